This design comes from an exercise in tuning for small area on the open sky130 flow, not from production work. Only simulation tests tie the RTL to the original design; equivalence was not proved. Order is by start time. A run may have started before the one above it ended, and the first run may already hold edits. Not every run is shown, and edits may drop behaviour that the tests do not exercise.

**design/flow/run.sh**
```bash
#!/bin/bash
# synth_recipe.tcl (not shown) runs the flow's synth.tcl, then flattens the netlist and writes it again
# the make line also repeats each setting of config.mk as NAME=value (left out here)
make -C /OpenROAD-flow-scripts/flow DESIGN_CONFIG=/design/flow/config.mk WORK_HOME=/design/flow/orfs CLKGATE_MAP_FILE= SYNTH_SCRIPT=/design/flow/synth_recipe.tcl finish
```
**design/flow/config.mk**
```make
export PLATFORM = sky130hd
export DESIGN_NAME = simon
export DESIGN_NICKNAME = simon
export VERILOG_FILES = /design/flow/design.v
export SDC_FILE = /design/flow/constraint.sdc
export NUM_CORES = 4
export LEC_CHECK = 0
export CAP_MARGIN = 20
export CORE_MARGIN = 2
export CORE_UTILIZATION = 40
export SLEW_MARGIN = 20
```
**design/flow/constraint.sdc**
```tcl
create_clock -name core_clock -period 10.0 [get_ports {clk}]
set_input_delay 2.0000 -clock core_clock [delete_from_list [all_inputs] [get_ports {clk}]]
set_output_delay 2.0000 -clock core_clock [all_outputs]
set_load 0.01 [all_outputs]
```
**design/flow/design.v**
```verilog
`timescale 1ns / 1ps
module sevenSeg(
    input clk,
    input rst,
    input[6:0] score,
    input game_started,
    output reg[6:0] seg,
    output reg[3:0] an
    );
    reg[6:0] score_r;
    reg[3:0] ones;     
    reg[3:0] tens;
    localparam ZERO = 'b1000000;
    localparam ONE = 'b1111001;
    localparam TWO = 'b0100100;
    localparam THREE = 'b0110000;
    localparam FOUR = 'b0011001;
    localparam FIVE = 'b0010010;
    localparam SIX = 'b0000010;
    localparam SEVEN = 'b1111000;
    localparam EIGHT = 'b0000000;
    localparam NINE = 'b0010000;
    localparam SEG_DIV = 10**1/2;   
    reg counter;
    reg[31:0] counter2;
    reg clk2;
    wire clk2_rise = (counter2 + 1 == SEG_DIV) && !clk2;   
    always@(posedge clk)begin    
        if(rst)begin
            counter2 <= 0;
            clk2 <= 0;
        end
        else if(counter2 + 1 == SEG_DIV)begin
            clk2 <= ~clk2;
            counter2 <= 1;
        end
        else
            counter2 <= counter2 + 1;
    end
    always@(posedge clk)begin
        if(rst)begin
            seg <= ZERO;
            an <= 'b1111;
            counter <= 0;
        end
        else if(clk2_rise)begin
        if(!game_started)    
            an <= 'b1111;
        else begin
            score_r = score;
            ones = score % 10;
            score_r = (score_r - ones)/10;
            tens = score_r % 10;
            if(counter == 0)begin
                case (tens)
                    0: seg <= ZERO;
                    1: seg <= ONE;
                    2: seg <= TWO;
                    3: seg <= THREE;
                    4: seg <= FOUR;
                    5: seg <= FIVE;
                    6: seg <= SIX;
                    7: seg <= SEVEN;
                    8: seg <= EIGHT;
                    9: seg <= NINE;
                endcase
                an <= 'b1101;
                counter <= 1;
            end
            else begin
                case (ones)
                    0: seg <= ZERO;
                    1: seg <= ONE;
                    2: seg <= TWO;
                    3: seg <= THREE;
                    4: seg <= FOUR;
                    5: seg <= FIVE;
                    6: seg <= SIX;
                    7: seg <= SEVEN;
                    8: seg <= EIGHT;
                    9: seg <= NINE;
                endcase
                an <= 'b1110;
                counter <= 0;
            end
        end
        end
    end
endmodule
`timescale 1ns / 1ps
module simon(
    input clk,
    input rst,   
    input btnR,  
    input btnD,
    input btnU,
    input btnL,
    input btnC,
    output reg[3:0] led,
    output [6:0] seg,
    output [3:0] an
    );
    localparam START_STATE = 'b00;
    localparam LED_STATE = 'b01;
    localparam INPUT_STATE = 'b10;
    localparam FAIL_STATE = 'b11;
    localparam TICK_DIV = 10**2/2;   
    localparam [511:0] COLORS = 512'h00000000000000000000000000011111141848248142184218284182418142841418482481421842182841824181428414184824814218421828418241814281;
    reg[31:0] counter; 
    reg[1:0] state;
    reg blink; 
    reg[6:0] score; 
    reg[6:0] button_counter;   
    reg[6:0] color_counter;     
    reg[31:0] timeout;  
    reg btnC_next,btnR_next,btnL_next,btnD_next,btnU_next;
    reg game_started;  
    reg[1:0] state_v;
    reg blink_v;
    reg[6:0] score_v;
    reg[6:0] button_counter_v;
    reg[6:0] color_counter_v;
    reg[6:0] color_prev_v;
    reg[31:0] timeout_v;
    reg[3:0] led_v;
    reg[3:0] color_cur;
    reg[3:0] color_prev;
    reg game_started_v;
    wire tick = (counter == TICK_DIV);
    sevenSeg an0(.clk(clk),.rst(rst),.score(score-7'd1),.game_started(game_started),.seg(seg),.an(an));
    always@(posedge clk) begin   
        if(rst)
            counter <= 0;
        else if(counter == TICK_DIV)
            counter <= 1;
        else
            counter <= counter + 1;
    end
    always@(posedge clk)begin
        if(rst)begin
            btnC_next <= 0;
            btnU_next <= 0;
            btnD_next <= 0;
            btnR_next <= 0;
            btnL_next <= 0;
            state <= START_STATE;
            blink <= 0;
            score <= 0;
            button_counter <= 0;
            color_counter <= 0;
            timeout <= 0;
            led <= 0;
            game_started <= 0;
        end
        else begin
        btnC_next <= btnC;
        btnU_next <= btnU;
        btnD_next <= btnD;
        btnR_next <= btnR;
        btnL_next <= btnL;
        state_v = state;
        blink_v = blink;
        score_v = score;
        button_counter_v = button_counter;
        color_counter_v = color_counter;
        timeout_v = timeout;
        led_v = led;
        game_started_v = game_started;
        if(tick)begin
            timeout_v = timeout_v + 1;
        end
        if(btnC_next)begin    
            score_v = 1 ;
            timeout_v = 0;
            color_counter_v = 0;
            button_counter_v = 0;
            state_v = LED_STATE;
            game_started_v = 'b1;
        end
        if(state_v == START_STATE && tick)begin   
            led_v[0] = blink;
            led_v[1] = ~blink;
            led_v[2] = blink;
            led_v[3] = ~blink;
            blink_v = ~blink;
        end
        else if(state_v == LED_STATE && tick)begin
            led_v = COLORS[{color_counter_v,2'b00} +: 4];
            color_counter_v = color_counter_v + 1;
            if(color_counter_v == score_v+1)begin  
                color_counter_v = 0;
                button_counter_v = 0;
                timeout_v = 'd0;
                state_v = INPUT_STATE;
            end
        end
        else if(state_v == INPUT_STATE)begin
            led_v = 'b0000;
            if(timeout_v >= score_v * 3 + 1)  
                state_v = FAIL_STATE;
            color_cur = COLORS[{color_counter_v,2'b00} +: 4];
            if(color_cur == 'b0001)begin
                if(btnU_next == 1)begin
                    button_counter_v = button_counter_v + 1;
                    color_counter_v = color_counter_v + 1;
                end
            end
            else if(color_cur == 'b0010)begin
                if(btnR_next == 1)begin
                    color_counter_v = color_counter_v + 1;
                    button_counter_v = button_counter_v + 1;
                end
            end
            else if(color_cur == 'b0100)begin
                if(btnD_next == 1)begin
                    color_counter_v = color_counter_v + 1;
                    button_counter_v = button_counter_v + 1;
                end
            end
            else if(color_cur == 'b1000)begin
                if(btnL_next == 1)begin
                    color_counter_v = color_counter_v + 1;
                    button_counter_v = button_counter_v + 1;
                end
            end
            color_prev_v = color_counter_v - 7'd1;
            color_prev = COLORS[{color_prev_v,2'b00} +: 4];
            if ((btnU_next && (color_prev != 'b0001)) ||	 
                (btnR_next && (color_prev != 'b0010)) ||
                (btnD_next && (color_prev != 'b0100)) ||
                (btnL_next && (color_prev != 'b1000))) begin
                state_v = FAIL_STATE;
            end
            if(button_counter_v == score_v)begin   
                score_v = score_v + 1;
                color_counter_v = 'd0;
                button_counter_v = 'd0;
                led_v = 'b0000;
                state_v = LED_STATE;
            end
            if(score_v-1 == 100)     
                state_v = FAIL_STATE;
        end
        else if(state_v == FAIL_STATE)begin
            button_counter_v = 'd0;
            color_counter_v = 'd0;
            state_v = START_STATE;
        end
        state <= state_v;
        blink <= blink_v;
        score <= score_v;
        button_counter <= button_counter_v;
        color_counter <= color_counter_v;
        timeout <= timeout_v;
        led <= led_v;
        game_started <= game_started_v;
        end
    end
endmodule
```
==> results of run 1 <==
final cells by class:
type,count,area [µm²],area share (%)
multi-input cells,1176,7520,63.4
flip-flops and latches,141,2820,23.8
clock buffers,21,450,3.79
well taps,341,427,3.59
repair buffers,42,358,3.01
inverters,53,199,1.68
clock inverters,9,91.3,0.769
metal layers:
metal,global-route usage (%),vias to the layer above
met5,0,-
met4,5.86,0
met3,3.69,49
met2,31.6,311
met1,26.1,4651
li1,-,5094
per-stage QoR:
step / util (%) / cell area [µm²] / TNS [ns]
6_report: 44.5 / 11900 / 0
3_5_place_dp: 42.2 / 11200 / 0
2_1_floorplan: - / 10800 / 0
5_1_grt: 44.5 / 11900 / -0.0207
3_3_place_gp: 42.2 / 11200 / 0
4_1_cts: 44.2 / 11800 / 0
cell usage in the layout (no fill, tap or decap), types with 5 or more instances in the layout:
cell type / netlist / layout
nor2_1: 225 / 225
mux2i_1: 16 / 16
ha_1: 43 / 42
nand3b_1: 6 / 6
clkbuf_16: 0 / 17
o21a_1: 11 / 11
a31oi_1: 16 / 15
clkdlybuf4s50_1: 0 / 18
o21ai_0: 46 / 45
nand3_1: 73 / 73
a21oi_1: 80 / 79
dfxtp_1: 141 / 140
xor2_1: 80 / 80
nor2b_1: 26 / 26
nand2_1: 120 / 120
nand2b_1: 16 / 16
o211ai_1: 9 / 9
inv_1: 48 / 48
and2_1: 9 / 10
xnor2_1: 74 / 72
mux2_2: 5 / 5
and3_1: 26 / 26
a21o_1: 8 / 8
nor3_1: 59 / 59
a211oi_1: 8 / 8
o22ai_1: 10 / 10
nor4_1: 19 / 19
o31ai_1: 10 / 9
buf_4: 4 / 23
and4_1: 8 / 8
or3_1: 13 / 13
nand4_1: 25 / 25
a22oi_1: 14 / 14
a211o_1: 10 / 10
logic make-up after synthesis:
logic type | synth area share (%)
simple gates | 29.9
buf+inv | 4.53
other cells | 0.0349
compound gates | 19.1
mux | 2.01
fa+ha+maj | 5.28
flops | 26.2
xor+xnor | 12.9
repair_timing:
action / 4_1_cts / 5_1_grt
resized for setup: 0 / 14
setup endpoints to repair: 0 / 7
buffers inserted: 0 / 3
critical path: cells and delay by family, from the launching register on:
| kind | cells | cell delay [ns] |
|---|---|---|
| buf+inv | 3 | 0.49 |
| fa+ha+maj | 5 | 1.39 |
| xor+xnor | 1 | 0.24 |
| flops | 1 | 0.34 |
| compound gates | 17 | 3.97 |
| mux | 1 | 0.33 |
| simple gates | 10 | 2.38 |
flip-flops by register name, indices dropped and copies added (netlist names), 2 cells and up:
signal and count:
an0.an 2, an0.counter2 32, an0.seg 7, button_counter 7
color_counter 7, counter 32, led 4, score 7
state 2, timeout 32
worst max-delay path by stage:
| stage | from | slack (ns) | endpoint | cells past startpoint |
|---|---|---|---|---|
| after global placement | score[0] | 0.49 | an0.seg[6] | 37 |
| final | score[3] | 0.73 | an0.seg[6] | 37 |
| after CTS | score[0] | 0.21 | an0.seg[6] | 39 |
| after detailed placement | score[0] | 0.25 | an0.seg[6] | 39 |
| after floorplan | score[0] | 0.83 | an0.seg[6] | 42 |
| after global routing | score[3] | -0.02 | an0.seg[6] | 38 |
==> results.cfg, run 1 <==
[run_status]
status = timing/DRC/antenna clean

[worst_hold_path]
whs_path_depth = 2
hold_end = an0.seg[4]
hold_path_class = reg -> reg
hold_start = an0.seg[4]

[cells_and_area]
layout.cells.non_filler = 1783
n_antenna_cell = 0
drive_gt1_share_pct = 7.28
syn_to_final_growth_pct = 10.3
fill_cells = 2659
num-nets-final = 1482

[grt]
track_usage_pct = 19.4
first_global_vias = 9307
grt_pass1_wl_um = 45500
grt_max_degree = 62
antenna_found_initial = 0
grt-ovfl-total = 0

[routing]
wl_met1_um = 12900
drt-initial-drc-count = 934
num_vias = 10105
wl_met3_um = 1310
ant_nets = 0
vias_per_cell = 5.67
route.met2.wl_um = 12300
wire_per_inst_um = 15.2
top_layer_used = met4
drt-pass1-iter-count = 8
wirelength_um = 27100
drcViolationCount = 0

[logic_synthesis]
ys_warn_count = 2
yosys_register_bits = 141
synth_top_cell_by_area = dfxtp_1
synth_edf_count = 0
ys.flop_type = dfxtp_1
synth_cell_types = 99
syn_area_um2 = 10800
netlist_top_cells_area = dfxtp_1, nor2_1, xor2_1
synthCells = 1435
synth_most_common_cell = nor2_1
ys_seq_area_share_pct = 26.2
synth_common_cells = nor2_1, dfxtp_1, nand2_1, a21oi_1, xor2_1
avgSynthCellArea_um2 = 7.50
async_flop_share_pct = 0
yosysTopAreaCellShare_pct = 26.2

[critical_path]
cp_max_fo = 12
r2r_end = an0.seg[6]
worstSetupPathType = reg -> reg
critPathCaptureType = register
crit_arrival_ns = 9.59
cp_common_cell = ha_1
cpPeakStageDelay_ns = 0.41
cpMaxStageDelayCell = nor4_4
start_kind = register
r2r_slack_ns = 0.73
rr_worst_depth = 37
required_ns = 10.32
timing.rr.start = score[3]

[cts]
clkTransAtPathRegs_ns = 0.06
numCtsBuffers = 17
insertion_delay_ns = 0.43
cts_sinks = 141
cts-root-buf = clkbuf_16
tritoncts = done
hold_buffers = 0
cts_max_level = 4
cts_buffer_depth = 2

[placed_design]
pre_cts_ws_ns = 0.253
dp.cells = 1750
place.gp.congestion = 0.918
port_buffers = 19
hpwl_um = 19500

[floorplanning]
die_area_um2 = 28200
rows = 60
core-area_um2 = 26700
initial_utilization_pct = 40.4
die_w_um = 168
io_pins = 22
dieHeight_um = 168

[timing]
max_freq_mhz = 108
skew_ns = 0.0116
slew_violations = 0
finalSetupViolCount = 0
period_share_pct = 92.7
finalCriticalPeriod_ns = 9.27
tightest_slew_ns = 1.03
finalHoldViolCount = 0
whs_ns = 0.476
relSlewSlack_pct = 31.2
fin_ws_ns = 0.734

[job]
maxCapViolations = 0
Power of run 1 is not shown: the default activity estimate is doubtful for this run.
==> inputs of run 2 (changes only) <==
==> design/flow/design.v (replaced) <==
`timescale 1ns / 1ps
module sevenSeg(
    input clk,
    input rst,
    input clr,
    input inc,
    input seg_en,           
    output reg[6:0] seg,
    output[3:0] an
    );
    reg[3:0] tens;       
    reg[3:0] ones;
    reg clr_p, inc_p;    
    reg counter;         
    reg on;              
    wire game_started = clr_p || !(tens[3] && tens[2]);
    wire upd = seg_en && game_started;
    always@(posedge clk)begin
        if(rst)begin
            tens <= 4'd15;
            ones <= 4'd0;
            clr_p <= 0;
            counter <= 0;
            on <= 0;
        end
        else begin
            clr_p <= clr || (clr_p && !upd);
            if(upd)begin
                if(clr_p)begin
                    tens <= 4'd0;
                    ones <= 4'd0;
                end
                else if(inc_p)begin
                    if(ones == 4'd9)begin
                        ones <= 4'd0;
                        tens <= tens + 4'd1;
                    end
                    else
                        ones <= ones + 4'd1;
                end
                counter <= ~counter;
                on <= 1;
            end
        end
    end
    always@(posedge clk)
        inc_p <= inc || (inc_p && !upd);
    assign an = {2'b11, ~counter, ~(on & ~counter)};
    localparam [15:0] SEG0 = 16'h0012;
    localparam [15:0] SEG1 = 16'h0060;
    localparam [15:0] SEG2 = 16'h0004;
    localparam [15:0] SEG3 = 16'h0092;
    localparam [15:0] SEG4 = 16'h02ba;
    localparam [15:0] SEG5 = 16'h008e;
    localparam [15:0] SEG6 = 16'hfc83;
    wire[3:0] digit = counter ? tens : ones;
    always@(*)begin
        seg = {SEG6[digit], SEG5[digit], SEG4[digit], SEG3[digit], SEG2[digit], SEG1[digit], SEG0[digit]};
    end
endmodule
`timescale 1ns / 1ps
module simon(
    input clk,
    input rst,   
    input btnR,  
    input btnD,
    input btnU,
    input btnL,
    input btnC,
    output reg[3:0] led,
    output [6:0] seg,
    output [3:0] an
    );
    localparam START_STATE = 2'b00;
    localparam LED_STATE = 2'b01;
    localparam INPUT_STATE = 2'b10;
    localparam FAIL_STATE = 2'b11;
    reg[7:0] div;
    wire tick = (div == 8'd50) || (div == 8'd100) || (div == 8'd150) || (div == 8'd200);
    wire seg_en = (div[2:0] == 3'd4);
    always@(posedge clk) begin
        if(rst)
            div <= 0;
        else if(div == 8'd207)
            div <= 8'd8;
        else
            div <= div + 8'd1;
    end
    localparam [1:0] CU = 2'd0, CR = 2'd1, CD = 2'd2, CL = 2'd3;
    function [1:0] base;
        input [4:0] i;
        case(i)
            5'd0: base = CD;   5'd1: base = CL;   5'd2: base = CR;   5'd3: base = CD;
            5'd4: base = CU;   5'd5: base = CL;   5'd6: base = CU;   5'd7: base = CD;
            5'd8: base = CR;   5'd9: base = CL;   5'd10: base = CU;  5'd11: base = CD;
            5'd12: base = CL;  5'd13: base = CR;  5'd14: base = CL;  5'd15: base = CU;
            5'd16: base = CR;  5'd17: base = CD;  5'd18: base = CL;  5'd19: base = CU;
            5'd20: base = CR;  5'd21: base = CD;  5'd22: base = CU;  5'd23: base = CL;
            5'd24: base = CD;  5'd25: base = CR;  5'd26: base = CL;  5'd27: base = CD;
            5'd28: base = CL;  5'd29: base = CU;  5'd30: base = CD;  default: base = CU;
        endcase
    endfunction
    function [3:0] onehot;
        input [1:0] c;
        onehot = 4'b0001 << c;
    endfunction
    reg[1:0] state;
    reg blink;
    reg[6:0] sc;            
    reg[6:0] cc;            
    reg[6:0] th;            
    reg[1:0] lo;            
    reg btnC_next,btnR_next,btnL_next,btnD_next,btnU_next;
    wire[3:0] btn = {btnL_next, btnD_next, btnR_next, btnU_next};
    wire pos0 = (cc == 7'd0);
    wire pos_hi = (cc[6:2] == 5'b11000);     
    wire[1:0] cur_code = (pos0 || pos_hi) ? CU : base(cc[4:0]);
    wire[1:0] prev_code = (pos_hi || cc == 7'd1) ? CU : base(cc[4:0] - 5'd1);
    wire[3:0] color_cur = onehot(cur_code);
    wire[3:0] color_before = pos0 ? 4'b0000 : onehot(prev_code);
    wire at_score = (cc == sc);
    reg[1:0] state_v;
    reg blink_v;
    reg[6:0] sc_v, cc_v, th_v;
    reg[1:0] lo_v;
    reg[3:0] led_v;
    reg[3:0] color_prev;
    reg match, fail, inc;
    always@(*) begin
        state_v = state;
        blink_v = blink;
        sc_v = sc;
        cc_v = cc;
        th_v = th;
        lo_v = lo;
        led_v = led;
        color_prev = 4'b0000;
        match = 1'b0;
        fail = 1'b0;
        inc = 1'b0;
        if(btnC_next)begin
            sc_v = 7'd0;
            cc_v = 7'd0;
            lo_v = 2'd0;
            state_v = LED_STATE;
            if(tick)begin
                led_v = onehot(CU);
                cc_v = 7'd1;
                lo_v = 2'd2;
            end
        end
        else case(state)
        START_STATE: begin
            if(tick)begin
                led_v = {~blink, blink, ~blink, blink};
                blink_v = ~blink;
            end
        end
        LED_STATE: begin
            if(tick)begin
                led_v = color_cur;
                if(lo == 2'd2)begin
                    cc_v = 7'd0;
                    th_v = sc;
                    lo_v = 2'd3;
                    state_v = INPUT_STATE;
                end
                else begin
                    cc_v = cc + 7'd1;
                    if(at_score)
                        lo_v = 2'd2;
                end
            end
        end
        INPUT_STATE: begin
            led_v = 4'b0000;
            if(tick)begin
                if(th == 7'd0 && lo == 2'd2)
                    fail = 1'b1;
                if(lo == 2'd2)begin
                    lo_v = 2'd0;
                    th_v = th - 7'd1;
                end
                else
                    lo_v = lo + 2'd1;
            end
            match = |(btn & color_cur);
            color_prev = match ? color_cur : color_before;
            if(|(btn & ~color_prev))
                fail = 1'b1;
            if(match && at_score)begin
                inc = 1'b1;
                sc_v = sc + 7'd1;
                cc_v = 7'd0;
                lo_v = 2'd0;
                state_v = (sc == 7'd99) ? FAIL_STATE : LED_STATE;
            end
            else begin
                if(match)
                    cc_v = cc + 7'd1;
                if(fail)
                    state_v = FAIL_STATE;
            end
        end
        FAIL_STATE: begin
            state_v = START_STATE;
        end
        endcase
    end
    always@(posedge clk)begin
        if(rst)begin
            btnC_next <= 0;
            btnU_next <= 0;
            btnD_next <= 0;
            btnR_next <= 0;
            btnL_next <= 0;
            state <= START_STATE;
            blink <= 0;
            led <= 0;
        end
        else begin
            btnC_next <= btnC;
            btnU_next <= btnU;
            btnD_next <= btnD;
            btnR_next <= btnR;
            btnL_next <= btnL;
            state <= state_v;
            blink <= blink_v;
            led <= led_v;
        end
    end
    always@(posedge clk)begin
        sc <= sc_v;
        cc <= cc_v;
        th <= th_v;
        lo <= lo_v;
    end
    sevenSeg an0(.clk(clk),.rst(rst),.clr(btnC_next),.inc(inc),.seg_en(seg_en),.seg(seg),.an(an));
endmodule
--- a/design/flow/config.mk
+++ b/design/flow/config.mk
@@ -5,7 +5,8 @@
 export SDC_FILE = /design/flow/constraint.sdc
 export NUM_CORES = 4
 export LEC_CHECK = 0
+export ABC_AREA = 1
 export CAP_MARGIN = 20
 export CORE_MARGIN = 2
-export CORE_UTILIZATION = 40
+export CORE_UTILIZATION = 65
 export SLEW_MARGIN = 20
==> results.cfg, run 2 <==
[critical_path]
crit_arrival_ns = 2.55
cpMaxStageDelayCell = clkdlybuf4s50_1
startpoint = an0.counter
worstSetupPathType = reg -> out
timing.rr.start = cc[0]
critical_path.cell_chain = inv_1 > or2_2 > o21ai_0 > inv_1 > ha_1 > o21ai_0 > a21oi_1 > clkdlybuf4s50_1
cp_max_fo = 7
start_kind = register
rr_worst_depth = 12
required_ns = 8.00
cpPeakStageDelay_ns = 0.49
critPathCaptureType = primary output

[routing]
route.met2.wl_um = 3960
drt-pass1-iter-count = 5
wl_met3_um = 365
wire_per_inst_um = 12.7
ant_nets = 0
wl_met1_um = 3910
num_vias = 3586
wirelength_um = 8330
drcViolationCount = 0
vias_per_cell = 5.47
top_layer_used = met4
drt-initial-drc-count = 261

[timing]
fin_tns_setup_ns = 0
relSlewSlack_pct = 41.0
finalSetupViolCount = 0
finalCriticalPeriod_ns = 4.55
finalHoldViolCount = 0
max_freq_mhz = 220
slew_violations = 0
period_share_pct = 45.5
tightest_slew_ns = 0.881
rsz0062_at_grt = no
skew_ns = 0.00719

[grt]
grt-ovfl-total = 0
antenna_found_initial = 0
first_global_vias = 3282
grt_pass1_wl_um = 14200
track_usage_pct = 27.4
grt_max_degree = 18

[job]
maxCapViolations = 0

[logic_synthesis]
synth_top_cell_by_area = dfxtp_1
avgSynthCellArea_um2 = 6.75
ys.flop_type = dfxtp_1
yosys_register_bits = 55
yosysTopAreaCellShare_pct = 20.4
netlist_top_cells_area = dfxtp_1, nand2_1, edfxtp_1
synth_common_cells = nand2_1, inv_1, nor2_1, nand3_1, dfxtp_1
ys_seq_area_share_pct = 33.0
synthCells = 567
synth_most_common_cell = nand2_1
async_flop_share_pct = 0
synth_cell_types = 43
syn_area_um2 = 3830
synth_edf_count = 16
ys_warn_count = 2

[cells_and_area]
drive_gt1_share_pct = 5.65
syn_to_final_growth_pct = 8.92
final_common_cell = nand2_1
final_cell_mix = nand2_1, inv_1, nor2_1
n_antenna_cell = 0
top_register = div
largest_reg_flops = 8
num-nets-final = 616

[cts]
hold_buffers = 0
clkTransAtPathRegs_ns = 0.09
tritoncts = done
cts_buffer_depth = 2
cts_sinks = 55
cts_max_level = 2
insertion_delay_ns = 0.31
cts-root-buf = clkbuf_8
ctsResizeCount = 0
numCtsBuffers = 5
cts_setup_buffers = 0

[floorplanning]
dieHeight_um = 80.7
rows = 27
die_w_um = 80.7
core-area_um2 = 5610
initial_utilization_pct = 68.3
io_pins = 22
die_area_um2 = 6520

[placed_design]
port_buffers = 19
hpwl_um = 6450
place.gp.congestion = 0.818

[worst_hold_path]
hold_start = div[0]
whs_path_depth = 1
hold_path_class = reg -> reg

[run_status]
status = timing/DRC/antenna clean
## run 2: cell count changes in the layout (fill, tap and decap cells not counted), moves of 26 or more
| cell | delta |
|---|---|
| nor2b_1 | -26 |
| and3_1 | -26 |
| xnor2_1 | -68 |
| nor3_1 | -49 |
| nor2_1 | -156 |
| nand3_1 | -30 |
| a21oi_1 | -47 |
| xor2_1 | -72 |
| inv_1 | +34 |
| dfxtp_1 | -101 |
## run 2: cell type report
class	instances	area [µm²]
sequential	55	1260
multi-input combinational	415	2190
inverter	86	323
tap	72	90.1
clock inverter	2	38.8
fill	486	1440
timing repair buffer	20	198
clock buffer	6	72.6
## run 2: per-layer routing
| layer | up-vias | global-route usage (%) |
|---|---|---|
| met5 | - | 0 |
| met4 | 0 | 7.63 |
| met3 | 8 | 4.22 |
| met2 | 82 | 47.8 |
| met1 | 1633 | 35.5 |
| li1 | 1863 | - |
## run 2: worst paths after layout
kind              endpoint  slack [ns]
hold / removal      div[0]        0.46
setup / recovery    seg[3]        5.45
setup reg to reg     cc[2]        6.79
hold reg to reg     div[0]        0.46
## run 2: kinds of logic after synthesis
logic type               share of synthesized area (%)
AND/OR/NAND/NOR                                   32.8
other                                           0.0980
adder cells (fa/ha/maj)                           8.50
XOR/XNOR                                          2.75
flip-flops                                        33.0
AO/OA/AOI/OAI                                     12.8
buffers and inverters                             10.2
## run 2: through the flow
step | area (µm²) | cells | setup slack [ns] | hold slack [ns] | util (%)
2_1_floorplan | 3830 | 568 | 6.41 | 0.417 | -
3_3_place_gp | 4050 | 648 | 5.92 | 0.433 | 72.3
3_5_place_dp | 4050 | 648 | 5.82 | 0.447 | 72.3
4_1_cts | 4160 | 656 | 5.46 | 0.466 | 74.3
5_1_grt | 4170 | 656 | 5.26 | 0.492 | 74.3
6_report | 4170 | 656 | 5.45 | 0.459 | 74.3
## run 2: critical path: cells and delay by family (launching register included)
family,cells,cell delay [ns]
DFF,1,0.43
and+or+nand+nor,1,0.28
buffers and inverters,3,0.77
adders and majority gates,1,0.24
AOI/OAI and AO/OA,3,0.54
Power of run 2 is not shown: the default activity estimate is doubtful for this run.
==> inputs of run 3 (changes only) <==
--- a/design/flow/design.v
+++ b/design/flow/design.v
@@ -75,30 +75,36 @@
     localparam LED_STATE = 2'b01;
     localparam INPUT_STATE = 2'b10;
     localparam FAIL_STATE = 2'b11;
-    reg[7:0] div;
-    wire tick = (div == 8'd50) || (div == 8'd100) || (div == 8'd150) || (div == 8'd200);
-    wire seg_en = (div[2:0] == 3'd4);
+    localparam [31:0] F25 = 32'hf0a00f0f;
+    localparam [4:0] I25 = 5'd6;
+    localparam [4:0] Z25 = 5'd22;
+    reg[2:0] c8;
+    reg[4:0] m25;
+    wire tick = (m25 == Z25) && !c8[0];
+    wire seg_en = (c8 == 3'd4);
     always@(posedge clk) begin
-        if(rst)
-            div <= 0;
-        else if(div == 8'd207)
-            div <= 8'd8;
-        else
-            div <= div + 8'd1;
+        if(rst)begin
+            c8 <= 3'd0;
+            m25 <= I25;
+        end
+        else begin
+            c8 <= c8 + 3'd1;
+            m25 <= {m25[3:0], F25[m25]};
+        end
     end
     localparam [1:0] CU = 2'd0, CR = 2'd1, CD = 2'd2, CL = 2'd3;
-    function [1:0] base;
-        input [4:0] i;
-        case(i)
-            5'd0: base = CD;   5'd1: base = CL;   5'd2: base = CR;   5'd3: base = CD;
-            5'd4: base = CU;   5'd5: base = CL;   5'd6: base = CU;   5'd7: base = CD;
-            5'd8: base = CR;   5'd9: base = CL;   5'd10: base = CU;  5'd11: base = CD;
-            5'd12: base = CL;  5'd13: base = CR;  5'd14: base = CL;  5'd15: base = CU;
-            5'd16: base = CR;  5'd17: base = CD;  5'd18: base = CL;  5'd19: base = CU;
-            5'd20: base = CR;  5'd21: base = CD;  5'd22: base = CU;  5'd23: base = CL;
-            5'd24: base = CD;  5'd25: base = CR;  5'd26: base = CL;  5'd27: base = CD;
-            5'd28: base = CL;  5'd29: base = CU;  5'd30: base = CD;  default: base = CU;
-        endcase
+    localparam [31:0] FS = 32'h0cfef301;      
+    localparam [31:0] PS = 32'h55a5aaa9;      
+    localparam [31:0] ROM0 = 32'h62b2b686;   
+    localparam [31:0] ROM1 = 32'heb02ee73;
+    localparam [4:0] S1 = 5'd1, S2 = 5'd2, S3 = 5'd4, S31 = 5'd16;
+    function [6:0] succ;
+        input [6:0] p;
+        succ = {p[6:5] + {1'b0, p[4:0] == S31}, p[3:0], FS[p[4:0]]};
+    endfunction
+    function [6:0] pred;
+        input [6:0] p;
+        pred = {p[6:5] - {1'b0, p[4:0] == 5'd0}, PS[p[4:0]], p[4:1]};
     endfunction
     function [3:0] onehot;
         input [1:0] c;
@@ -110,21 +116,18 @@
     reg[6:0] cc;            
     reg[6:0] th;            
     reg[1:0] lo;            
+    reg[1:0] prev;          
     reg btnC_next,btnR_next,btnL_next,btnD_next,btnU_next;
     wire[3:0] btn = {btnL_next, btnD_next, btnR_next, btnU_next};
-    wire pos0 = (cc == 7'd0);
-    wire pos_hi = (cc[6:2] == 5'b11000);     
-    wire[1:0] cur_code = (pos0 || pos_hi) ? CU : base(cc[4:0]);
-    wire[1:0] prev_code = (pos_hi || cc == 7'd1) ? CU : base(cc[4:0] - 5'd1);
-    wire[3:0] color_cur = onehot(cur_code);
-    wire[3:0] color_before = pos0 ? 4'b0000 : onehot(prev_code);
+    wire r_low = (cc[4:0] == 5'd0) || (cc[4:0] == S1) || (cc[4:0] == S2) || (cc[4:0] == S3);
+    wire exc = ((cc[6:5] == 2'd0) && (cc[4:0] == 5'd0)) || ((cc[6:5] == 2'd3) && r_low);
+    wire[1:0] cur = exc ? CU : {ROM1[cc[4:0]], ROM0[cc[4:0]]};
     wire at_score = (cc == sc);
     reg[1:0] state_v;
     reg blink_v;
     reg[6:0] sc_v, cc_v, th_v;
-    reg[1:0] lo_v;
+    reg[1:0] lo_v, prev_v;
     reg[3:0] led_v;
-    reg[3:0] color_prev;
     reg match, fail, inc;
     always@(*) begin
         state_v = state;
@@ -133,8 +136,8 @@
         cc_v = cc;
         th_v = th;
         lo_v = lo;
+        prev_v = prev;
         led_v = led;
-        color_prev = 4'b0000;
         match = 1'b0;
         fail = 1'b0;
         inc = 1'b0;
@@ -145,7 +148,7 @@
             state_v = LED_STATE;
             if(tick)begin
                 led_v = onehot(CU);
-                cc_v = 7'd1;
+                cc_v = {2'd0, S1};
                 lo_v = 2'd2;
             end
         end
@@ -158,15 +161,16 @@
         end
         LED_STATE: begin
             if(tick)begin
-                led_v = color_cur;
+                led_v = onehot(cur);
                 if(lo == 2'd2)begin
                     cc_v = 7'd0;
                     th_v = sc;
                     lo_v = 2'd3;
+                    prev_v = CU;
                     state_v = INPUT_STATE;
                 end
                 else begin
-                    cc_v = cc + 7'd1;
+                    cc_v = succ(cc);
                     if(at_score)
                         lo_v = 2'd2;
                 end
@@ -179,25 +183,26 @@
                     fail = 1'b1;
                 if(lo == 2'd2)begin
                     lo_v = 2'd0;
-                    th_v = th - 7'd1;
+                    th_v = pred(th);
                 end
                 else
                     lo_v = lo + 2'd1;
             end
-            match = |(btn & color_cur);
-            color_prev = match ? color_cur : color_before;
-            if(|(btn & ~color_prev))
+            match = btn[cur];
+            if(|(btn & ~onehot(match ? cur : prev)))
                 fail = 1'b1;
+            if(match)
+                prev_v = cur;
             if(match && at_score)begin
                 inc = 1'b1;
-                sc_v = sc + 7'd1;
+                sc_v = succ(sc);
                 cc_v = 7'd0;
                 lo_v = 2'd0;
-                state_v = (sc == 7'd99) ? FAIL_STATE : LED_STATE;
+                state_v = (sc == {2'd3, S3}) ? FAIL_STATE : LED_STATE;
             end
             else begin
                 if(match)
-                    cc_v = cc + 7'd1;
+                    cc_v = succ(cc);
                 if(fail)
                     state_v = FAIL_STATE;
             end
@@ -234,6 +239,7 @@
         cc <= cc_v;
         th <= th_v;
         lo <= lo_v;
+        prev <= prev_v;
     end
     sevenSeg an0(.clk(clk),.rst(rst),.clr(btnC_next),.inc(inc),.seg_en(seg_en),.seg(seg),.an(an));
 endmodule
==> design/flow/flow/run.sh (new file) <==
#!/bin/bash
# Layout flow: the standard layout, except that synthesis maps the logic
# with an area-oriented ABC script (flow/abc.script) and without Yosys's
# adder extraction. Everything after synthesis is the standard flow.
set -euo pipefail
W=$PWD
rm -rf "$W/scripts_synth"
cp -r "$FLOW_HOME/scripts" "$W/scripts_synth"
cp "$W/flow/abc.script" "$W/scripts_synth/abc_area.script"
cp "$W/flow/abc.script" "$W/scripts_synth/abc_speed.script"
# synthesis (the same ORFS synthesis steps, with the ABC script above)
SCRIPTS_DIR="$W/scripts_synth" ADDER_MAP_FILE= bash standard.sh synth > "$W/synth.log" 2>&1
# the rest of the standard flow, from the synthesized netlist
bash standard.sh > "$W/layout.log" 2>&1
==> design/flow/flow/abc.script (new file) <==
strash
&get -n
&deepsyn -T 60
&put
dch -f
map -a
topo
==> design/flow/standard.sh (new file) <==
#!/bin/bash
# synth_recipe.tcl (not shown) runs the flow's synth.tcl, then flattens the netlist and writes it again
# the make line also repeats each setting of config.mk as NAME=value (left out here)
make -C /OpenROAD-flow-scripts/flow DESIGN_CONFIG=/design/flow/config.mk WORK_HOME=/design/flow/orfs CLKGATE_MAP_FILE= SYNTH_SCRIPT=/design/flow/synth_recipe.tcl "${@:-finish}"
removed: design/flow/run.sh
==> results.cfg, run 3 <==
[run_status]
status = timing/DRC/antenna clean

[grt]
first_global_vias = 2234
antenna_found_initial = 0
grt_max_degree = 21
grt_pass1_wl_um = 9390
grt-ovfl-total = 0
track_usage_pct = 27.3

[floorplanning]
io_pins = 22
die_w_um = 68.1
initial_utilization_pct = 67.3
core-area_um2 = 3970
dieHeight_um = 68.1
rows = 23
die_area_um2 = 4640

[routing]
wire_per_inst_um = 13.4
vias_per_cell = 5.56
ant_nets = 0
drcViolationCount = 0
drt-pass1-iter-count = 4
wirelength_um = 5740
num_vias = 2387
drt-initial-drc-count = 118

[cts]
clkTransAtPathRegs_ns = 0.06
hold_buffers = 0
ctsResizeCount = 0
cts_buffer_depth = 2
cts-root-buf = clkbuf_8
cts_setup_buffers = 0
cts_max_level = 3
insertion_delay_ns = 0.33
numCtsBuffers = 9
cts_sinks = 57
tritoncts = done

[cells_and_area]
drive_gt1_share_pct = 4.75
layout.cells.non_filler = 429
seqCellArea_um2 = 1320
multi_input_area_um2 = 1110
fill_cells = 301
n_antenna_cell = 0
syn_to_final_growth_pct = 16.5
final_cell_mix = nor2_1, clkinv_1, nand2_1
reg_top3 = cc (7), sc (7), th (7)
final_common_cell = nor2_1
num-nets-final = 382

[logic_synthesis]
yosysTopAreaCellShare_pct = 29.2
synth_top_cell_by_area = dfxtp_1
async_flop_share_pct = 0
ys.flop_type = dfxtp_1
avgSynthCellArea_um2 = 7.72
synth_cell_types = 30
synth_common_cells = nor2_1, clkinv_1, nand2_1, dfxtp_1, o21ai_0
ys_seq_area_share_pct = 49.5
synth_most_common_cell = nor2_1
ys_warn_count = 2
synthCells = 346
yosys_register_bits = 57
netlist_top_cells_area = dfxtp_1, edfxtp_1, nor2_1
synth_edf_count = 18
syn_area_um2 = 2670

[timing]
period_share_pct = 46.9
tightest_slew_ns = 1.08
fin_ws_ns = 5.31
finalSetupViolCount = 0
fin_tns_setup_ns = 0
rsz0062_at_grt = no
finalHoldViolCount = 0
slew_violations = 0
max_freq_mhz = 213
finalCriticalPeriod_ns = 4.69
relSlewSlack_pct = 27.3
skew_ns = 0.00525

[critical_path]
cp_max_fo = 10
crit_arrival_ns = 2.69
worstSetupPathType = reg -> out
critical_path.cell_chain = clkinv_1 > or2_2 > o21ai_0 > clkinv_1 > a211oi_1 > nand2_1 > nand2_1 > nor3_1 > clkdlybuf4s50_1
required_ns = 8.00
start_kind = register
critPathCaptureType = primary output
cpPeakStageDelay_ns = 0.50
cpMaxStageDelayCell = clkdlybuf4s50_1

[placed_design]
place.gp.congestion = 0.903
dp.cells = 414
hpwl_um = 4240
port_buffers = 19
pre_cts_ws_ns = 5.66

[job]
maxCapViolations = 0

[worst_hold_path]
hold_path_class = reg -> reg
[run 3: path summary, 6_finish.rpt]
kind / start / endpoint / slack, ns / depth (start not counted)
worst max-delay path: an0.counter / seg[1] / 5.31 / 9
worst min-delay path: m25[3] / m25[4] / 0.44 / 2
worst max register to register: cc[3] / cc[0] / 6.47 / 18
worst min register to register: m25[3] / m25[4] / 0.44 / 2
[run 3: worst max-delay path: cells and delay by family, from the launching register on]
| family | cells | cell delay [ns] |
|---|---|---|
| buf+inv | 3 | 0.86 |
| simple gates | 4 | 0.56 |
| compound gates | 2 | 0.48 |
| flops | 1 | 0.46 |
[run 3: kinds of logic after synthesis]
logic type             count (synthesis)  synth area share (%)
AND/OR/NAND/NOR                      140                  21.6
AO/OA/AOI/OAI                         79                  17.8
buffers and inverters                 64                  9.27
flip-flops                            57                  49.5
XOR/XNOR                               5                  1.64
other                                  1                 0.140
[run 3: layout make-up]
type                       instances  area share, %
clock inverter                     1          0.161
inverter                          62           7.48
sequential                        57           42.4
tap                               50           2.01
timing repair buffer              19           6.11
clock buffer                      14           6.27
multi-input combinational        226           35.5
[run 3: through the flow]
step	cell area, µm²	hold slack, ns	utilization [%]
final	3110	0.439	78.4
after global routing	3110	0.450	78.4
after CTS	3110	0.437	78.4
after detailed placement	2910	0.428	73.3
after global placement	2910	0.423	73.3
after floorplan	2680	0.407	-
[run 3: per-layer routing]
layer	GRT usage (%)	wire length, µm
met1	33.0	2680
met2	46.2	2750
met3	5.26	233
met4	14.0	74
met5	0	0
Power of run 3 is not shown: the default activity estimate is doubtful for this run.
==> inputs of run 4 (changes only) <==
--- a/design/flow/design.v
+++ b/design/flow/design.v
@@ -12,16 +12,15 @@
     reg[3:0] ones;
     reg clr_p, inc_p;    
     reg counter;         
-    reg on;              
-    wire game_started = clr_p || !(tens[3] && tens[2]);
+    wire on = !(tens[3] && tens[2]);
+    wire game_started = clr_p || on;
     wire upd = seg_en && game_started;
     always@(posedge clk)begin
         if(rst)begin
-            tens <= 4'd15;
+            tens[3:2] <= 2'b11;
             ones <= 4'd0;
             clr_p <= 0;
             counter <= 0;
-            on <= 0;
         end
         else begin
             clr_p <= clr || (clr_p && !upd);
@@ -39,7 +38,6 @@
                         ones <= ones + 4'd1;
                 end
                 counter <= ~counter;
-                on <= 1;
             end
         end
     end
@@ -71,10 +69,11 @@
     output [6:0] seg,
     output [3:0] an
     );
-    localparam START_STATE = 2'b00;
-    localparam LED_STATE = 2'b01;
-    localparam INPUT_STATE = 2'b10;
-    localparam FAIL_STATE = 2'b11;
+    localparam START_STATE = 3'b000;
+    localparam FAIL_STATE = 3'b001;
+    localparam LED_STATE = 3'b010;
+    localparam LAST_STATE = 3'b011;
+    localparam INPUT_STATE = 3'b111;
     localparam [31:0] F25 = 32'hf0a00f0f;
     localparam [4:0] I25 = 5'd6;
     localparam [4:0] Z25 = 5'd22;
@@ -110,12 +109,11 @@
         input [1:0] c;
         onehot = 4'b0001 << c;
     endfunction
-    reg[1:0] state;
+    reg[2:0] state;
     reg blink;
     reg[6:0] sc;            
     reg[6:0] cc;            
     reg[6:0] th;            
-    reg[1:0] lo;            
     reg[1:0] prev;          
     reg btnC_next,btnR_next,btnL_next,btnD_next,btnU_next;
     wire[3:0] btn = {btnL_next, btnD_next, btnR_next, btnU_next};
@@ -123,10 +121,10 @@
     wire exc = ((cc[6:5] == 2'd0) && (cc[4:0] == 5'd0)) || ((cc[6:5] == 2'd3) && r_low);
     wire[1:0] cur = exc ? CU : {ROM1[cc[4:0]], ROM0[cc[4:0]]};
     wire at_score = (cc == sc);
-    reg[1:0] state_v;
+    reg[2:0] state_v;
     reg blink_v;
     reg[6:0] sc_v, cc_v, th_v;
-    reg[1:0] lo_v, prev_v;
+    reg[1:0] prev_v;
     reg[3:0] led_v;
     reg match, fail, inc;
     always@(*) begin
@@ -135,7 +133,6 @@
         sc_v = sc;
         cc_v = cc;
         th_v = th;
-        lo_v = lo;
         prev_v = prev;
         led_v = led;
         match = 1'b0;
@@ -144,49 +141,24 @@
         if(btnC_next)begin
             sc_v = 7'd0;
             cc_v = 7'd0;
-            lo_v = 2'd0;
             state_v = LED_STATE;
             if(tick)begin
                 led_v = onehot(CU);
                 cc_v = {2'd0, S1};
-                lo_v = 2'd2;
-            end
-        end
-        else case(state)
-        START_STATE: begin
-            if(tick)begin
-                led_v = {~blink, blink, ~blink, blink};
-                blink_v = ~blink;
-            end
-        end
-        LED_STATE: begin
-            if(tick)begin
-                led_v = onehot(cur);
-                if(lo == 2'd2)begin
-                    cc_v = 7'd0;
-                    th_v = sc;
-                    lo_v = 2'd3;
-                    prev_v = CU;
-                    state_v = INPUT_STATE;
-                end
-                else begin
-                    cc_v = succ(cc);
-                    if(at_score)
-                        lo_v = 2'd2;
-                end
-            end
-        end
-        INPUT_STATE: begin
+                state_v = LAST_STATE;
+            end
+        end
+        else if(state[2])begin
             led_v = 4'b0000;
             if(tick)begin
-                if(th == 7'd0 && lo == 2'd2)
+                if(th == 7'd0 && state[1:0] == 2'd2)
                     fail = 1'b1;
-                if(lo == 2'd2)begin
-                    lo_v = 2'd0;
+                if(state[1:0] == 2'd2)begin
+                    state_v = 3'b100;
                     th_v = pred(th);
                 end
                 else
-                    lo_v = lo + 2'd1;
+                    state_v = {1'b1, state[1:0] + 2'd1};
             end
             match = btn[cur];
             if(|(btn & ~onehot(match ? cur : prev)))
@@ -197,7 +169,6 @@
                 inc = 1'b1;
                 sc_v = succ(sc);
                 cc_v = 7'd0;
-                lo_v = 2'd0;
                 state_v = (sc == {2'd3, S3}) ? FAIL_STATE : LED_STATE;
             end
             else begin
@@ -207,7 +178,30 @@
                     state_v = FAIL_STATE;
             end
         end
-        FAIL_STATE: begin
+        else case(state[1:0])
+        2'b00: begin
+            if(tick)begin
+                led_v = {~blink, blink, ~blink, blink};
+                blink_v = ~blink;
+            end
+        end
+        2'b10, 2'b11: begin
+            if(tick)begin
+                led_v = onehot(cur);
+                if(state[0])begin
+                    cc_v = 7'd0;
+                    th_v = sc;
+                    prev_v = CU;
+                    state_v = INPUT_STATE;
+                end
+                else begin
+                    cc_v = succ(cc);
+                    if(at_score)
+                        state_v = LAST_STATE;
+                end
+            end
+        end
+        2'b01: begin
             state_v = START_STATE;
         end
         endcase
@@ -215,20 +209,12 @@
     always@(posedge clk)begin
         if(rst)begin
             btnC_next <= 0;
-            btnU_next <= 0;
-            btnD_next <= 0;
-            btnR_next <= 0;
-            btnL_next <= 0;
             state <= START_STATE;
             blink <= 0;
             led <= 0;
         end
         else begin
             btnC_next <= btnC;
-            btnU_next <= btnU;
-            btnD_next <= btnD;
-            btnR_next <= btnR;
-            btnL_next <= btnL;
             state <= state_v;
             blink <= blink_v;
             led <= led_v;
@@ -238,7 +224,10 @@
         sc <= sc_v;
         cc <= cc_v;
         th <= th_v;
-        lo <= lo_v;
+        btnU_next <= btnU;
+        btnD_next <= btnD;
+        btnR_next <= btnR;
+        btnL_next <= btnL;
         prev <= prev_v;
     end
     sevenSeg an0(.clk(clk),.rst(rst),.clr(btnC_next),.inc(inc),.seg_en(seg_en),.seg(seg),.an(an));
==> design/flow/flow/run.sh (replaced) <==
#!/bin/bash
# Layout flow: the standard layout (standard.sh) with these changes:
#  - synthesis maps the logic with an area-oriented ABC script (flow/abc.script)
#    and without Yosys's adder extraction; the synthesis steps are otherwise
#    ORFS's, so the registers are the standard synthesis's;
#  - the port buffers are buf_1 cells;
#  - clock tree synthesis uses clkbuf_8 buffers and no dummy loads.
set -euo pipefail
W=$PWD
rm -rf "$W/scripts_synth"
cp -r "$FLOW_HOME/scripts" "$W/scripts_synth"
cp "$W/flow/abc.script" "$W/scripts_synth/abc_area.script"
cp "$W/flow/abc.script" "$W/scripts_synth/abc_speed.script"
SCRIPTS_DIR="$W/scripts_synth" ADDER_MAP_FILE= bash standard.sh synth > "$W/synth.log" 2>&1
export BUFFER_PORTS_ARGS="-buffer_cell sky130_fd_sc_hd__buf_1"
export CTS_ARGS="-buf_list sky130_fd_sc_hd__clkbuf_8 -sink_clustering_enable -repair_clock_nets -dont_use_dummy_load"
bash standard.sh > "$W/layout.log" 2>&1
==> design/flow/flow/abc.script (replaced) <==
strash
&get -n
&deepsyn -T 60
&put
dch -f
amap
topo
==> results.cfg, run 4 <==
[run_status]
status = timing/DRC/antenna clean

[cells_and_area]
reg_top3 = cc (7), sc (7), th (7)
final_cell_mix = nor2_1, clkinv_1, dfxtp_1
n_antenna_cell = 0
fin_area_um2 = 2720
fill_cells = 290
syn_to_final_growth_pct = 7.77
layout.cells.non_filler = 379
num-nets-final = 340
drive_gt1_share_pct = 1.81
final_common_cell = nor2_1

[routing]
wirelength_um = 5200
num_vias = 2201
ant_nets = 0
drt-pass1-iter-count = 6
drt-initial-drc-count = 242
drcViolationCount = 0
wire_per_inst_um = 13.7
vias_per_cell = 5.81

[timing]
max_freq_mhz = 222
relSlewSlack_pct = 47.7
skew_ns = 0.0154
finalHoldViolCount = 0
period_share_pct = 45.0
finalCriticalPeriod_ns = 4.50
fin_tns_setup_ns = 0
tightest_slew_ns = 0.776
rsz0062_at_grt = no
slew_violations = 0
finalSetupViolCount = 0
fin_ws_ns = 5.50

[logic_synthesis]
avgSynthCellArea_um2 = 8.23
async_flop_share_pct = 0
synth_top_cell_by_area = dfxtp_1
ys.flop_type = dfxtp_1
yosys_register_bits = 55
synthCells = 307
synth_common_cells = nor2_1, clkinv_1, dfxtp_1, o22ai_1
synth_edf_count = 18
synth_cell_types = 36
syn_area_um2 = 2530
ys_warn_count = 2
yosysTopAreaCellShare_pct = 29.3
ys_seq_area_share_pct = 50.7
synth_most_common_cell = nor2_1
netlist_top_cells_area = dfxtp_1, edfxtp_1, nor2_1

[grt]
grt-ovfl-total = 0
grt_max_degree = 18
antenna_found_initial = 0
first_global_vias = 2056
track_usage_pct = 26.2
grt_pass1_wl_um = 8810

[critical_path]
crit_family = compound AO/OA/AOI/OAI gates
required_ns = 8.00
critPathBufInv = 3
cpPeakStageDelay_ns = 0.44
cpMaxStageDelayCell = dfxtp_1
crit_arrival_ns = 2.50
cp_common_cell = clkinv_1
cp_max_fo = 7
critical_path.cell_chain = clkinv_1 > o22ai_1 > clkinv_1 > o21a_1 > a31oi_1 > o31ai_1 > or2_0 > nor2_1 > nor3_1 > buf_1
start_kind = register
critPathCaptureType = primary output
worstSetupPathType = reg -> out

[floorplanning]
initial_utilization_pct = 68.5
core-area_um2 = 3690
rows = 22
dieHeight_um = 66.4
die_area_um2 = 4400
io_pins = 22
die_w_um = 66.4

[cts]
insertion_delay_ns = 0.30
numCtsBuffers = 5
cts-root-buf = clkbuf_8
cts_setup_buffers = 0
cts_buffer_depth = 2
hold_buffers = 0
cts_max_level = 2
tritoncts = done
ctsResizeCount = 0
cts_sinks = 55
clkTransAtPathRegs_ns = 0.09

[placed_design]
place.gp.congestion = 0.925
port_buffers = 19
dp.cells = 374
dpl_cell_area_um2 = 2660
pre_cts_ws_ns = 5.84
hpwl_um = 4000

[job]
maxCapViolations = 0

[worst_hold_path]
hold_path_class = reg -> reg
[run 4: cell types whose count changed in the layout (fill, tap and decap cells not counted), sizes merged, moves of 8 or more]
cell	delta
nor3	-8
o22ai	+17
clkdlybuf4s50	-19
nand3	-8
clkbuf	-9
nand2	-25
buf	+20
o21ai	-11
clkinv	-15
[run 4: worst reg2reg max path, cell delays in order, from the launching register on]
cell,delay (ns)
edfxtp_1,0.49
clkinv_1,0.19
nor2_1,0.22
clkinv_1,0.09
a31oi_1,0.19
a21oi_1,0.05
o21ai_0,0.46
clkinv_1,0.18
o221a_1,0.17
o21ai_0,0.32
nor2_1,0.09
nor2_1,0.13
o311ai_0,0.13
a211oi_1,0.32
nor2_1,0.11
o21a_1,0.20
nor2_1,0.08
nor2_1,0.04
[run 4: stage by stage]
stage	hold WS [ns]	util (%)
floorplan	0.417	-
global placement	0.430	72.0
detailed placement	0.439	72.0
CTS	0.461	73.8
global route	0.487	73.8
finish	0.456	73.8
[run 4: layout make-up]
class                      count  area, µm²  share of cell area, %
sequential                    55       1280                   47.0
multi-input combinational    203       1050                   38.7
inverter                      48        180                   6.61
timing repair buffer          20       78.8                   2.89
clock buffer                   5       68.8                   2.53
tap                           48       60.1                   2.20
[run 4: worst paths after layout]
| path | from | end | slack [ns] | cells after the start |
|---|---|---|---|---|
| setup / recovery | an0.counter | seg[5] | 5.50 | 10 |
| hold / removal | led[2] | led[2] | 0.46 | 2 |
| setup reg to reg | cc[1] | state[0] | 6.40 | 17 |
| hold reg to reg | led[2] | led[2] | 0.46 | 2 |
[run 4: logic make-up (layout without fill, tap and decap cells)]
| group | after synthesis | count (layout) | share of synthesized area, % |
|---|---|---|---|
| simple gates | 114 | 114 | 19.6 |
| compound gates | 87 | 87 | 21.8 |
| flops | 55 | 55 | 50.7 |
| other cells | 1 | 2 | 0.148 |
| buf+inv | 50 | 73 | 7.72 |
[run 4: metal layers]
metal	track usage, %	wire length [µm]
met1	34.2	2380
met2	42.0	2430
met3	6.30	327
met4	10.2	63
met5	0	0
Power of run 4 is not shown: the default activity estimate is doubtful for this run.
==> inputs of run 5 (changes only) <==
--- a/design/flow/design.v
+++ b/design/flow/design.v
@@ -92,11 +92,11 @@
         end
     end
     localparam [1:0] CU = 2'd0, CR = 2'd1, CD = 2'd2, CL = 2'd3;
-    localparam [31:0] FS = 32'h0cfef301;      
-    localparam [31:0] PS = 32'h55a5aaa9;      
-    localparam [31:0] ROM0 = 32'h62b2b686;   
-    localparam [31:0] ROM1 = 32'heb02ee73;
-    localparam [4:0] S1 = 5'd1, S2 = 5'd2, S3 = 5'd4, S31 = 5'd16;
+    localparam [31:0] FS = 32'h5d0ca2f3;      
+    localparam [31:0] PS = 32'h66a655a5;      
+    localparam [31:0] ROM0 = 32'hbe4a1c1a;   
+    localparam [31:0] ROM1 = 32'hce205df7;
+    localparam [4:0] S1 = 5'd1, S2 = 5'd3, S3 = 5'd6, S31 = 5'd16;
     function [6:0] succ;
         input [6:0] p;
         succ = {p[6:5] + {1'b0, p[4:0] == S31}, p[3:0], FS[p[4:0]]};
@@ -105,9 +105,9 @@
         input [6:0] p;
         pred = {p[6:5] - {1'b0, p[4:0] == 5'd0}, PS[p[4:0]], p[4:1]};
     endfunction
-    function [3:0] onehot;
+    function [3:0] onehot;      
         input [1:0] c;
-        onehot = 4'b0001 << c;
+        onehot = {c == CL, c == CD, c == CR, c == CU};
     endfunction
     reg[2:0] state;
     reg blink;
@@ -160,16 +160,16 @@
                 else
                     state_v = {1'b1, state[1:0] + 2'd1};
             end
-            match = btn[cur];
+            match = |(btn & onehot(cur));
             if(|(btn & ~onehot(match ? cur : prev)))
                 fail = 1'b1;
             if(match)
                 prev_v = cur;
             if(match && at_score)begin
                 inc = 1'b1;
-                sc_v = succ(sc);
+                sc_v = succ(cc);        
                 cc_v = 7'd0;
-                state_v = (sc == {2'd3, S3}) ? FAIL_STATE : LED_STATE;
+                state_v = (cc == {2'd3, S3}) ? FAIL_STATE : LED_STATE;
             end
             else begin
                 if(match)
==> design/flow/flow/run.sh (replaced) <==
#!/bin/bash
# Layout flow: the standard layout (standard.sh) with these changes:
#  - synthesis maps the logic with an area-oriented ABC script (flow/abc.script,
#    deep synthesis with random seed @SEED@) and without Yosys's adder
#    extraction; it runs for four seeds and keeps the smallest netlist. The
#    synthesis steps are otherwise ORFS's, so the registers are the standard
#    synthesis's;
#  - the port buffers are buf_1 cells;
#  - clock tree synthesis uses clkbuf_8 buffers and no dummy loads.
set -euo pipefail
W=$PWD
best=""
bestarea=""
for s in 0 1 2 3; do
  rm -rf "$W/scripts_s$s" "$W/orfs_s$s"
  cp -r "$FLOW_HOME/scripts" "$W/scripts_s$s"
  sed "s/@SEED@/$s/" "$W/flow/abc.script" > "$W/scripts_s$s/abc_area.script"
  cp "$W/scripts_s$s/abc_area.script" "$W/scripts_s$s/abc_speed.script"
  sed "s#WORK_HOME=[^ ]*#WORK_HOME=$W/orfs_s$s#" standard.sh > "$W/standard_s$s.sh"
  (SCRIPTS_DIR="$W/scripts_s$s" ADDER_MAP_FILE= bash "$W/standard_s$s.sh" synth > "$W/synth_s$s.log" 2>&1) &
done
wait
for s in 0 1 2 3; do
  a=$(grep -h "Chip area for module" "$W/orfs_s$s/reports/$FLOW_PLATFORM/simon/base/synth_stat.txt" | awk '{print $NF}')
  echo "seed $s: synthesized area $a" >> "$W/synth_choice.log"
  if [[ -z "$bestarea" ]] || awk "BEGIN {exit !($a < $bestarea)}"; then best=$s; bestarea=$a; fi
done
echo "kept seed $best" >> "$W/synth_choice.log"
rm -rf "$W/orfs"
cp -a "$W/orfs_s$best" "$W/orfs"
export BUFFER_PORTS_ARGS="-buffer_cell sky130_fd_sc_hd__buf_1"
export CTS_ARGS="-buf_list sky130_fd_sc_hd__clkbuf_8 -sink_clustering_enable -repair_clock_nets -dont_use_dummy_load"
bash standard.sh > "$W/layout.log" 2>&1
==> design/flow/flow/abc.script (replaced) <==
strash
&get -n
&deepsyn -T 60 -S @SEED@
&put
dch -f
amap
topo
==> results.cfg, run 5 <==
[run_status]
status = timing/DRC/antenna clean

[logic_synthesis]
syn_area_um2 = 2540
synth_most_common_cell = nor2_1
avgSynthCellArea_um2 = 8.30
ys.flop_type = dfxtp_1
synthCells = 306
yosys_register_bits = 55
async_flop_share_pct = 0
synth_top_cell_by_area = dfxtp_1
synth_cell_types = 36
synth_common_cells = nor2_1, clkinv_1, dfxtp_1, o21ai_0
netlist_top_cells_area = dfxtp_1, edfxtp_1, nor2_1
ys_seq_area_share_pct = 50.4
ys_warn_count = 2
synth_edf_count = 18
yosysTopAreaCellShare_pct = 29.2

[cells_and_area]
final_cell_mix = nor2_1, clkinv_1, dfxtp_1
drive_gt1_share_pct = 1.82
final_common_cell = nor2_1
num-nets-final = 338
reg_top3 = cc (7), sc (7), th (7)
syn_to_final_growth_pct = 7.64
n_antenna_cell = 0

[grt]
track_usage_pct = 25.4
grt_use_met3_pct = 6.08
grt_max_degree = 21
first_global_vias = 1928
grt_pass1_wl_um = 8450
top_usage_layer = met2
grt-ovfl-total = 0
grt_util_met2_pct = 40.4
globalRouteMet1Util_pct = 33.3
antenna_found_initial = 0

[routing]
drt-initial-drc-count = 162
ant_nets = 0
vias_per_cell = 5.93
wirelength_um = 5190
drcViolationCount = 0
drt-pass1-iter-count = 5
num_vias = 2235
wire_per_inst_um = 13.8

[cts]
numCtsBuffers = 5
hold_buffers = 0
clkTransAtPathRegs_ns = 0.09
cts_buffer_depth = 2
cts_setup_buffers = 0
tritoncts = done
insertion_delay_ns = 0.30
ctsResizeCount = 0
cts_max_level = 2
cts_sinks = 55
cts-root-buf = clkbuf_8

[timing]
finalSetupViolCount = 0
relSlewSlack_pct = 43.8
skew_ns = 0.00903
max_freq_mhz = 212
fin_tns_setup_ns = 0
tightest_slew_ns = 0.835
period_share_pct = 47.2
rsz0062_at_grt = no
slew_violations = 0
finalHoldViolCount = 0
finalCriticalPeriod_ns = 4.72

[critical_path]
critPathCaptureType = register
required_ns = 10.20
worstSetupPathType = reg -> reg
cpMaxStageDelayCell = edfxtp_1
cpPeakStageDelay_ns = 0.50
start_kind = register
crit_arrival_ns = 4.92
critical_path.cell_chain = clkinv_1 > nand2_1 > o211ai_1 > or4_1 > o311ai_0 > o32ai_1 > o31ai_1 > o221ai_1 > o21ai_0 > nor2_1 > a21oi_1 > clkinv_1 > o32a_1 > a2111oi_0 > nor2_1 > or3_1 > o21ai_0 > a21oi_1
cp_max_fo = 8

[floorplanning]
die_area_um2 = 4420
initial_utilization_pct = 68.4
io_pins = 22
dieHeight_um = 66.5
core-area_um2 = 3720
rows = 22
die_w_um = 66.5

[placed_design]
place.gp.congestion = 0.988
hpwl_um = 3810
port_buffers = 19

[worst_hold_path]
hold_path_class = reg -> reg

[job]
maxCapViolations = 0
run 5: routing by layer:
layer / vias up / share of wire, % / wire [µm]
li1: 1130 / - / -
met1: 1011 / 46 / 2410
met2: 82 / 45 / 2350
met3: 12 / 6.4 / 331
met4: 0 / 1.8 / 92
met5: - / 0 / 0
run 5: kinds of logic after synthesis:
family                 count (synthesis)  synth area share, %
AOI/OAI and AO/OA                     91                 23.0
buffers and inverters                 52                 7.98
DFF                                   55                 50.4
other                                  1                0.148
and+or+nand+nor                      107                 18.4
run 5: worst max-delay path: cells and delay by family (launching register included):
kind	cells	cell delay, ns
buffers and inverters	2	0.35
DFF	1	0.50
and+or+nand+nor	5	1.19
AOI/OAI and AO/OA	11	2.58
run 5: final cells by class:
type	instances	area (µm²)
Clock buffer	5	68.8
Timing Repair Buffer	19	71.3
Tap cell	48	60.1
Fill cell	297	982
Inverter	50	188
Multi-Input combinational cell	200	1060
Sequential cell	55	1280
run 5: final timing paths:
path	slack [ns]	cells after the start	startpoint	endpoint
setup / recovery	5.28	18	cc[3]	state[0]
hold / removal	0.46	2	led[2]	led[2]
setup reg to reg	5.28	18	cc[3]	state[0]
hold reg to reg	0.46	2	led[2]	led[2]
run 5: per-stage QoR:
stage	instances	util [%]	setup WS (ns)	area (µm²)	hold slack, ns
floorplan	307	-	5.95	2540	0.418
global placement	372	71.6	5.61	2660	0.426
detailed placement	372	71.6	5.43	2660	0.433
CTS	377	73.4	5.42	2730	0.469
global route	377	73.6	4.90	2730	0.474
finish	377	73.6	5.28	2730	0.462
Power of run 5 is not shown: the default activity estimate is doubtful for this run.
==> inputs of run 6 (changes only) <==
--- a/design/flow/design.v
+++ b/design/flow/design.v
@@ -109,6 +109,10 @@
         input [1:0] c;
         onehot = {c == CL, c == CD, c == CR, c == CU};
     endfunction
+    function [1:0] ledbit;      
+        input [1:0] c;
+        ledbit = (c == CU) ? 2'd0 : (c == CR) ? 2'd1 : (c == CD) ? 2'd2 : 2'd3;
+    endfunction
     reg[2:0] state;
     reg blink;
     reg[6:0] sc;            
@@ -121,6 +125,7 @@
     wire exc = ((cc[6:5] == 2'd0) && (cc[4:0] == 5'd0)) || ((cc[6:5] == 2'd3) && r_low);
     wire[1:0] cur = exc ? CU : {ROM1[cc[4:0]], ROM0[cc[4:0]]};
     wire at_score = (cc == sc);
+    wire multi = (btn[0] & btn[1]) | (btn[2] & btn[3]) | ((btn[0] | btn[1]) & (btn[2] | btn[3]));
     reg[2:0] state_v;
     reg blink_v;
     reg[6:0] sc_v, cc_v, th_v;
@@ -160,8 +165,8 @@
                 else
                     state_v = {1'b1, state[1:0] + 2'd1};
             end
-            match = |(btn & onehot(cur));
-            if(|(btn & ~onehot(match ? cur : prev)))
+            match = btn[ledbit(cur)];
+            if(multi || (!match && (btn != 4'd0) && !btn[ledbit(prev)]))
                 fail = 1'b1;
             if(match)
                 prev_v = cur;
--- a/design/flow/flow/run.sh
+++ b/design/flow/flow/run.sh
@@ -2,7 +2,8 @@
 # Layout flow: the standard layout (standard.sh) with these changes:
 #  - synthesis maps the logic with an area-oriented ABC script (flow/abc.script,
 #    deep synthesis with random seed @SEED@) and without Yosys's adder
-#    extraction; it runs for four seeds and keeps the smallest netlist. The
+#    extraction; it runs for eight seeds (four at a time) and keeps the
+#    smallest netlist. The
 #    synthesis steps are otherwise ORFS's, so the registers are the standard
 #    synthesis's;
 #  - the port buffers are buf_1 cells;
@@ -11,18 +12,20 @@
 W=$PWD
 best=""
 bestarea=""
-for s in 0 1 2 3; do
+for s in 0 1 2 3 4 5 6 7; do
   rm -rf "$W/scripts_s$s" "$W/orfs_s$s"
   cp -r "$FLOW_HOME/scripts" "$W/scripts_s$s"
   sed "s/@SEED@/$s/" "$W/flow/abc.script" > "$W/scripts_s$s/abc_area.script"
   cp "$W/scripts_s$s/abc_area.script" "$W/scripts_s$s/abc_speed.script"
   sed "s#WORK_HOME=[^ ]*#WORK_HOME=$W/orfs_s$s#" standard.sh > "$W/standard_s$s.sh"
   (SCRIPTS_DIR="$W/scripts_s$s" ADDER_MAP_FILE= bash "$W/standard_s$s.sh" synth > "$W/synth_s$s.log" 2>&1) &
+  if [[ $s == 3 ]]; then wait; fi
 done
 wait
-for s in 0 1 2 3; do
-  a=$(grep -h "Chip area for module" "$W/orfs_s$s/reports/$FLOW_PLATFORM/simon/base/synth_stat.txt" | awk '{print $NF}')
+for s in 0 1 2 3 4 5 6 7; do
+  a=$(grep -h "Chip area for module" "$W/orfs_s$s/reports/$FLOW_PLATFORM/simon/base/synth_stat.txt" 2>/dev/null | awk '{print $NF}' || true)
   echo "seed $s: synthesized area $a" >> "$W/synth_choice.log"
+  if [[ -z "$a" || ! -f "$W/orfs_s$s/results/$FLOW_PLATFORM/simon/base/1_synth.odb" ]]; then continue; fi
   if [[ -z "$bestarea" ]] || awk "BEGIN {exit !($a < $bestarea)}"; then best=$s; bestarea=$a; fi
 done
 echo "kept seed $best" >> "$W/synth_choice.log"
==> results.cfg, run 6 <==
[cells_and_area]
drive_gt1_share_pct = 1.54
final_cell_mix = clkinv_1, nor2_1, dfxtp_1
final_common_cell = clkinv_1
num-nets-final = 334
n_antenna_cell = 0
reg_top3 = cc (7), sc (7), th (7)
syn_to_final_growth_pct = 7.48

[logic_synthesis]
synth-compound-area-share_pct = 23.0
syn_area_um2 = 2530
muxShareOfSynthArea_pct = 0
ys_seq_area_share_pct = 50.7
ys_warn_count = 2
synth_edf_count = 18
avgSynthCellArea_um2 = 8.37
yosysTopAreaCellShare_pct = 29.3
synth_top_cell_by_area = dfxtp_1
synth_fa_ha_area_share_pct = 0
synth_xor_xnor_area_share_pct = 0
yosys_register_bits = 55
synth_top_family_by_area = compound AO/OA/AOI/OAI gates
ys.flop_type = dfxtp_1
async_flop_share_pct = 0
synth_common_cells = clkinv_1, nor2_1, dfxtp_1, nand2_1, o21ai_0
netlist_top_cells_area = dfxtp_1, edfxtp_1, clkinv_1
synth_most_common_cell = clkinv_1
synth_cell_types = 38
synthCells = 302
synth-simple-area-share_pct = 18.3

[routing]
drt-initial-drc-count = 186
drcViolationCount = 0
wire_per_inst_um = 13.9
wirelength_um = 5190
num_vias = 2234
ant_nets = 0
drt-pass1-iter-count = 5
vias_per_cell = 5.99

[grt]
grt-ovfl-total = 0
first_global_vias = 1986
grt_pass1_wl_um = 8900
grt_max_degree = 20
antenna_found_initial = 0
track_usage_pct = 26.7

[run_status]
status = timing/DRC/antenna clean

[floorplanning]
dieHeight_um = 66.4
core-area_um2 = 3690
rows = 22
die_area_um2 = 4400
initial_utilization_pct = 68.5
die_w_um = 66.4
io_pins = 22

[timing]
skew_ns = 0.0352
fin_tns_setup_ns = 0
finalCriticalPeriod_ns = 4.35
slew_violations = 0
max_freq_mhz = 230
rsz0062_at_grt = no
fin_ws_ns = 5.65
period_share_pct = 43.5
tightest_slew_ns = 1.03
finalHoldViolCount = 0
finalSetupViolCount = 0
relSlewSlack_pct = 30.5

[critical_path]
critPathBufInv = 2
r2r_slack_ns = 6.13
crit_family = compound AO/OA/AOI/OAI gates
cp_max_fo = 7
cpPeakStageDelay_ns = 0.43
critical_path.cell_chain = clkinv_1 > o22ai_1 > o21a_1 > a31oi_1 > o31ai_1 > or2_0 > nor2_1 > nor4_1 > buf_1
cpMaxStageDelayCell = o22ai_1
start_kind = register
critPathCaptureType = primary output
required_ns = 8.00
worstSetupPathType = reg -> out
crit_arrival_ns = 2.35

[placed_design]
pre_cts_ws_ns = 6.00
place.gp.congestion = 0.926
hpwl_um = 3980
port_buffers = 19

[cts]
hold_buffers = 0
cts_setup_buffers = 0
ctsResizeCount = 0
cts_max_level = 2
clkTransAtPathRegs_ns = 0.11
cts_sinks = 55
tritoncts = done
numCtsBuffers = 5
cts_buffer_depth = 2
insertion_delay_ns = 0.32
cts-root-buf = clkbuf_8

[worst_hold_path]
hold_path_class = reg -> reg

[job]
maxCapViolations = 0
## run 6: changes by cell type after synthesis, moves of 3 or more
cell / delta
nand2_1: +7
nor2_1: -5
o22ai_1: -4
a31oi_1: +3
nor3_1: -3
## run 6: cells by family after synthesis
group,after synthesis
AO/OA/AOI/OAI,89
buffers and inverters,51
flip-flops,55
other,1
AND/OR/NAND/NOR,106
## run 6: path summary, 6_finish.rpt
check,to,cells past startpoint,from
worst min register to register,m25[2],1,m25[1]
worst max-delay path,seg[2],9,an0.counter
worst max register to register,state[1],18,cc[2]
worst min-delay path,m25[2],1,m25[1]
## run 6: per-stage QoR
step	area, µm²	instances	hold WS, ns	util, %
floorplan	2530	303	0.409	-
global placement	2650	368	0.426	71.8
detailed placement	2650	368	0.438	71.8
CTS	2720	373	0.464	73.6
global route	2720	373	0.488	73.6
finish	2720	373	0.459	73.6
## run 6: layer usage
| layer | vias up | global-route usage (%) | share of wire (%) |
|---|---|---|---|
| met5 | - | 0 | 0 |
| met2 | 78 | 41.8 | 45 |
| met3 | 10 | 4.26 | 6.6 |
| met4 | 0 | 13.3 | 2.0 |
| li1 | 1120 | - | - |
| met1 | 1026 | 35.9 | 46 |
## run 6: final cells by class
class / instances / area, µm²
Clock buffer: 5 / 68.8
Fill cell: 302 / 972
Inverter: 49 / 184
Multi-Input combinational cell: 197 / 1050
Sequential cell: 55 / 1280
Tap cell: 48 / 60.1
Timing Repair Buffer: 19 / 71.3
## run 6: worst register-to-register path: stages, from the launching register on
cell and delay, ns:
edfxtp_1 0.50, clkinv_1 0.20, nor2_1 0.08, nor3_1 0.11
o21ai_0 0.10, nand3_1 0.09, nand2_1 0.09, a31oi_1 0.24
clkinv_1 0.11, nor2_1 0.29, clkinv_1 0.19, a22o_1 0.26
o32ai_1 0.19, clkinv_1 0.18, o211ai_1 0.26, o21ai_0 0.15
o21ai_0 0.40, o2111a_1 0.25, nor3_1 0.04
Power of run 6 is not shown: the default activity estimate is doubtful for this run.
==> inputs of run 7 (changes only) <==
--- a/design/flow/design.v
+++ b/design/flow/design.v
@@ -6,11 +6,12 @@
     input inc,
     input seg_en,           
     output reg[6:0] seg,
-    output[3:0] an
+    output[3:0] an,
+    output reg[3:0] tens,   
+    output reg[3:0] ones,
+    output reg clr_p,       
+    output reg inc_p
     );
-    reg[3:0] tens;       
-    reg[3:0] ones;
-    reg clr_p, inc_p;    
     reg counter;         
     wire on = !(tens[3] && tens[2]);
     wire game_started = clr_p || on;
@@ -92,50 +93,36 @@
         end
     end
     localparam [1:0] CU = 2'd0, CR = 2'd1, CD = 2'd2, CL = 2'd3;
-    localparam [31:0] FS = 32'h5d0ca2f3;      
-    localparam [31:0] PS = 32'h66a655a5;      
-    localparam [31:0] ROM0 = 32'hbe4a1c1a;   
-    localparam [31:0] ROM1 = 32'hce205df7;
-    localparam [4:0] S1 = 5'd1, S2 = 5'd3, S3 = 5'd6, S31 = 5'd16;
-    function [6:0] succ;
-        input [6:0] p;
-        succ = {p[6:5] + {1'b0, p[4:0] == S31}, p[3:0], FS[p[4:0]]};
-    endfunction
-    function [6:0] pred;
-        input [6:0] p;
-        pred = {p[6:5] - {1'b0, p[4:0] == 5'd0}, PS[p[4:0]], p[4:1]};
-    endfunction
+    localparam [31:0] ROM0 = 32'h16957326;   
+    localparam [31:0] ROM1 = 32'h5da65aab;
     function [3:0] onehot;      
         input [1:0] c;
         onehot = {c == CL, c == CD, c == CR, c == CU};
     endfunction
-    function [1:0] ledbit;      
-        input [1:0] c;
-        ledbit = (c == CU) ? 2'd0 : (c == CR) ? 2'd1 : (c == CD) ? 2'd2 : 2'd3;
-    endfunction
     reg[2:0] state;
     reg blink;
-    reg[6:0] sc;            
     reg[6:0] cc;            
     reg[6:0] th;            
     reg[1:0] prev;          
     reg btnC_next,btnR_next,btnL_next,btnD_next,btnU_next;
     wire[3:0] btn = {btnL_next, btnD_next, btnR_next, btnU_next};
-    wire r_low = (cc[4:0] == 5'd0) || (cc[4:0] == S1) || (cc[4:0] == S2) || (cc[4:0] == S3);
-    wire exc = ((cc[6:5] == 2'd0) && (cc[4:0] == 5'd0)) || ((cc[6:5] == 2'd3) && r_low);
+    wire[3:0] sc_t, sc_1;
+    wire sc_clr, sc_inc;
+    wire[6:0] sc = {sc_t, 3'b000} + {sc_t, 1'b0} + sc_1;    
+    wire pos0 = (cc == 7'd0);
+    wire exc = pos0 || (cc[6:2] == 5'b11000);
     wire[1:0] cur = exc ? CU : {ROM1[cc[4:0]], ROM0[cc[4:0]]};
-    wire at_score = (cc == sc);
-    wire multi = (btn[0] & btn[1]) | (btn[2] & btn[3]) | ((btn[0] | btn[1]) & (btn[2] | btn[3]));
+    wire at_score = sc_clr ? pos0 : (!sc_inc && cc == sc);
+    wire h_zero = (th == 7'd0);
     reg[2:0] state_v;
     reg blink_v;
-    reg[6:0] sc_v, cc_v, th_v;
+    reg[6:0] cc_v, th_v;
     reg[1:0] prev_v;
     reg[3:0] led_v;
     reg match, fail, inc;
     always@(*) begin
         state_v = state;
         blink_v = blink;
-        sc_v = sc;
         cc_v = cc;
         th_v = th;
         prev_v = prev;
@@ -144,41 +131,39 @@
         fail = 1'b0;
         inc = 1'b0;
         if(btnC_next)begin
-            sc_v = 7'd0;
             cc_v = 7'd0;
             state_v = LED_STATE;
             if(tick)begin
                 led_v = onehot(CU);
-                cc_v = {2'd0, S1};
+                cc_v = 7'd1;
                 state_v = LAST_STATE;
             end
         end
         else if(state[2])begin
             led_v = 4'b0000;
             if(tick)begin
-                if(th == 7'd0 && state[1:0] == 2'd2)
+                if(h_zero && state[1:0] == 2'd2)
                     fail = 1'b1;
                 if(state[1:0] == 2'd2)begin
                     state_v = 3'b100;
-                    th_v = pred(th);
+                    th_v = th - 7'd1;
                 end
                 else
                     state_v = {1'b1, state[1:0] + 2'd1};
             end
-            match = btn[ledbit(cur)];
-            if(multi || (!match && (btn != 4'd0) && !btn[ledbit(prev)]))
+            match = |(btn & onehot(cur));
+            if(|(btn & ~onehot(match ? cur : prev)))
                 fail = 1'b1;
             if(match)
                 prev_v = cur;
             if(match && at_score)begin
                 inc = 1'b1;
-                sc_v = succ(cc);        
                 cc_v = 7'd0;
-                state_v = (cc == {2'd3, S3}) ? FAIL_STATE : LED_STATE;
+                state_v = (cc == 7'd99) ? FAIL_STATE : LED_STATE;
             end
             else begin
                 if(match)
-                    cc_v = succ(cc);
+                    cc_v = cc + 7'd1;
                 if(fail)
                     state_v = FAIL_STATE;
             end
@@ -200,7 +185,7 @@
                     state_v = INPUT_STATE;
                 end
                 else begin
-                    cc_v = succ(cc);
+                    cc_v = cc + 7'd1;
                     if(at_score)
                         state_v = LAST_STATE;
                 end
@@ -226,14 +211,14 @@
         end
     end
     always@(posedge clk)begin
-        sc <= sc_v;
         cc <= cc_v;
         th <= th_v;
+        prev <= prev_v;
         btnU_next <= btnU;
         btnD_next <= btnD;
         btnR_next <= btnR;
         btnL_next <= btnL;
-        prev <= prev_v;
-    end
-    sevenSeg an0(.clk(clk),.rst(rst),.clr(btnC_next),.inc(inc),.seg_en(seg_en),.seg(seg),.an(an));
+    end
+    sevenSeg an0(.clk(clk),.rst(rst),.clr(btnC_next),.inc(inc),.seg_en(seg_en),.seg(seg),.an(an),
+                 .tens(sc_t),.ones(sc_1),.clr_p(sc_clr),.inc_p(sc_inc));
 endmodule
==> results.cfg, run 7 <==
[critical_path]
start_kind = register
rr_worst_depth = 20
cpPeakStageDelay_ns = 0.42
crit_arrival_ns = 2.21
r2r_slack_ns = 6.13
worstSetupPathType = reg -> out
critPathCaptureType = primary output
critical_path.cell_chain = clkinv_1 > o22ai_1 > o21a_1 > a31oi_1 > o31ai_1 > nor3_1 > nor4_1 > buf_1
cp_max_fo = 7
r2r_end = cc[5]
required_ns = 8.00
startpoint = an0.counter
timing.rr.start = an0.tens[1]
cpMaxStageDelayCell = dfxtp_1

[cts]
cts-root-buf = clkbuf_8
cts_buffer_depth = 2
cts_max_level = 2
cts_setup_buffers = 0
hold_buffers = 0
clkTransAtPathRegs_ns = 0.08
tritoncts = done
insertion_delay_ns = 0.30
ctsResizeCount = 0
cts_sinks = 48
numCtsBuffers = 5

[grt]
grt_pass1_wl_um = 8710
antenna_found_initial = 0
grt-ovfl-total = 0
first_global_vias = 2042
grt_max_degree = 15
track_usage_pct = 26.1

[timing]
skew_ns = 0.0155
fin_tns_setup_ns = 0
rsz0062_at_grt = no
slew_violations = 0
tightest_slew_ns = 0.807
finalHoldViolCount = 0
relSlewSlack_pct = 46.2
fin_ws_ns = 5.79
finalCriticalPeriod_ns = 4.21
finalSetupViolCount = 0
period_share_pct = 42.1
max_freq_mhz = 237

[routing]
vias_per_cell = 5.89
num_vias = 2268
drt-pass1-iter-count = 4
drcViolationCount = 0
ant_nets = 0
drt-initial-drc-count = 116
wire_per_inst_um = 13.4
wirelength_um = 5170

[cells_and_area]
final_util_pct = 72.8
reg_top3 = cc (7), th (7), m25 (5)
final_cell_mix = nor2_1, clkinv_1, dfxtp_1
num-nets-final = 346
n_antenna_cell = 0
drive_gt1_share_pct = 1.78
final_common_cell = nor2_1
syn_to_final_growth_pct = 8.02

[logic_synthesis]
synth_top_cell_by_area = dfxtp_1
netlist_top_cells_area = dfxtp_1, edfxtp_1, nor2_1
syn_area_um2 = 2470
async_flop_share_pct = 0
avgSynthCellArea_um2 = 7.88
synth_most_common_cell = nor2_1
yosys_register_bits = 48
synth_common_cells = nor2_1, clkinv_1, dfxtp_1, o21ai_0, nand2_1
ys_warn_count = 2
ys.flop_type = dfxtp_1
synth_cell_types = 31
yosysTopAreaCellShare_pct = 24.4
synth_edf_count = 18
ys_seq_area_share_pct = 46.3
synthCells = 313

[placed_design]
place.gp.congestion = 0.924
hpwl_um = 3990
port_buffers = 19
pre_cts_ws_ns = 6.11

[floorplanning]
initial_utilization_pct = 67.4
core-area_um2 = 3660
io_pins = 22
dieHeight_um = 65.6
die_area_um2 = 4300
die_w_um = 65.6
rows = 22

[worst_hold_path]
whs_path_depth = 1
hold_start = m25[1]
hold_path_class = reg -> reg
hold_end = m25[2]

[run_status]
status = timing/DRC/antenna clean

[job]
maxCapViolations = 0
run 7: cell count changes after synthesis, moves of 5 or more:
cell	previous run	this run
nor2_1	47	64
dfxtp_1	37	30
nor3_1	12	19
o22ai_1	17	10
clkinv_1	49	44
nand2_1	28	23
nand3_1	3	8
o21ai_0	21	26
run 7: worst max-delay path, delay by kind of cell, from the launching register on:
kind                   cells  cell delay, ns
AOI/OAI and AO/OA          4            0.76
buffers and inverters      2            0.38
and+or+nand+nor            2            0.36
DFF                        1            0.42
run 7: per-layer routing:
layer	vias to the layer above	part of all wire, %	GRT usage (%)
li1	1165	-	-
met1	1017	45	33.9
met2	77	47	43.9
met3	9	6.0	5.48
met4	0	1.4	7.81
met5	-	0	0
run 7: kinds of logic after synthesis:
family	synth area share (%)
compound gates	23.8
buf+inv	7.31
flops	46.3
other cells	0.152
simple gates	22.4
run 7: final cells by class:
cell class / instances / area [µm²]
fillers: 305 / 997
clock buffers: 5 / 68.8
inverters: 44 / 165
flip-flops and latches: 48 / 1140
well taps: 48 / 60.1
multi-input cells: 220 / 1150
repair buffers: 20 / 78.8
run 7: stage by stage:
step / hold slack, ns / instances / instance area [µm²]
6_report: 0.450 / 385 / 2660
5_1_grt: 0.469 / 385 / 2660
4_1_cts: 0.452 / 385 / 2660
3_5_place_dp: 0.438 / 380 / 2590
3_3_place_gp: 0.422 / 380 / 2590
2_1_floorplan: 0.409 / 314 / 2470
run 7: how the worst max path moves through the flow:
stage                         to  slack, ns  cells after the start
after CTS                 seg[2]       5.78                      8
final                     seg[2]       5.79                      8
after global placement    seg[2]       6.12                      8
after floorplan           seg[2]       6.03                      7
after detailed placement  seg[2]       6.11                      8
after global routing      seg[2]       5.60                      8
Power of run 7 is not shown: the default activity estimate is doubtful for this run.
==> inputs of run 8 (changes only) <==
==> design/flow/flow/run.sh (replaced) <==
#!/bin/bash
# Layout flow: the standard layout (standard.sh) with these changes:
#  - synthesis maps the logic with an area-oriented ABC script (flow/abc.script,
#    deep synthesis with random seed @SEED@) and without Yosys's adder
#    extraction; it runs for sixteen seeds (four at a time) and keeps the
#    smallest netlist. The
#    synthesis steps are otherwise ORFS's, so the registers are the standard
#    synthesis's;
#  - the port buffers are buf_1 cells;
#  - clock tree synthesis uses clkbuf_8 buffers and no dummy loads.
set -euo pipefail
W=$PWD
best=""
bestarea=""
for s in $(seq 0 15); do
  rm -rf "$W/scripts_s$s" "$W/orfs_s$s"
  cp -r "$FLOW_HOME/scripts" "$W/scripts_s$s"
  sed "s/@SEED@/$s/" "$W/flow/abc.script" > "$W/scripts_s$s/abc_area.script"
  cp "$W/scripts_s$s/abc_area.script" "$W/scripts_s$s/abc_speed.script"
  sed "s#WORK_HOME=[^ ]*#WORK_HOME=$W/orfs_s$s#" standard.sh > "$W/standard_s$s.sh"
  (SCRIPTS_DIR="$W/scripts_s$s" ADDER_MAP_FILE= bash "$W/standard_s$s.sh" synth > "$W/synth_s$s.log" 2>&1) &
  if (( s % 4 == 3 )); then wait; fi
done
wait
for s in $(seq 0 15); do
  a=$(grep -h "Chip area for module" "$W/orfs_s$s/reports/$FLOW_PLATFORM/simon/base/synth_stat.txt" 2>/dev/null | awk '{print $NF}' || true)
  echo "seed $s: synthesized area $a" >> "$W/synth_choice.log"
  if [[ -z "$a" || ! -f "$W/orfs_s$s/results/$FLOW_PLATFORM/simon/base/1_synth.odb" ]]; then continue; fi
  if [[ -z "$bestarea" ]] || awk "BEGIN {exit !($a < $bestarea)}"; then best=$s; bestarea=$a; fi
done
echo "kept seed $best" >> "$W/synth_choice.log"
rm -rf "$W/orfs"
cp -a "$W/orfs_s$best" "$W/orfs"
for s in $(seq 0 15); do
  if [[ $s != "$best" ]]; then rm -rf "$W/orfs_s$s" "$W/scripts_s$s"; fi
done
export BUFFER_PORTS_ARGS="-buffer_cell sky130_fd_sc_hd__buf_1"
export CTS_ARGS="-buf_list sky130_fd_sc_hd__clkbuf_8 -sink_clustering_enable -repair_clock_nets -dont_use_dummy_load"
bash standard.sh > "$W/layout.log" 2>&1
==> design/flow/flow/abc.script (replaced) <==
strash
&get -n
&deepsyn -T 30 -S @SEED@
&put
dch -f
amap
topo
==> results.cfg, run 8 <==
[cells_and_area]
final_common_cell = nor2_1
layout.cells.non_filler = 384
reg_top3 = cc (7), th (7), m25 (5)
n_antenna_cell = 0
drive_gt1_share_pct = 1.49
fill_cells = 306
num-nets-final = 345
final_cell_mix = nor2_1, clkinv_1, nand2_1
syn_to_final_growth_pct = 7.65
seqCellArea_um2 = 1140
multi_input_area_um2 = 1150

[placed_design]
dp.cells = 379
hpwl_um = 3960
port_buffers = 19
place.gp.congestion = 0.920

[floorplanning]
io_pins = 22
initial_utilization_pct = 67.5
die_w_um = 65.7
die_area_um2 = 4310
dieHeight_um = 65.7
core-area_um2 = 3660
rows = 22

[job]
maxCapViolations = 0

[logic_synthesis]
synth_edf_count = 18
netlist_top_cells_area = dfxtp_1, edfxtp_1, nor2_1
syn_area_um2 = 2470
synth_most_common_cell = nor2_1
ys.flop_type = dfxtp_1
avgSynthCellArea_um2 = 7.89
synth_top_cell_by_area = dfxtp_1
synthCells = 313
synth_cell_types = 35
async_flop_share_pct = 0
synth_common_cells = nor2_1, clkinv_1, nand2_1, dfxtp_1, o21ai_0
yosys_register_bits = 48
yosysTopAreaCellShare_pct = 24.3
ys_seq_area_share_pct = 46.2
ys_warn_count = 2

[cts]
cts_buffer_depth = 2
cts_sinks = 48
cts_max_level = 2
tritoncts = done
ctsResizeCount = 0
hold_buffers = 0
clkTransAtPathRegs_ns = 0.08
cts_setup_buffers = 0
insertion_delay_ns = 0.30
numCtsBuffers = 5
cts-root-buf = clkbuf_8

[timing]
max_freq_mhz = 238
slew_violations = 0
period_share_pct = 42.0
finalCriticalPeriod_ns = 4.20
finalHoldViolCount = 0
fin_tns_setup_ns = 0
relSlewSlack_pct = 47.5
tightest_slew_ns = 0.780
finalSetupViolCount = 0
skew_ns = 0.0114
rsz0062_at_grt = no
whs_ns = 0.456

[grt]
track_usage_pct = 26.6
grt_max_degree = 18
grt-ovfl-total = 0
grt_pass1_wl_um = 8800
first_global_vias = 2001
antenna_found_initial = 0

[critical_path]
r2r_slack_ns = 6.02
cpMaxStageDelayCell = dfxtp_1
timing.rr.start = an0.tens[1]
critPathBufInv = 2
critical_path.cell_chain = clkinv_1 > o22ai_1 > nor2_1 > a32o_1 > nor2_1 > nand2_1 > nand2_1 > nor3_1 > buf_1
critPathCaptureType = primary output
crit_family = compound AO/OA/AOI/OAI gates
r2r_end = state[0]
required_ns = 8.00
cpPeakStageDelay_ns = 0.45
rr_worst_depth = 23
worstSetupPathType = reg -> out
cp_max_fo = 7
crit_arrival_ns = 2.20
start_kind = register

[routing]
wire_per_inst_um = 13.5
route.met2.wl_um = 2450
top_layer_used = met4
ant_nets = 0
wl_met3_um = 273
wirelength_um = 5170
drt-pass1-iter-count = 5
vias_per_cell = 5.96
drcViolationCount = 0
wl_met1_um = 2390
num_vias = 2290
drt-initial-drc-count = 150

[worst_hold_path]
hold_start = m25[1]
hold_path_class = reg -> reg
hold_end = m25[2]
whs_path_depth = 1

[run_status]
status = timing/DRC/antenna clean
## run 8: how the worst max path moves through the flow
stage | to | startpoint | slack, ns | cells past startpoint
global route | state[1] | cc[0] | 5.48 | 22
finish | seg[2] | an0.counter | 5.80 | 9
CTS | seg[3] | an0.counter | 5.81 | 7
floorplan | seg[2] | an0.counter | 6.35 | 7
global placement | cc[4] | an0.tens[1] | 6.19 | 20
detailed placement | state[0] | an0.tens[1] | 6.11 | 23
## run 8: kinds of logic (layout without fill, tap and decap cells)
group | after synthesis | after routing | share of synthesized area, %
AO/OA/AOI/OAI | 93 | 93 | 25.2
other | 1 | 2 | 0.152
flip-flops | 48 | 48 | 46.2
AND/OR/NAND/NOR | 125 | 125 | 21.2
buffers and inverters | 46 | 68 | 7.29
## run 8: layout make-up
type	count	area share [%]
inverters	44	6.21
clock buffers	5	2.59
multi-input cells	220	43.4
well taps	48	2.26
flip-flops and latches	48	42.9
repair buffers	19	2.68
## run 8: stage by stage
stage | setup WS, ns | utilization, % | instance area [µm²]
global route | 5.48 | 72.7 | 2660
global placement | 6.19 | 70.8 | 2590
floorplan | 6.35 | - | 2470
finish | 5.80 | 72.7 | 2660
CTS | 5.81 | 72.7 | 2660
detailed placement | 6.11 | 70.8 | 2590
## run 8: metal layers
layer | GRT usage, % | up-vias
met5 | 0 | -
met4 | 8.59 | 0
met3 | 5.82 | 7
met2 | 42.9 | 70
met1 | 35.6 | 1062
li1 | - | 1151
Power of run 8 is not shown: the default activity estimate is doubtful for this run.
==> inputs of run 9 (changes only) <==
--- a/design/flow/design.v
+++ b/design/flow/design.v
@@ -92,9 +92,9 @@
             m25 <= {m25[3:0], F25[m25]};
         end
     end
-    localparam [1:0] CU = 2'd0, CR = 2'd1, CD = 2'd2, CL = 2'd3;
-    localparam [31:0] ROM0 = 32'h16957326;   
-    localparam [31:0] ROM1 = 32'h5da65aab;
+    localparam [1:0] CU = 2'd0, CR = 2'd2, CD = 2'd3, CL = 2'd1;
+    localparam [31:0] ROM0 = 32'h5da65aab;   
+    localparam [31:0] ROM1 = 32'h4b33298d;
     function [3:0] onehot;      
         input [1:0] c;
         onehot = {c == CL, c == CD, c == CR, c == CU};
==> results.cfg, run 9 <==
[timing]
finalSetupViolCount = 0
period_share_pct = 42.9
fin_tns_setup_ns = 0
rsz0062_at_grt = no
max_freq_mhz = 233
finalHoldViolCount = 0
skew_ns = 0.0103
tightest_slew_ns = 0.798
relSlewSlack_pct = 45.4
finalCriticalPeriod_ns = 4.29
slew_violations = 0

[run_status]
status = timing/DRC/antenna clean

[floorplanning]
dieHeight_um = 65.7
die_w_um = 65.7
initial_utilization_pct = 67.5
core-area_um2 = 3660
die_area_um2 = 4310
io_pins = 22
rows = 22

[grt]
grt_pass1_wl_um = 9350
track_usage_pct = 28.0
antenna_found_initial = 0
grt-ovfl-total = 0
grt_max_degree = 18
first_global_vias = 2140

[critical_path]
critPathBufInv = 3
crit_family = compound AO/OA/AOI/OAI gates
cp_common_cell = nor2_1
cpMaxStageDelayCell = dfxtp_1
critPathCaptureType = primary output
timing.rr.start = cc[0]
cp_max_fo = 7
worstSetupPathType = reg -> out
required_ns = 8.00
critical_path.cell_chain = clkinv_1 > o22ai_1 > nor2_1 > nor2_1 > clkinv_1 > a211oi_1 > nor2_1 > o21ai_0 > buf_1
startpoint = an0.counter
cpPeakStageDelay_ns = 0.42
crit_arrival_ns = 2.29
start_kind = register

[routing]
wire_per_inst_um = 13.7
drt-pass1-iter-count = 4
drt-initial-drc-count = 190
num_vias = 2291
ant_nets = 0
vias_per_cell = 5.92
drcViolationCount = 0
wirelength_um = 5290

[cells_and_area]
syn_to_final_growth_pct = 7.95
num-nets-final = 348
n_antenna_cell = 0
drive_gt1_share_pct = 1.77
reg_top3 = cc (7), th (7), m25 (5)
final_cell_mix = nor2_1, clkinv_1, dfxtp_1
final_common_cell = nor2_1
layout.cells.non_filler = 387

[cts]
clkTransAtPathRegs_ns = 0.08
insertion_delay_ns = 0.29
ctsResizeCount = 0
cts-root-buf = clkbuf_8
hold_buffers = 0
numCtsBuffers = 5
cts_sinks = 48
cts_buffer_depth = 2
cts_max_level = 2
tritoncts = done
cts_setup_buffers = 0

[logic_synthesis]
synth_most_common_cell = nor2_1
netlist_top_cells_area = dfxtp_1, edfxtp_1, nor2_1
synth_common_cells = nor2_1, clkinv_1, dfxtp_1, a21oi_1, nand2_1
syn_area_um2 = 2470
ys_warn_count = 2
avgSynthCellArea_um2 = 7.85
synth_cell_types = 35
synth_top_cell_by_area = dfxtp_1
async_flop_share_pct = 0
synthCells = 315
ys_seq_area_share_pct = 46.2
yosysTopAreaCellShare_pct = 24.3
synth_edf_count = 18
ys.flop_type = dfxtp_1
yosys_register_bits = 48

[placed_design]
dp.cells = 382
place.gp.congestion = 0.899
port_buffers = 19
hpwl_um = 4120

[worst_hold_path]
hold_start = m25[0]
hold_path_class = reg -> reg

[job]
maxCapViolations = 0
## run 9: cells by family after synthesis
| logic type | synth area share (%) |
|---|---|
| simple gates | 20.8 |
| flops | 46.2 |
| buf+inv | 7.89 |
| compound gates | 25.0 |
| other cells | 0.152 |
## run 9: cell type report
cell class / instances / area, µm²
Clock buffer: 5 / 68.8
Timing Repair Buffer: 20 / 78.8
Sequential cell: 48 / 1140
Tap cell: 48 / 60.1
Fill cell: 304 / 992
Inverter: 48 / 180
Multi-Input combinational cell: 218 / 1140
## run 9: final timing paths
path              slack [ns]  endpoint  cells after the start
setup / recovery        5.71    seg[4]                      9
hold / removal          0.45    m25[1]                      1
setup reg to reg        5.77  state[1]                     20
hold reg to reg         0.45    m25[1]                      1
## run 9: routing by layer
| layer | vias up | GRT usage (%) | share of wire (%) |
|---|---|---|---|
| met5 | - | 0 | 0 |
| met2 | 89 | 47.1 | 49 |
| met1 | 1021 | 36.4 | 44 |
| met3 | 10 | 4.97 | 5.9 |
| met4 | 0 | 9.11 | 1.2 |
| li1 | 1171 | - | - |
## run 9: through the flow
step	setup WS (ns)	util (%)	area, µm²	hold slack [ns]
after floorplan	5.97	-	2480	0.418
after global placement	6.05	71.0	2600	0.424
after detailed placement	5.86	71.0	2600	0.434
after CTS	5.70	72.9	2670	0.457
after global routing	5.21	72.9	2670	0.479
final	5.71	72.9	2670	0.451
Power of run 9 is not shown: the default activity estimate is doubtful for this run.

-- port drivers added, routing unchanged --
No port has a modelled driver above. Below, the same layouts with a new extraction and two added sets of constraints. Step 1 sets driving cells, clkbuf_16 on the clock port and buf_2 on the other inputs (assumed; they add their load-dependent delay and slew). Step 2 times the ports against the registers' clock, not the clock port: input delays grow and output delays shrink by t, the midpoint of the rising clock arrivals with the driver on. Slacks: ideal ports / drivers / drivers and shift; pairs: ideal ports / drivers.
run | shift t [ns] | slack for setup (ns) | hold WS [ns] | worst register clock-pin slew, ns | worst slew at a driven data input, ns
run 1 | 0.470 | 0.734 / 0.734 / 0.734 | 0.476 / 0.476 / 0.476 | 0.07 / 0.07 | 0.04
run 2 | 0.342 | 5.449 / 5.417 / 5.759 | 0.459 / 0.459 / 0.459 | 0.10 / 0.10 | 0.04
run 3 | 0.350 | 5.306 / 5.282 / 5.632 | 0.439 / 0.439 / 0.439 | 0.06 / 0.06 | 0.03
run 4 | 0.325 | 5.504 / 5.476 / 5.800 | 0.456 / 0.456 / 0.456 | 0.09 / 0.09 | 0.03
run 5 | 0.326 | 5.280 / 5.280 / 5.280 | 0.462 / 0.462 / 0.462 | 0.09 / 0.09 | 0.03
run 6 | 0.331 | 5.647 / 5.618 / 5.948 | 0.459 / 0.459 / 0.459 | 0.11 / 0.11 | 0.03
run 7 | 0.313 | 5.786 / 5.762 / 6.075 | 0.450 / 0.450 / 0.450 | 0.08 / 0.08 | 0.03
run 8 | 0.321 | 5.796 / 5.770 / 6.020 | 0.456 / 0.456 / 0.456 | 0.08 / 0.08 | 0.03
run 9 | 0.311 | 5.708 / 5.683 / 5.772 | 0.451 / 0.451 / 0.451 | 0.08 / 0.08 | 0.03
After both steps setup and hold are still met in every run listed.
